This design comes from an exercise in tuning for small area on the open sky130 flow, not from production work.
Where RTL was checked, it was by simulation tests only, not by an equivalence proof against the original.
Order is by start time. A run may have started before the one above it ended, and the first run may already hold edits.
Not every run is shown, and edits may drop behaviour that the tests do not exercise.
Function not checked in run 2: the RTL went through the layout flow alone.
No driver is modelled on the clock port, so clocking that relies on it looks cheaper here than on a real chip.
Power is estimated from default activity; no workload was simulated.

File: design.v
module clk_divider (
    input sys_clk_in,
    input reset,
    output new_clk_out
);
parameter clk_freq = 28'd100_000000;  
parameter Hz = 28'd100_000000;  
localparam timeCount = clk_freq / Hz;  
parameter dutyCycle = timeCount / 2;  
reg [28:0] count;  
reg freq;  
always @(posedge sys_clk_in or negedge reset) 
begin
        if(!reset)  
            count <= 28'd1;  
        else if(count == timeCount && timeCount != dutyCycle)
            count <= 28'd1;
        else if(timeCount != dutyCycle)
            count <= count + 28'd1;  
        else if(timeCount == dutyCycle)
            count <= 28'd1;
end    
always @(posedge sys_clk_in or negedge reset)
begin
        if(!reset)  
            freq <= 1'b0;  
        else if(count > dutyCycle && timeCount != dutyCycle)  
            freq <= 1'b0;  
        else if(timeCount != dutyCycle)  
            freq <= 1'b1;  
        else if(timeCount == dutyCycle)  
            freq <= ~freq;   
end
assign new_clk_out = freq;  
endmodule
module bcd_decoder(
    input [3:0] bcd_in,
    output reg [6:0] seg_out
);
always @(*) begin
    case (bcd_in)
        4'b0000: seg_out = 7'b0000001;  
        4'b0001: seg_out = 7'b1001111;  
        4'b0010: seg_out = 7'b0010010;  
        4'b0011: seg_out = 7'b0000110;  
        4'b0100: seg_out = 7'b1001100;  
        4'b0101: seg_out = 7'b0100100;  
        4'b0110: seg_out = 7'b0100000;  
        4'b0111: seg_out = 7'b0001111;  
        4'b1000: seg_out = 7'b0000000;  
        4'b1001: seg_out = 7'b0000100;  
        4'b1010: seg_out = 7'b1111110;  
        default: seg_out = 7'b1111111;  
    endcase
end
endmodule
module bcd_display(
    input sys_clk_in,
    input reset,
    input [7:0] display0,
    input [7:0] display1,
    input [7:0] display2,
    input [7:0] display3,
    input [7:0] display4,
    input [7:0] display5,
    input [7:0] display6,
    input [7:0] display7,
    output reg [7:0] display_out,
    output reg [7:0] seg_control
);
parameter clk_freq = 28'd100_000000;  
parameter refresh_rate_Hz = 28'd1000;  
parameter single_display_refresh_rate = refresh_rate_Hz * 8;  
parameter maximum_count = 4'd8;  
wire clk_out;
reg [3:0] count;
reg clk_out_q;  
wire refresh_tick;
clk_divider #(
    .clk_freq(clk_freq),
    .Hz(single_display_refresh_rate)
)clk(
    .sys_clk_in(sys_clk_in),
    .reset(reset),
    .new_clk_out(clk_out)
);
always @(posedge sys_clk_in or negedge reset)
begin
    if (!reset)
        clk_out_q <= 1'b0;
    else
        clk_out_q <= clk_out;
end
assign refresh_tick = clk_out & ~clk_out_q;
always @(posedge sys_clk_in or negedge reset) 
begin
    if (!reset)  
        count <= 4'd0;  
    else if(!refresh_tick)
        count <= count;
    else if(count == maximum_count)
        count <= 4'd1;  
    else
        count <= count + 1'd1;  
end
always @(*)
begin
    case (count)
        4'd1: 
        begin 
            display_out = display0;  
            seg_control = 8'b0111_1111;  
        end
        4'd2: 
        begin
            display_out = display1;  
            seg_control = 8'b1011_1111;  
        end
        4'd3: 
        begin
            display_out = display2;  
            seg_control = 8'b1101_1111;  
        end
        4'd4: 
        begin
            display_out = display3;  
            seg_control = 8'b1110_1111;  
        end
        4'd5: 
        begin 
            display_out = display4;  
            seg_control = 8'b1111_0111;  
        end
        4'd6: 
        begin
            display_out = display5;  
            seg_control = 8'b1111_1011;  
        end
        4'd7: 
        begin
            display_out = display6;  
            seg_control = 8'b1111_1101;  
        end
        4'd8: 
        begin
            display_out = display7;  
            seg_control = 8'b1111_1110;  
        end
        default: 
        begin
            display_out = 8'b11111111;  
            seg_control = 8'b1111_1111;  
        end
    endcase
end
endmodule
module bcd_display_module(
    input sys_clk_in,
    input reset,
    input [31:0] binary_in,
    input [7:0] dp,
    output [7:0] display_out,
    output [7:0] seg_control
);
wire [3:0] bcd_in [7:0];
wire [6:0] seg_out [7:0];
wire [7:0] display [7:0];
assign {bcd_in[0], bcd_in[1], bcd_in[2], bcd_in[3], bcd_in[4], bcd_in[5], bcd_in[6], bcd_in[7]} = binary_in;
genvar bcd_count;
generate
    for(bcd_count = 0; bcd_count < 8; bcd_count = bcd_count + 1) 
    begin : bcd_decoder
        bcd_decoder bcd_dec(
            .bcd_in(bcd_in[bcd_count]),
            .seg_out(seg_out[bcd_count])
        );
    end
endgenerate
genvar display_count;
generate
    for(display_count = 0; display_count < 8; display_count = display_count + 1) 
    begin : segments_info_compose
        assign display[display_count] = {seg_out[display_count], dp[7 - display_count]};
    end
endgenerate
bcd_display bcd_display1(
    .sys_clk_in(sys_clk_in),
    .reset(reset),
    .display0(display[0]),
    .display1(display[1]),
    .display2(display[2]),
    .display3(display[3]),
    .display4(display[4]),
    .display5(display[5]),
    .display6(display[6]),
    .display7(display[7]),
    .display_out(display_out),
    .seg_control(seg_control)
);
endmodule
module circulate_shift_ver2(
    input sys_clk_in,  
    input reset,  
    input pause,  
    input direction,  
    input [4:0] shifting_bits,  
    input [binary_in_length - 1:0] binary_in,  
    output reg [binary_in_length - 1:0] binary_out,  
    output clk_out  
);
parameter clk_freq = 28'd100_000000;  
parameter shift_freqHz = 28'd1;  
parameter binary_in_length = 32;  
reg [6:0] shift_count;
reg clk_out_q;  
wire shift_tick;
clk_divider #(
    .clk_freq(clk_freq),
    .Hz(shift_freqHz)
) clk_div (
    .sys_clk_in(sys_clk_in),
    .reset(reset),
    .new_clk_out(clk_out)
);
always @(posedge sys_clk_in or negedge reset)
begin
    if (!reset)
        clk_out_q <= 1'b0;
    else
        clk_out_q <= clk_out;
end
assign shift_tick = clk_out & ~clk_out_q;
always @(posedge sys_clk_in or negedge reset)
begin
    if (!reset)
    begin
        shift_count <= 1'd0;
    end
    else if(shift_tick && !pause)
    begin
        if (direction == 1'b0) 
        begin  
            if (shift_count >= binary_in_length - 4'd4)
                shift_count <= 4'd0;
            else 
                shift_count <= shift_count + shifting_bits;
        end
        else if (direction == 1'b1) 
        begin  
             if (shift_count <= 4'd0)
                shift_count <= binary_in_length - 4'd4;
             else 
                shift_count <= shift_count - shifting_bits;
        end
    end
end
always @(*)
begin
    binary_out = (binary_in << shift_count) | (binary_in >> (binary_in_length - shift_count));
end
endmodule
module digital_clock(
    input sys_clk_in,
    input reset,
    input switch,
    input freq_switch1,
    input freq_switch2,
    input pause_switch,
    input direction_switch,
    output [83:0] binary_out,
    output [7:0] display_out,
    output [7:0] seg_control
);
parameter clk_freq = 28'd172_800;  
parameter shift_freqHz = 2'd2;
parameter binary_in_length = 84;
parameter timer_freqHz = 28'd1;  
reg [3:0] year [3:0];
reg [3:0] month [1:0];
reg [3:0] day [1:0];
reg [3:0] hour [1:0];
reg [3:0] minute [1:0];
reg [3:0] second [1:0];
reg [83:0] binary_in;
reg clock_clk;
reg clock_clk_q;  
wire clock_tick;
wire slow_clk_out;
wire mid_clk_out;
wire fast_clk_out;
wire super_clk_out;
wire clk_out;
circulate_shift_ver2 #(
    .clk_freq(clk_freq), 
    .shift_freqHz(shift_freqHz),
    .binary_in_length(binary_in_length) 
) circulate_shift1(
    .sys_clk_in(sys_clk_in),
    .reset(reset),
    .pause(pause_switch),
    .direction(direction_switch), 
    .shifting_bits(5'b0_0100),
    .binary_in(binary_in),
    .binary_out(binary_out),
    .clk_out(clk_out)
);
bcd_display_module bcd_display1(
    .sys_clk_in(sys_clk_in),
    .reset(reset),
    .binary_in(binary_out),
    .dp(8'b1111_1111),
    .display_out(display_out),
    .seg_control(seg_control)
);
clk_divider #(
    .clk_freq(clk_freq),
    .Hz(timer_freqHz)
) clk_div_slow (
    .sys_clk_in(sys_clk_in),
    .reset(reset),
    .new_clk_out(slow_clk_out)
);
clk_divider #(
    .clk_freq(clk_freq),
    .Hz(timer_freqHz*60)
) clk_div_mid (
    .sys_clk_in(sys_clk_in),
    .reset(reset),
    .new_clk_out(mid_clk_out)
);
clk_divider #(
    .clk_freq(clk_freq),
    .Hz(timer_freqHz*60*60)
) clk_div_fast (
    .sys_clk_in(sys_clk_in),
    .reset(reset),
    .new_clk_out(fast_clk_out)
);
clk_divider #(
    .clk_freq(clk_freq),
    .Hz(timer_freqHz*60*60*24)
) clk_div_super (
    .sys_clk_in(sys_clk_in),
    .reset(reset),
    .new_clk_out(super_clk_out)
);
always@(*)
begin
    case({freq_switch2, freq_switch1})
        2'b00: clock_clk = slow_clk_out;
        2'b01: clock_clk = mid_clk_out;
        2'b10: clock_clk = fast_clk_out;
        default: clock_clk = super_clk_out;
    endcase
end
always@(posedge sys_clk_in or negedge reset)
begin
    if(!reset)
        clock_clk_q <= 1'b0;
    else
        clock_clk_q <= clock_clk;
end
assign clock_tick = clock_clk & ~clock_clk_q;
always@(posedge sys_clk_in or negedge reset)
begin
    if(!reset)
    begin    
        year[3] <= 4'd2;
        year[2] <= 4'd0;
        year[1] <= 4'd2;
        year[0] <= 4'd5;
        month[1] <= 4'd0;
        month[0] <= 4'd5;
        day[1] <= 4'd0;
        day[0] <= 4'd1;
        hour[1] <= 4'd0;
        hour[0] <= 4'd0;
        minute[1] <= 4'd0;
        minute[0] <= 4'd0;
        second[1] <= 4'd0;
        second[0] <= 4'd0;
        binary_in <= 4'd0;
    end
    else if(clock_tick)
    begin
        if(second[0] < 4'd9)
            second[0] <= second[0] + 4'd1;
        else 
        begin
            second[0] <= 4'd0;
            if(second[1] < 4'd5)
                second[1] <= second[1] + 4'd1;
            else
            begin
                second[1] <= 4'd0;
                if(minute[0] < 4'd9)
                    minute[0] <= minute[0] + 4'd1;
                else
                begin
                    minute[0] <= 4'd0;
                    if(minute[1] < 4'd5)
                        minute[1] <= minute[1] + 4'd1;
                    else
                    begin
                        minute[1] <= 4'd0;
                        if(!((hour[1] == 4'd2 && hour[0] == 4'd3) || hour[0] >= 4'd9))
                            hour[0] <= hour[0] + 4'd1;
                        else
                        begin
                            hour[0] <= 4'd0;
                            if(!(hour[1] >= 4'd2))
                                hour[1] <= hour[1] + 4'd1;
                            else
                            begin 
                                hour[1] <= 4'd0;
                                if(!((day[1] == 4'd3 && day[0] == 4'd1) || day[0] >= 4'd9))
                                    day[0] <= day[0] + 4'd1;
                                else
                                begin
                                    day[0] <= 4'd1;
                                    if(!(day[1] >= 4'd3))
                                        day[1] <= day[1] + 4'd1;
                                    else
                                        day[1] <= 4'd0;
                                end
                            end
                        end
                    end
                end
            end
        end
        binary_in <= {year[3],year[2],year[1],year[0],4'd10,
                      month[1],month[0],4'd10,
                      day[1],day[0],4'd10,
                      hour[1],hour[0],4'd10,
                      minute[1],minute[0],4'd10,
                      second[1],second[0],4'd10,
                      4'd15};
    end
end
endmodule
File: run.sh
#!/bin/bash
# synth_recipe.tcl (not shown) runs the flow's synth.tcl, then flattens the netlist and writes it again
# the make line also repeats each setting of config.mk as NAME=value (left out here)
make -C /OpenROAD-flow-scripts/flow DESIGN_CONFIG=/design/flow/config.mk WORK_HOME=/design/flow/orfs CLKGATE_MAP_FILE= SYNTH_SCRIPT=/design/flow/synth_recipe.tcl finish
File: config.mk
export PLATFORM = sky130hd
export DESIGN_NAME = digital_clock
export DESIGN_NICKNAME = digital_clock
export VERILOG_FILES = /design/flow/design.v
export SDC_FILE = /design/flow/constraint.sdc
export NUM_CORES = 4
export LEC_CHECK = 0
export CAP_MARGIN = 20
export CORE_MARGIN = 2
export CORE_UTILIZATION = 40
export SLEW_MARGIN = 20
File: constraint.sdc
create_clock -name core_clock -period 10.0 [get_ports {sys_clk_in}]
set_input_delay 2.0000 -clock core_clock [delete_from_list [all_inputs] [get_ports {sys_clk_in}]]
set_output_delay 2.0000 -clock core_clock [all_outputs]
set_load 0.01 [all_outputs]
==> impl_results.md, run 1 <==
- Outcome: no timing/DRC/antenna violations
- Fin cells: 3013
- Top cells by area, synth: dfrtp_1, nand2_1, xnor2_1
- Req. time, crit path: 8000 ps
- GRT Overall Usage: 28.2%
- Worst Tran Pin Value: 1110 ps
- Half-perimeter wire length after placement: 53900 um
- Final setup violation count: 0
- Post-route cell area: 21900 sq um
- Inst Count DP: 2962
- Crit path largest cell delay: 900 ps
- Core Area: 47700 sq um
- Avg WL per Cell: 23.6 um
- Hold Violations, Final: 0
- Max-slew headroom: 25.4%
- Gr ovfl total: 0
- Layout area overhead: 13.1%
- Clock root buffer: clkbuf_16
- Hold slack: 374 ps
- Pin count of the biggest net entering global routing: 113
- Final TNS setup: 0 ps
- Cts bufs inserted: 27
- GP Congestion: 1.06
- Most common cell in the netlist: nand2_1
- DR DRC count: 0
- CTS Sinks: 257
- #FFs+latches synth: 257
- Post-Synthesis Cells: 2321
- CP bufs+invs: 3
- Postcts setup bufs: 0
- Met1 Usage GRT: 37.9%
- Vias in the first global route: 17768
- Die H: 224 um
- CTS Hold Bufs: 0
- Crit-path max FO: 24
- Clk_skew: 13.0 ps
- Synth cell count leaders: nand2_1, dfrtp_1, nor2_1, o21ai_0, a21oi_1
- Asr flop ratio synth: 100%
- Unrepaired setup endpoints after global routing: false
- Worst slack at placement: 2340 ps
- Max Cap Violations: 0
- Crit path max-delay cell type: a211oi_2
- Antenna violations before repair: 2
- VDD IR max: 0.145 mV
- Placed Instance Area: 20900 sq um
- Global route hottest layer: met2
- HP Class: register to register
- Nets@finish: 2470
- Mapped cell area: 19400 sq um
- Cells on Worst Hold Path: 0
- Clk latency of the worst-skew pair: 530 ps
- Distinct cell type count of the synthesized netlist: 99
- Detailed Routing Iterations Pass 1: 6
- Grt met3 use: 3.93%
- Critical Path AT: 6460 ps
- Tot Pwr: 2.94 mW
- Starting Density: 40.6%
- Period minus WS final: 8460 ps
- First-pass GRT wire length: 109000 um
- Stages on worst setup path: 14
- R2R Path Start: clk_div_fast.freq
- R2r setup slk: 6830 ps
- Avg Inst Size Synth: 8.34 sq um
- DRT antenna net count: 0
- GRT met2 Usage: 44.1%
- PortBufs: 104
- Top_reg_cell synth: dfrtp_1
- Sequential share of the synthesized area: 33.2%
- CTS tree: yes
- Total number of vias: 18381
- Cell Chain, Critical Path: inv_2, ha_1, nor3_2, a211oi_2, a21oi_1, o21ai_0, nor2_1, o21ai_0, inv_1, ha_1, a211oi_1, o221ai_1, or4_1, clkdlybuf4s50_1
- Worst setup path start: circulate_shift1.shift_count[3]
- Die width: 224 um
- DR iter-0 viols: 2080
- Total Wirelength: 71300 um
- Fmax: 118 MHz
- Crit end category: output port
- Fin. max-slew vios: 0
- PwrDens: 134 nW/um^2
- H-Tree Depth: 1
- Leak pwr: 9.61 nW
- Length in cells of the worst reg-to-reg path: 9
- Clk slew on worst S/H paths: 60 ps
- Layout Utilization: 45.9%
- # rows: 80
- Synth warn: 18
- Post-synth EDFFs: 0
- Final Cycle Share: 84.6%
- Setup CP Type: register to output port
- # IOs: 107
- Layout cell share with drive strength beyond 1: 7.93%
- Critical Path Start Type: register
- Die footprint: 50200 sq um
- CP top delay family: compound AO/OA/AOI/OAI gates
- Clock tree buffer depth: 3
- Final WS setup: 1540 ps
- Via density: 6.10
- Synth area leader: dfrtp_1
- Hold Crit Start: bcd_display1.bcd_display1.clk.freq
- Synth top area share: 32.3%
- Net Count, Synth: 2414
- Post-CTS Resized: 0
[cell type report]
cell class | instances | area, sq um
multi-input combinational | 1844 | 12000
sequential | 257 | 6450
antenna | 2 | 5.00
fill | 4743 | 25800
timing repair buffer | 150 | 1400
clock inverter | 6 | 115
inverter | 97 | 364
clock buffer | 42 | 832
tap | 615 | 769
[final timing paths]
check	to
min	bcd_display1.bcd_display1.clk_out_q
max	display_out[7]
min reg2reg	bcd_display1.bcd_display1.clk_out_q
max in group asynchronous	clk_div_mid.count[22]
min in group asynchronous	circulate_shift1.shift_count[6]
max reg2reg	day[1][2]
[cells by family (layout without fill, tap and decap cells)]
logic type,count (synthesis),in the layout,share of synthesized area (%)
AOI/OAI and AO/OA,571,571,19.4
xor gates and xnor gates,177,177,8.00
adders and majority gates,86,86,5.56
buffers and inverters,220,295,5.08
DFF,257,257,33.2
muxes,97,97,5.90
other,1,3,0.0194
and+or+nand+nor,912,912,22.8
[flip-flops by register name, indices dropped and copies added (netlist names)]
signal	cells
circulate_shift1.clk_div.count	29
day	8
clk_div_mid.count	29
bcd_display1.bcd_display1.clk_out_q	1
circulate_shift1.clk_out_q	1
minute	8
clk_div_slow.count	29
bcd_display1.bcd_display1.clk.freq	1
bcd_display1.bcd_display1.count	4
hour	8
clk_div_fast.freq	1
clk_div_super.freq	1
circulate_shift1.shift_count	5
second	8
clk_div_mid.freq	1
clk_div_fast.count	29
binary_in	33
circulate_shift1.clk_div.freq	1
clock_clk_q	1
clk_div_slow.freq	1
bcd_display1.bcd_display1.clk.count	29
clk_div_super.count	29
[placed cells by master (no fill, tap or decap), types with 24 or more instances in the layout]
cell / count
xor2_1: 52
and3_1: 37
nor3_1: 46
nor4_1: 35
and2_1: 24
clkbuf_16: 27
dfrtp_1: 246
a211oi_1: 28
nand2b_1: 25
buf_4: 44
nand2_1: 302
clkdlybuf4s50_1: 103
o22ai_1: 29
mux2i_1: 59
xnor2_1: 124
o21ai_0: 156
ha_1: 86
nand4_1: 41
nand3_1: 115
inv_1: 94
nor2_1: 184
mux2_2: 24
a21oi_1: 129
[per-layer routing]
metal / wire length, um / vias up / part of all wire [%]
met5: 0 / - / 0
met4: 4230 / 0 / 5.9
met3: 5480 / 208 / 7.7
met2: 31300 / 814 / 44
met1: 30200 / 8922 / 42
li1: - / 8437 / -
[where the power goes]
| group | internal, mW | total, mW | switching, mW |
|---|---|---|---|
| registers | 1.07 | 1.12 | 0.0501 |
| logic | 0.278 | 0.772 | 0.493 |
| clock network | 0.647 | 1.05 | 0.404 |
==> run 2, diff against run 1 <==
==> design.v (replaced) <==
module digital_clock(
    input sys_clk_in,
    input reset,
    input switch,
    input freq_switch1,
    input freq_switch2,
    input pause_switch,
    input direction_switch,
    output [83:0] binary_out,
    output [7:0] display_out,
    output [7:0] seg_control
);
reg [4:0] c24;
reg [5:0] c60;
reg [4:0] c30;
reg [1:0] c4;
wire t24 = (c24 == 5'd23);
wire t60 = t24 & (c60 == 6'd59);
wire t30 = t60 & (c30 == 5'd29);
always @(posedge sys_clk_in or negedge reset)
    if (!reset) begin
        c24 <= 5'd23;
        c60 <= 6'd59;
        c30 <= 5'd29;
        c4  <= 2'd3;
    end else begin
        c24 <= t24 ? 5'd0 : c24 + 5'd1;
        if (t24) c60 <= (c60 == 6'd59) ? 6'd0 : c60 + 6'd1;
        if (t60) c30 <= (c30 == 5'd29) ? 5'd0 : c30 + 5'd1;
        if (t30) c4 <= c4 + 2'd1;
    end
wire super_f = ~c24[0];
wire fast_f  = ~c60[0];
wire mid_f   = ~c30[0];
wire rot_f_n = c4[0];
wire slow_f  = ~c4[1];
reg sel;
always @(*)
    case ({freq_switch2, freq_switch1})
        2'b00: sel = slow_f;
        2'b01: sel = mid_f;
        2'b10: sel = fast_f;
        default: sel = super_f;
    endcase
reg sel_q;
reg rot_tick;
always @(posedge sys_clk_in or negedge reset)
    if (!reset) begin
        sel_q <= 1'b0;
        rot_tick <= 1'b0;
    end else begin
        sel_q <= sel;
        rot_tick <= t30 & rot_f_n;
    end
wire tick = sel & ~sel_q;
reg [1:0] d1;
reg [3:0] d0;
reg [1:0] h1;
reg [3:0] h0;
reg [2:0] m1;
reg [3:0] m0;
reg [2:0] s1;
reg [3:0] s0;
wire loaded = |d0;
wire s0w = (s0 == 4'd9);
wire s1w = s0w & (s1 == 3'd5);
wire m0w = s1w & (m0 == 4'd9);
wire m1w = m0w & (m1 == 3'd5);
wire h0w = m1w & ((h1 == 2'd2 && h0 == 4'd3) || h0 == 4'd9);
wire h1w = h0w & (h1 == 2'd2);
wire d0w = h1w & ((d1 == 2'd3 && d0 == 4'd1) || d0 == 4'd9);
wire [3:0] s0n = s0w ? 4'd0 : s0 + 4'd1;
wire [3:0] d0n = d0w ? 4'd1 : d0 + 4'd1;
always @(posedge sys_clk_in or negedge reset)
    if (!reset) begin
        d1 <= 2'd0; d0 <= 4'd0; h1 <= 2'd0; h0 <= 4'd0;
        m1 <= 3'd0; m0 <= 4'd0; s1 <= 3'd0; s0 <= 4'd0;
    end else if (tick) begin
        s0 <= {s0n[3:1], s0n[0] & loaded};
        if (s0w) s1 <= (s1 == 3'd5) ? 3'd0 : s1 + 3'd1;
        if (s1w) m0 <= (m0 == 4'd9) ? 4'd0 : m0 + 4'd1;
        if (m0w) m1 <= (m1 == 3'd5) ? 3'd0 : m1 + 3'd1;
        if (m1w) h0 <= h0w ? 4'd0 : h0 + 4'd1;
        if (h0w) h1 <= (h1 == 2'd2) ? 2'd0 : h1 + 2'd1;
        if (h1w) d0 <= d0n;
        else if (!loaded) d0 <= 4'd1;
        if (d0w) d1 <= (d1 == 2'd3) ? 2'd0 : d1 + 2'd1;
    end
wire [3:0] A = {4{loaded}} & 4'hA;
wire [83:0] word = {{16{loaded}} & 16'h2025, A, {8{loaded}} & 8'h05, A,
                    2'b00, d1, d0, A, 2'b00, h1, h0, A,
                    1'b0, m1, m0, A, 1'b0, s1, s0, A, {4{loaded}} & 4'hF};
reg [2:0] q;
reg [1:0] r;
always @(posedge sys_clk_in or negedge reset)
    if (!reset) begin
        q <= 3'd0;
        r <= 2'd0;
    end else if (rot_tick && !pause_switch) begin
        if (!direction_switch) begin
            r <= (r == 2'd2) ? 2'd0 : r + 2'd1;
            if (r == 2'd2) q <= (q == 3'd6) ? 3'd0 : q + 3'd1;
        end else begin
            r <= (r == 2'd0) ? 2'd2 : r - 2'd1;
            if (r == 2'd0) q <= (q == 3'd0) ? 3'd6 : q - 3'd1;
        end
    end
reg [83:0] sa;
reg [83:0] rot;
integer i, j, s;
always @(*) begin
    sa = 84'd0;
    for (i = 0; i < 21; i = i + 1)
        for (s = 0; s < 7; s = s + 1)
            if (q == s) sa[4*i +: 4] = sa[4*i +: 4] | word[4*((i + 21 - 3*s) % 21) +: 4];
    rot = 84'd0;
    for (j = 0; j < 21; j = j + 1)
        for (s = 0; s < 3; s = s + 1)
            if (r == s) rot[4*j +: 4] = rot[4*j +: 4] | sa[4*((j + 21 - s) % 21) +: 4];
end
assign binary_out = rot;
reg [13:0] w;
reg [2:0] k;
reg started;
wire stick = (w == 14'd0);
always @(posedge sys_clk_in or negedge reset)
    if (!reset) begin
        w <= 14'd1;
        k <= 3'd7;
        started <= 1'b0;
    end else begin
        w <= stick ? 14'd12499 : w - 14'd1;
        if (stick) begin
            k <= k + 3'd1;
            started <= 1'b1;
        end
    end
wire [3:0] nib = binary_out[31 - 4*k -: 4];
reg [6:0] seg;
always @(*)
    case (nib)
        4'd0: seg = 7'b0000001;
        4'd1: seg = 7'b1001111;
        4'd2: seg = 7'b0010010;
        4'd3: seg = 7'b0000110;
        4'd4: seg = 7'b1001100;
        4'd5: seg = 7'b0100100;
        4'd6: seg = 7'b0100000;
        4'd7: seg = 7'b0001111;
        4'd8: seg = 7'b0000000;
        4'd9: seg = 7'b0000100;
        4'd10: seg = 7'b1111110;
        default: seg = 7'b1111111;
    endcase
assign display_out = started ? {seg, 1'b1} : 8'hFF;
assign seg_control = started ? ~(8'b1000_0000 >> k) : 8'hFF;
endmodule
==> impl_results.md, run 2 <==
- Outcome: no timing/DRC/antenna violations
- Avg WL per Cell: 21.0 um (-11%)
- Switching Share: 29.9% (-2.3 points)
- Worst setup path start: q[2]
- Top_reg_cell synth: dfrtp_1
- Worst Tran Pin Value: 984 ps (-131 ps)
- Die width: 140 um (-38%)
- Via density: 6.46 (+5.8%)
- Avg Inst Size Synth: 8.18 sq um (-1.9%)
- PwrDens: 87.9 nW/um^2 (-35%)
- GP Congestion: 0.944 (-11%)
- Top reg by flops: w
- Final setup violation count: 0 (unchanged)
- Starting Density: 40.8% (+0.26 points)
- Most frequent cells in the layout: clkdlybuf4s50_1, nand2_1, dfrtp_1
- Crit end category: output port
- Clk latency of the worst-skew pair: 350 ps (-180 ps)
- Post-synth EDFFs: 0 (unchanged)
- Post-Synthesis Cells: 899 (-61%)
- Clk network pwr share: 41.1% (+5.4 points)
- Half-perimeter wire length after placement: 17400 um (-68%)
- Hold Violations, Final: 0 (unchanged)
- Leak pwr: 3.54 nW (-63%)
- Largest register FFs: 14 (-58%)
- Req. time, crit path: 8000 ps (about the same)
- Total number of vias: 7497 (-59%)
- Nets@finish: 969 (-61%)
- Vias in the first global route: 6764 (-62%)
- Fill cells: 1857 (-61%)
- Unrepaired setup endpoints after global routing: false
- Layout area overhead: 15.0%
- Detailed Routing Iterations Pass 1: 6 (unchanged)
- Antenna violations before repair: 0 (-2)
- Most common cell after layout, fill and taps aside: clkdlybuf4s50_1
- Met1 Usage GRT: 36.0% (-1.9 points)
- First-pass GRT wire length: 38800 um (-65%)
- Critical Path Start Type: register
- Pin count of the biggest net entering global routing: 70 (-38%)
- Max-slew headroom: 34.1% (+8.7 points)
- Critical Path AT: 5650 ps (-810 ps)
- VDD IR max: 0.0915 mV (-37%)
- Global route hottest layer: met2
- Setup CP Type: register to output port
- Total Wirelength: 24400 um (-66%)
- Postcts setup bufs: 0 (unchanged)
- Core Area: 18000 sq um (-62%)
- Net switching power: 0.222 mW (-77%)
- Fin. max-slew vios: 0 (unchanged)
- Inserted Diodes: 0 (-2)
- Sequential share of the synthesized area: 23.8% (-9.5 points)
- Clk slew on worst S/H paths: 60 ps (about the same)
- Top flop regs: w (14), c60 (6)
- Synth warn: 1 (-17)
- CTS Sinks: 69 (-73%)
- H-Tree Depth: 3 (+2)
- Sequential Power Share: 44.1% (+6.1 points)
- Cts bufs inserted: 9 (-67%)
- Internal cell power: 0.521 mW (-74%)
- Post-CTS Resized: 0 (unchanged)
- Final WS setup: 2350 ps (+810 ps)
- Period minus WS final: 7650 ps (-810 ps)
- DRT antenna net count: 0 (unchanged)
- Clock root buffer: clkbuf_16
- Clk_skew: 9.32 ps (-3.73 ps)
- Die H: 140 um (-38%)
- Top cells by area, synth: dfrtp_1, dfstp_2, ha_1
- Hold Crit Start: w[12]
- Net Count, Synth: 941 (-61%)
- Gr ovfl total: 0 (unchanged)
- Final Cycle Share: 76.5% (-8.1 points)
- HP Class: register to register
- Clock tree buffer depth: 2 (-1)
- Grt met3 use: 4.89% (+0.95 points)
- Asr flop ratio synth: 100% (unchanged)
- # IOs: 107 (unchanged)
- Die footprint: 19500 sq um (-61%)
- Power share of the combinational group: 14.9% (-11 points)
- # rows: 49 (-39%)
- Distinct cell type count of the synthesized netlist: 88 (-11%)
- DR DRC count: 0 (unchanged)
- Synth area leader: dfrtp_1
- Synth cell count leaders: nand2_1, clkbuf_1, dfrtp_1, a22oi_1, o21ai_0
- Synth top area share: 17.0% (-15 points)
- #FFs+latches synth: 69 (-73%)
- Cells on Worst Hold Path: 1 (+1)
- CTS tree: yes
- DR iter-0 viols: 1046 (-50%)
- Fmax: 131 MHz (+11%)
- PortBufs: 104 (unchanged)
- Max Cap Violations: 0 (unchanged)
- Crit-path max FO: 58 (+140%)
- Worst slack at placement: 2840 ps (+502 ps)
- Mapped cell area: 7360 sq um (-62%)
- Most common cell in the netlist: nand2_1
- Length in cells of the worst reg-to-reg path: 6 (-3)
- Layout cell share with drive strength beyond 1: 9.66% (+1.7 points)
- Final TNS setup: 0 ps (unchanged)
- GRT met2 Usage: 36.9% (-7.2 points)
- CTS Hold Bufs: 0 (unchanged)
- R2R Path Start: s0[2]
- GRT Overall Usage: 24.6% (-3.6 points)
-- run 2: changes by cell type after synthesis, sizes merged, moves of 37 or more --
cell and change:
a21oi -113, a22o +37, buf -43, dfrtp -200, ha -51, inv -57
mux2i -52, nand2 -213, nand3 -84, nor2 -141, o21ai -113, xnor2 -110
xor2 -45
-- run 2: final timing paths --
check | slack, ps | endpoint
min | 470 | w[12]
min in group asynchronous | 1840 | c24[3]
max in group asynchronous | 7570 | m1[0]
max reg2reg | 7040 | d1[1]
max | 2350 | display_out[4]
min reg2reg | 470 | w[12]
-- run 2: critical path, stage by stage (launching register included) --
cell and delay, ps:
dfrtp_1 320, buf_4 470, inv_1 550, ha_1 370
buf_4 250, a21o_1 210, a222oi_1 540, o221ai_1 320
or2b_1 280, o2111a_1 130, or4_4 590, inv_1 130
ha_1 250, o211a_1 110, o31ai_1 220, clkdlybuf4s50_1 570
-- run 2: through the flow --
| step | area (sq um) | cells | util, % | total power [mW] | hold WS [ps] |
|---|---|---|---|---|---|
| after CTS | 8460 | 1161 | 46.9 | 0.748 | 477 |
| final | 8460 | 1161 | 46.9 | 0.743 | 468 |
| after global routing | 8460 | 1161 | 46.9 | 0.775 | 492 |
| after floorplan | 7360 | 899 | - | 0.387 | 443 |
| after global placement | 8180 | 1145 | 45.4 | 0.438 | 461 |
| after detailed placement | 8180 | 1145 | 45.4 | 0.438 | 462 |
-- run 2: kinds of logic (layout without fill, tap and decap cells) --
family          after synthesis  in the layout  synth area share, %
fa+ha+maj                    35             35                 5.95
flops                        69             69                 23.8
buf+inv                     143            176                 10.6
other cells                   1              1               0.0510
compound gates              324            324                 34.3
xor+xnor                     22             22                 2.62
mux                          19             19                 3.09
simple gates                286            286                 19.5
-- run 2: cell type report --
class	instances	area, sq um	share of cell area (%)
Timing Repair Buffer	119	1150	13.6
Inverter	41	154	1.82
Tap cell	229	287	3.39
Clock buffer	10	239	2.83
Sequential cell	69	1750	20.7
Multi-Input combinational cell	687	4840	57.2
Clock inverter	6	42.5	0.503
-- run 2: routing by layer --
layer,wire (um),vias up
met5,0,-
met3,2180,32
li1,-,3475
met1,11000,3587
met2,10800,403
met4,382,0
-- run 2: power groups by stage --
stage / Clock [mW] / Sequential [mW] / Combinational, mW
2_1_floorplan: 0 / 0.299 / 0.0885
3_3_place_gp: 0 / 0.330 / 0.108
3_5_place_dp: 0 / 0.330 / 0.108
4_1_cts: 0.314 / 0.325 / 0.109
5_1_grt: 0.326 / 0.329 / 0.120
6_report: 0.305 / 0.328 / 0.111
==> run 3, diff against run 2 <==
==> design.v (replaced) <==
module digital_clock(
    input sys_clk_in,
    input reset,
    input switch,
    input freq_switch1,
    input freq_switch2,
    input pause_switch,
    input direction_switch,
    output [83:0] binary_out,
    output [7:0] display_out,
    output [7:0] seg_control
);
reg [17:0] tb;
wire [4:0] c24 = tb[4:0];     
wire [5:0] c60 = tb[10:5];    
wire [4:0] c30 = tb[15:11];   
wire [1:0] c4  = tb[17:16];
wire t24 = &c24;
wire t60 = t24 & (&c60);
wire t30 = t60 & (&c30);
wire [17:0] tb_inc = tb + 18'd1;
always @(posedge sys_clk_in or negedge reset)
    if (!reset)
        tb <= 18'h3FFFF;
    else
        tb <= tb_inc | {2'b00, 3'b000, t30, 1'b0, 3'b000, t60, 2'b00, 1'b0, t24, 3'b000};
wire super_f = ~c24[0];
wire fast_f  = ~c60[0];
wire mid_f   = ~c30[0];
wire slow_f  = ~c4[1];
reg sel;
always @(*)
    case ({freq_switch2, freq_switch1})
        2'b00: sel = slow_f;
        2'b01: sel = mid_f;
        2'b10: sel = fast_f;
        default: sel = super_f;
    endcase
reg sel_q;
reg rot_tick;
always @(posedge sys_clk_in or negedge reset)
    if (!reset) begin
        sel_q <= 1'b0;
        rot_tick <= 1'b0;
    end else begin
        sel_q <= sel;
        rot_tick <= t30 & c4[0];
    end
wire tick = sel & ~sel_q;
reg [1:0] d1;
reg [3:0] d0;
reg [1:0] h1;
reg [3:0] h0;
reg [2:0] m1;
reg [3:0] m0;
reg [2:0] s1;
reg [3:0] s0;
wire loaded = |d0;
wire e0 = tick & loaded;
wire e1 = e0 & s0[3] & s0[0];
wire e2 = e1 & s1[2] & s1[0];
wire e3 = e2 & m0[3] & m0[0];
wire e4 = e3 & m1[2] & m1[0];
wire e5 = e4 & h0[0] & (h0[3] | (h1[1] & h0[1]));
wire e6 = e5 & h1[1];
wire d1_3 = d1[1] & d1[0];
wire e6d = e6 & ~d1_3;
wire e7 = e6 & (d1_3 | (d0[3] & d0[0]));
always @(posedge sys_clk_in or negedge reset)
    if (!reset) begin
        d1 <= 2'd0; d0 <= 4'd0; h1 <= 2'd0; h0 <= 4'd0;
        m1 <= 3'd0; m0 <= 4'd0; s1 <= 3'd0; s0 <= 4'd0;
    end else begin
        s0[0] <= s0[0] ^ e0;
        s0[1] <= s0[1] ^ (e0 & s0[0] & ~s0[3]);
        s0[2] <= s0[2] ^ (e0 & s0[0] & s0[1]);
        s0[3] <= s0[3] ^ (e0 & s0[0] & (s0[3] | (s0[1] & s0[2])));
        s1[0] <= s1[0] ^ e1;
        s1[1] <= s1[1] ^ (e1 & s1[0] & ~s1[2]);
        s1[2] <= s1[2] ^ (e1 & s1[0] & (s1[1] | s1[2]));
        m0[0] <= m0[0] ^ e2;
        m0[1] <= m0[1] ^ (e2 & m0[0] & ~m0[3]);
        m0[2] <= m0[2] ^ (e2 & m0[0] & m0[1]);
        m0[3] <= m0[3] ^ (e2 & m0[0] & (m0[3] | (m0[1] & m0[2])));
        m1[0] <= m1[0] ^ e3;
        m1[1] <= m1[1] ^ (e3 & m1[0] & ~m1[2]);
        m1[2] <= m1[2] ^ (e3 & m1[0] & (m1[1] | m1[2]));
        h0[0] <= h0[0] ^ e4;
        h0[1] <= h0[1] ^ (e4 & h0[0] & ~h0[3]);
        h0[2] <= h0[2] ^ (e4 & h0[0] & h0[1] & ~h1[1]);
        h0[3] <= h0[3] ^ (e4 & h0[0] & (h0[3] | (h0[1] & h0[2])));
        h1[0] <= h1[0] ^ (e5 & ~h1[1]);
        h1[1] <= h1[1] ^ (e5 & (h1[0] | h1[1]));
        d0[0] <= (d0[0] ^ (e6d & ~(d0[3] & d0[0]))) | (tick & ~loaded);
        d0[1] <= d0[1] ^ (e6d & d0[0] & ~d0[3]);
        d0[2] <= d0[2] ^ (e6d & d0[0] & d0[1]);
        d0[3] <= d0[3] ^ (e6d & d0[0] & (d0[3] | (d0[1] & d0[2])));
        d1[0] <= d1[0] ^ e7;
        d1[1] <= d1[1] ^ (e7 & d1[0]);
    end
wire [3:0] A = {4{loaded}} & 4'hA;
wire [83:0] word = {{16{loaded}} & 16'h2025, A, {8{loaded}} & 8'h05, A,
                    2'b00, d1, d0, A, 2'b00, h1, h0, A,
                    1'b0, m1, m0, A, 1'b0, s1, s0, A, {4{loaded}} & 4'hF};
reg [1:0] pa;    
reg [2:0] pb;    
wire pstep = rot_tick & ~pause_switch;
always @(posedge sys_clk_in or negedge reset)
    if (!reset) begin
        pa <= 2'b01;
        pb <= 3'b001;
    end else if (pstep) begin
        if (!direction_switch) begin
            pa <= {pa[0], pa[1] ^ pa[0]};
            pb <= {pb[1], pb[0], pb[2] ^ pb[1]};
        end else begin
            pa <= {pa[1] ^ pa[0], pa[1]};
            pb <= {pb[0] ^ pb[2], pb[2], pb[1]};
        end
    end
reg [2:0] ah;    
reg [6:0] bh;    
always @(*) begin
    ah = 3'd0;
    case (pa)
        2'b01: ah[0] = 1'b1;
        2'b11: ah[1] = 1'b1;
        default: ah[2] = 1'b1;
    endcase
    bh = 7'd0;
    case (pb)
        3'd1: bh[0] = 1'b1;
        3'd2: bh[1] = 1'b1;
        3'd5: bh[2] = 1'b1;
        3'd3: bh[3] = 1'b1;
        3'd7: bh[4] = 1'b1;
        3'd6: bh[5] = 1'b1;
        default: bh[6] = 1'b1;
    endcase
end
reg [83:0] sa;
reg [83:0] rot;
integer i, j, s;
always @(*) begin
    sa = 84'd0;
    for (i = 0; i < 21; i = i + 1)
        for (s = 0; s < 7; s = s + 1)
            if (bh[s]) sa[4*i +: 4] = sa[4*i +: 4] | word[4*((i + 21 - 3*((5*s) % 7)) % 21) +: 4];
    rot = 84'd0;
    for (j = 0; j < 21; j = j + 1)
        for (s = 0; s < 3; s = s + 1)
            if (ah[s]) rot[4*j +: 4] = rot[4*j +: 4] | sa[4*((j + 21 - 7*s) % 21) +: 4];
end
assign binary_out = rot;
reg [11:0] x;
wire x_end = (x[11:8] == 4'b0011) & (x[6:3] == 4'b0101) & (x[1:0] == 2'b10);
wire stick = x_end & (c24[1:0] == 2'b00);
reg [2:0] k;
reg started;
always @(posedge sys_clk_in or negedge reset)
    if (!reset) begin
        x <= 12'd2455;
        k <= 3'd7;
        started <= 1'b0;
    end else begin
        x <= {x[10:1], x[0] | x_end, x[0] ^ x[11]};
        if (stick) begin
            k <= k + 3'd1;
            started <= 1'b1;
        end
    end
reg [3:0] nib;
always @(*)
    case (k)
        3'd0: nib = binary_out[31:28];
        3'd1: nib = binary_out[27:24];
        3'd2: nib = binary_out[23:20];
        3'd3: nib = binary_out[19:16];
        3'd4: nib = binary_out[15:12];
        3'd5: nib = binary_out[11:8];
        3'd6: nib = binary_out[7:4];
        default: nib = binary_out[3:0];
    endcase
reg [6:0] seg;
always @(*)
    case (nib)
        4'd0: seg = 7'b0000001;
        4'd1: seg = 7'b1001111;
        4'd2: seg = 7'b0010010;
        4'd3: seg = 7'b0000110;
        4'd4: seg = 7'b1001100;
        4'd5: seg = 7'b0100100;
        4'd6: seg = 7'b0100000;
        4'd7: seg = 7'b0001111;
        4'd8: seg = 7'b0000000;
        4'd9: seg = 7'b0000100;
        4'd10: seg = 7'b1111110;
        default: seg = 7'b1111111;
    endcase
assign display_out = started ? {seg, 1'b1} : 8'hFF;
reg [7:0] sc;
always @(*)
    case (k)
        3'd0: sc = 8'b0111_1111;
        3'd1: sc = 8'b1011_1111;
        3'd2: sc = 8'b1101_1111;
        3'd3: sc = 8'b1110_1111;
        3'd4: sc = 8'b1111_0111;
        3'd5: sc = 8'b1111_1011;
        3'd6: sc = 8'b1111_1101;
        default: sc = 8'b1111_1110;
    endcase
assign seg_control = started ? sc : 8'hFF;
endmodule
--- a/config.mk
+++ b/config.mk
@@ -5,6 +5,7 @@
 export SDC_FILE = /design/flow/constraint.sdc
 export NUM_CORES = 4
 export LEC_CHECK = 0
+export ABC_AREA = 1
 export CAP_MARGIN = 20
 export CORE_MARGIN = 2
 export CORE_UTILIZATION = 40
==> impl_results.md, run 3 <==
- Met3 Wirelength: 1740 um (-20%)
- DR DRC count: 0 (unchanged)
- Gr ovfl total: 0 (unchanged)
- Register Area: 1710 sq um (-2.1%)
- Die footprint: 16500 sq um (-15%)
- Die width: 129 um (-7.9%)
- Postcts setup bufs: 0 (unchanged)
- PwrDens: 134 nW/um^2 (+52%)
- Clk slew on worst S/H paths: 60 ps (about the same)
- Final WS setup: 3060 ps (+717 ps)
- Clk latency of the worst-skew pair: 340 ps (about the same)
- Synth top area share: 21.1% (+4.1 points)
- CTS tree: yes
- Req. time, crit path: 8000 ps (about the same)
- Top flop regs: tb (18), x (12)
- Avg WL per Cell: 17.9 um (-15%)
- CTS Sinks: 67 (-2.9%)
- Synth cell count leaders: nand2_1, inv_1, nor2_1, o21ai_0, nand3_1
- Largest register FFs: 18 (+4)
- Post-synth EDFFs: 0 (unchanged)
- Total number of vias: 7043 (-6.1%)
- Layout area overhead: 22.9%
- R2r setup slk: 6090 ps (-950 ps)
- Inserted Diodes: 0 (unchanged)
- DRT met1 WL: 10700 um (-2.6%)
- Half-perimeter wire length after placement: 17200 um (-1.4%)
- Starting Density: 40.8% (about the same)
- First-pass GRT wire length: 36000 um (-7.1%)
- Synth Area in Compound Gates: 16.3% (-18 points)
- Largest family of logic cells by synthesized area: simple AND/OR/NAND/NOR gates
- Pin count of the biggest net entering global routing: 68 (-2.9%)
- Net Count, Synth: 1047 (+11%)
- Metal2 WL: 9780 um (-9.8%)
- Top reg by flops: tb
- HP Class: register to register
- Die H: 129 um (-7.9%)
- Fin. max-slew vios: 0 (unchanged)
- Cts bufs inserted: 9 (unchanged)
- Area of the multi-input gates: 3830 sq um (-21%)
- Final TNS setup: 0 ps (unchanged)
- PortBufs: 104 (unchanged)
- Total Wirelength: 22900 um (-6.0%)
- Max Cap Violations: 0 (unchanged)
- Fmax: 144 MHz (+10%)
- Post-Synthesis Cells: 1018 (+13%)
- Outcome: no timing/DRC/antenna violations
- Clk_skew: 8.39 ps (-0.923 ps)
- Layout cell share with drive strength beyond 1: 6.85% (-2.8 points)
- Final setup violation count: 0 (unchanged)
- Post-synthesis simple-gate area fraction: 37.9% (+18 points)
- Asr flop ratio synth: 100% (unchanged)
- Period minus WS final: 6940 ps (-717 ps)
- Synth area leader: nand2_1
- Vias in the first global route: 6531 (-3.4%)
- Clock root buffer: clkbuf_16
- H-Tree Depth: 3 (unchanged)
- # rows: 45 (-8.2%)
- Via density: 5.49 (-15%)
- Mux contribution to synthesized area: 0.181% (-2.9 points)
- Avg Inst Size Synth: 6.10 sq um (-26%)
- GP Congestion: 0.957 (+1.4%)
- Critical Path Start Type: register
- Placed Instance Area: 7320 sq um (-10%)
- Max-slew headroom: 36.1% (+2.0 points)
- Layout Utilization: 50.2% (+3.2 points)
- Sequential share of the synthesized area: 27.6% (+3.8 points)
- Most frequent cells in the layout: nand2_1, inv_1, clkdlybuf4s50_1
- VDD IR max: 0.107 mV (+17%)
- CTS Hold Bufs: 0 (unchanged)
- #FFs+latches synth: 67 (-2.9%)
- Most common cell after layout, fill and taps aside: nand2_1
- Worst Tran Pin Value: 957 ps (-27.0 ps)
- Synth warn: 1 (unchanged)
- Crit-path max FO: 22 (-62%)
- Top cells by area, synth: nand2_1, dfrtp_1, dfstp_2
- # IOs: 107 (unchanged)
- Mapped cell area: 6210 sq um (-16%)
- Post-route cell area: 7630 sq um (-9.9%)
- Final Cycle Share: 69.4% (-7.2 points)
- DR iter-0 viols: 818 (-22%)
- Uppermost routed layer: met4
- Post-Synth Adder-Cell Area: 4.44% (-1.5 points)
- Antenna violations before repair: 0 (unchanged)
- Distinct cell type count of the synthesized netlist: 41 (-53%)
- Crit end category: output port
- Setup CP Type: register to output port
- Post-CTS Resized: 0 (unchanged)
- Leak pwr: 3.62 nW (+2.2%)
- Most common cell in the netlist: nand2_1
- Clock tree buffer depth: 2 (unchanged)
- DRT antenna net count: 0 (unchanged)
- Critical Path AT: 4940 ps (-710 ps)
- GRT Overall Usage: 28.0% (+3.4 points)
- Hold Violations, Final: 0 (unchanged)
- Top_reg_cell synth: dfrtp_1
- Nets@finish: 1119 (+15%)
- Unrepaired setup endpoints after global routing: false
- Detailed Routing Iterations Pass 1: 5 (-1)
- Core Area: 15200 sq um (-16%)
- Fill cells: 1594 (-14%)
- Worst slack at placement: 3560 ps (+718 ps)
- XOR/XNOR Fraction of Synth Area: 2.82% (+0.20 points)
[run 3: changes by cell type in the layout (fill, tap and decap cells not counted), moves of 15 or more]
| cell | previous run | this run |
|---|---|---|
| nor2_1 | 46 | 101 |
| nand4_1 | 7 | 22 |
| a221o_1 | 27 | 1 |
| nand3_1 | 31 | 71 |
| inv_1 | 40 | 111 |
| a22o_1 | 44 | 1 |
| o21ai_0 | 48 | 78 |
| nand2_1 | 92 | 349 |
| a22oi_1 | 48 | 9 |
| nor3_1 | 30 | 6 |
[run 3: per-stage QoR]
step,instances,hold slack [ps],power (mW)
4_1_cts,1283,359,1.02
2_1_floorplan,1018,345,0.523
6_report,1283,360,1.02
3_5_place_dp,1267,349,0.688
3_3_place_gp,1267,346,0.687
5_1_grt,1283,359,1.07
[run 3: layout make-up]
type,count,area share (%)
inverter,118,5.81
timing repair buffer,113,14.5
tap,188,3.08
sequential,67,22.5
multi-input combinational,781,50.2
clock buffer,10,3.13
clock inverter,6,0.837
[run 3: path summary, 6_finish.rpt]
path                        from              to  depth (start not counted)
max                        pb[0]  display_out[2]                         20
min                         x[7]            x[8]                          0
max reg2reg                d0[0]           d0[0]                         19
min reg2reg                 x[7]            x[8]                          0
max in group asynchronous  reset           s0[2]                          2
min in group asynchronous  reset           d0[1]                          2
[run 3: where the power goes]
group	internal (mW)	switching, mW
combinational	0.135	0.199
clock	0.200	0.128
sequential	0.295	0.0625
[run 3: metal layers]
layer | vias up | track usage (%)
met5 | - | 0
met4 | 0 | 10.7
met3 | 50 | 4.16
met2 | 322 | 41.4
met1 | 3227 | 41.4
li1 | 3444 | -
[run 3: kinds of logic (layout without fill, tap and decap cells)]
kind of cell	count (synthesis)	in the layout
flip-flops	67	67
other	1	1
AO/OA/AOI/OAI	167	167
adder cells (fa/ha/maj)	22	22
buffers and inverters	170	247
XOR/XNOR	20	20
AND/OR/NAND/NOR	570	570
multiplexers	1	1
[run 3: worst max-delay path: stages (launching register included)]
cell and delay (ps):
dfstp_2 780, inv_1 330, nor2_2 720, nand2_1 450, nand2_1 220, nor2_1 70
o21ai_0 230, nand2_1 100, nand2_1 140, nand2_1 60, nand2_1 60, nor2_1 40
nand3_1 150, inv_1 120, ha_1 240, inv_1 60, nand4_1 80, nand2_1 90
nand2_1 50, nand3_1 70, clkdlybuf4s50_1 540
==> run 4, diff against run 3 <==
--- a/design.v
+++ b/design.v
@@ -10,7 +10,8 @@
     output [7:0] display_out,
     output [7:0] seg_control
 );
-reg [17:0] tb;
+reg [17:0] tbn;                 
+wire [17:0] tb = ~tbn;
 wire [4:0] c24 = tb[4:0];     
 wire [5:0] c60 = tb[10:5];    
 wire [4:0] c30 = tb[15:11];   
@@ -21,9 +22,9 @@
 wire [17:0] tb_inc = tb + 18'd1;
 always @(posedge sys_clk_in or negedge reset)
     if (!reset)
-        tb <= 18'h3FFFF;
+        tbn <= 18'h00000;
     else
-        tb <= tb_inc | {2'b00, 3'b000, t30, 1'b0, 3'b000, t60, 2'b00, 1'b0, t24, 3'b000};
+        tbn <= ~tb_inc & ~{2'b00, 3'b000, t30, 1'b0, 3'b000, t60, 2'b00, 1'b0, t24, 3'b000};
 wire super_f = ~c24[0];
 wire fast_f  = ~c60[0];
 wire mid_f   = ~c30[0];
@@ -107,15 +108,15 @@
 wire pstep = rot_tick & ~pause_switch;
 always @(posedge sys_clk_in or negedge reset)
     if (!reset) begin
-        pa <= 2'b01;
-        pb <= 3'b001;
+        pa <= 2'b00;
+        pb <= 3'b000;
     end else if (pstep) begin
         if (!direction_switch) begin
-            pa <= {pa[0], pa[1] ^ pa[0]};
-            pb <= {pb[1], pb[0], pb[2] ^ pb[1]};
+            pa <= {pa[0], ~(pa[1] ^ pa[0])};
+            pb <= {pb[1], pb[0], ~(pb[2] ^ pb[1])};
         end else begin
-            pa <= {pa[1] ^ pa[0], pa[1]};
-            pb <= {pb[0] ^ pb[2], pb[2], pb[1]};
+            pa <= {~(pa[0] ^ pa[1]), pa[1]};
+            pb <= {~(pb[0] ^ pb[2]), pb[2], pb[1]};
         end
     end
 reg [2:0] ah;    
@@ -123,18 +124,18 @@
 always @(*) begin
     ah = 3'd0;
     case (pa)
-        2'b01: ah[0] = 1'b1;
-        2'b11: ah[1] = 1'b1;
+        2'b00: ah[0] = 1'b1;
+        2'b01: ah[1] = 1'b1;
         default: ah[2] = 1'b1;
     endcase
     bh = 7'd0;
     case (pb)
-        3'd1: bh[0] = 1'b1;
-        3'd2: bh[1] = 1'b1;
-        3'd5: bh[2] = 1'b1;
-        3'd3: bh[3] = 1'b1;
-        3'd7: bh[4] = 1'b1;
-        3'd6: bh[5] = 1'b1;
+        3'd0: bh[0] = 1'b1;
+        3'd1: bh[1] = 1'b1;
+        3'd3: bh[2] = 1'b1;
+        3'd6: bh[3] = 1'b1;
+        3'd5: bh[4] = 1'b1;
+        3'd2: bh[5] = 1'b1;
         default: bh[6] = 1'b1;
     endcase
 end
@@ -155,35 +156,36 @@
 reg [11:0] x;
 wire x_end = (x[11:8] == 4'b0011) & (x[6:3] == 4'b0101) & (x[1:0] == 2'b10);
 wire stick = x_end & (c24[1:0] == 2'b00);
-reg [2:0] k;
+reg [2:0] kk;    
 reg started;
 always @(posedge sys_clk_in or negedge reset)
     if (!reset) begin
         x <= 12'd2455;
-        k <= 3'd7;
+        kk <= 3'd0;
         started <= 1'b0;
     end else begin
         x <= {x[10:1], x[0] | x_end, x[0] ^ x[11]};
         if (stick) begin
-            k <= k + 3'd1;
+            kk <= kk + 3'd1;
             started <= 1'b1;
         end
     end
 reg [3:0] nib;
 always @(*)
-    case (k)
-        3'd0: nib = binary_out[31:28];
-        3'd1: nib = binary_out[27:24];
-        3'd2: nib = binary_out[23:20];
-        3'd3: nib = binary_out[19:16];
-        3'd4: nib = binary_out[15:12];
-        3'd5: nib = binary_out[11:8];
-        3'd6: nib = binary_out[7:4];
+    case (kk)
+        3'd1: nib = binary_out[31:28];
+        3'd2: nib = binary_out[27:24];
+        3'd3: nib = binary_out[23:20];
+        3'd4: nib = binary_out[19:16];
+        3'd5: nib = binary_out[15:12];
+        3'd6: nib = binary_out[11:8];
+        3'd7: nib = binary_out[7:4];
         default: nib = binary_out[3:0];
     endcase
 reg [6:0] seg;
-always @(*)
-    case (nib)
+wire [3:0] nibg = nib | {4{~started}};
+always @(*)
+    case (nibg)
         4'd0: seg = 7'b0000001;
         4'd1: seg = 7'b1001111;
         4'd2: seg = 7'b0010010;
@@ -197,17 +199,17 @@
         4'd10: seg = 7'b1111110;
         default: seg = 7'b1111111;
     endcase
-assign display_out = started ? {seg, 1'b1} : 8'hFF;
+assign display_out = {seg, 1'b1};
 reg [7:0] sc;
 always @(*)
-    case (k)
-        3'd0: sc = 8'b0111_1111;
-        3'd1: sc = 8'b1011_1111;
-        3'd2: sc = 8'b1101_1111;
-        3'd3: sc = 8'b1110_1111;
-        3'd4: sc = 8'b1111_0111;
-        3'd5: sc = 8'b1111_1011;
-        3'd6: sc = 8'b1111_1101;
+    case (kk)
+        3'd1: sc = 8'b0111_1111;
+        3'd2: sc = 8'b1011_1111;
+        3'd3: sc = 8'b1101_1111;
+        3'd4: sc = 8'b1110_1111;
+        3'd5: sc = 8'b1111_0111;
+        3'd6: sc = 8'b1111_1011;
+        3'd7: sc = 8'b1111_1101;
         default: sc = 8'b1111_1110;
     endcase
 assign seg_control = started ? sc : 8'hFF;
==> flow/run.sh (new file) <==
#!/bin/bash
# Own flow: the standard layout (standard.sh), with the synthesis's
# technology mapping done by an area-oriented ABC script (flow/area.abc) in
# place of ORFS's. Everything else, including every register, is the
# standard synthesis's. Ports are buffered with buf_1, and the clock tree is
# built from clkbuf_4 without dummy loads. Each tool's full output is kept in the work folder:
# ORFS's per-step logs under orfs/logs/, and make's output in flow_make.log.
set -euo pipefail
W=$(pwd)
cat > "$W/area_synth.tcl" <<EOF
proc abc {args} {
  set i [lsearch -exact \$args -script]
  if {\$i >= 0} { lset args [expr {\$i + 1}] {$W/flow/area.abc} }
  yosys abc {*}\$args
}
source {$W/synth_recipe.tcl}
EOF
bash "$W/standard.sh" "SYNTH_SCRIPT=$W/area_synth.tcl" \
  "BUFFER_PORTS_ARGS=-buffer_cell sky130_fd_sc_hd__buf_1" \
  "CTS_ARGS=-sink_clustering_enable -repair_clock_nets -buf_list sky130_fd_sc_hd__clkbuf_4 -dont_use_dummy_load" \
  finish > "$W/flow_make.log" 2>&1
==> flow/area.abc (new file) <==
strash
dch -f
amap
topo
==> standard.sh (new file) <==
#!/bin/bash
# synth_recipe.tcl (not shown) runs the flow's synth.tcl, then flattens the netlist and writes it again
# the make line also repeats each setting of config.mk as NAME=value (left out here)
make -C /OpenROAD-flow-scripts/flow DESIGN_CONFIG=/design/flow/config.mk WORK_HOME=/design/flow/orfs CLKGATE_MAP_FILE= SYNTH_SCRIPT=/design/flow/synth_recipe.tcl "${@:-finish}"
--- a/config.mk
+++ b/config.mk
@@ -5,7 +5,6 @@
 export SDC_FILE = /design/flow/constraint.sdc
 export NUM_CORES = 4
 export LEC_CHECK = 0
-export ABC_AREA = 1
 export CAP_MARGIN = 20
 export CORE_MARGIN = 2
 export CORE_UTILIZATION = 40
removed: run.sh
==> impl_results.md, run 4 <==
- Total Wirelength: 19800 um (-14%)
- Starting Density: 40.7% (-0.14 points)
- Antenna violations before repair: 0 (unchanged)
- Asr flop ratio synth: 100% (unchanged)
- Gr ovfl total: 0 (unchanged)
- Vias in the first global route: 5374 (-18%)
- Die H: 117 um (-9.1%)
- Clk slew on worst S/H paths: 100 ps (+40 ps)
- Synth cell count leaders: o22ai_1, clkinv_1, nor2_1, dfrtp_1, o21ai_0
- PortBufs: 104 (unchanged)
- Postcts setup bufs: 0 (unchanged)
- Tot Pwr: 0.715 mW (-30%)
- DR DRC count: 0 (unchanged)
- Max-slew headroom: 31.5% (-4.7 points)
- Critical Path AT: 5810 ps (+870 ps)
- Final Cycle Share: 78.1% (+8.7 points)
- Net Count, Synth: 675 (-36%)
- HP Class: register to register
- Crit path largest cell delay: 810 ps (+30 ps)
- Max Cap Violations: 0 (unchanged)
- # IOs: 107 (unchanged)
- Via density: 6.56 (+19%)
- Outcome: no timing/DRC/antenna violations
- Period minus WS final: 7810 ps (+874 ps)
- Die footprint: 13600 sq um (-17%)
- Clk_skew: 40.3 ps (+31.9 ps)
- VDD IR max: 0.0861 mV (-20%)
- First-pass GRT wire length: 29900 um (-17%)
- Inst Count DP: 932 (-26%)
- Req. time, crit path: 8000 ps (about the same)
- Sequential share of the synthesized area: 33.1% (+5.5 points)
- Layout area overhead: 15.0%
- Most frequent cells in the layout: o22ai_1, buf_1, clkinv_1
- Mapped cell area: 5090 sq um (-18%)
- Clock tree buffer depth: 2 (unchanged)
- Final TNS setup: 0 ps (unchanged)
- Post-synth EDFFs: 0 (unchanged)
- CTS Sinks: 67 (unchanged)
- GRT Overall Usage: 28.6% (+0.52 points)
- Detailed Routing Iterations Pass 1: 6 (+1)
- Unrepaired setup endpoints after global routing: false
- GP Congestion: 0.969 (+1.3%)
- Top cells by area, synth: dfrtp_1, o22ai_1, o221ai_1
- Top flop regs: tbn (18), x (12)
- DRT antenna net count: 0 (unchanged)
- Clk latency of the worst-skew pair: 410 ps (+70 ps)
- Hold slack: 366 ps (+6.78 ps)
- Core Area: 12500 sq um (-18%)
- Die width: 117 um (-9.1%)
- Cell Chain, Critical Path: clkinv_1, nor2_1, clkinv_1, nor2_1, buf_4, clkinv_1, nor2_1, clkinv_1, nand3_1, nor4_1, or3_1, o221ai_1, nor2_1, a41oi_1, clkinv_1, ha_1, nor2b_1, o31ai_1, buf_1
- Cts bufs inserted: 9 (unchanged)
- CTS tree: yes
- Pin count of the biggest net entering global routing: 69 (+1.5%)
- Worst slack at placement: 2830 ps (-726 ps)
- Fin cells: 941 (-27%)
- Crit-path max FO: 20 (-9.1%)
- H-Tree Depth: 3 (unchanged)
- Post-Synthesis Cells: 645 (-37%)
- Layout cell share with drive strength beyond 1: 4.03% (-2.8 points)
- Fill cells: 1323 (-17%)
- Crit path max-delay cell type: nor2_1
- # rows: 41 (-8.9%)
- Setup CP Type: register to output port
- Avg WL per Cell: 21.0 um (+18%)
- Largest register FFs: 18 (unchanged)
- Half-perimeter wire length after placement: 14300 um (-17%)
- Nets@finish: 801 (-28%)
- Fin. max-slew vios: 0 (unchanged)
- DR iter-0 viols: 800 (-2.2%)
- Crit end category: output port
- Critical Path Start Type: register
- Post-CTS Resized: 0 (unchanged)
- Hold Violations, Final: 0 (unchanged)
- #FFs+latches synth: 67 (unchanged)
- Total number of vias: 6171 (-12%)
- Leak pwr: 2.04 nW (-44%)
- Synth top area share: 29.5% (+8.4 points)
- Top_reg_cell synth: dfrtp_1
- Clock root buffer: clkbuf_4
- Top reg by flops: tbn
- Avg Inst Size Synth: 7.90 sq um (+30%)
- Most common cell after layout, fill and taps aside: o22ai_1
- Most common cell in the netlist: o22ai_1
- Final WS setup: 2190 ps (-874 ps)
- Synth warn: 1 (unchanged)
- CP dominant cell by count: clkinv_1
- PwrDens: 122 nW/um^2 (-8.6%)
- Fmax: 128 MHz (-11%)
- CTS Hold Bufs: 0 (unchanged)
- Inserted Diodes: 0 (unchanged)
- Distinct cell type count of the synthesized netlist: 37 (-9.8%)
- Final setup violation count: 0 (unchanged)
- Synth area leader: dfrtp_1
- Worst Tran Pin Value: 1020 ps (+67.1 ps)
[run 4: cell count changes after synthesis, moves of 27 or more]
cell,change
o22ai_1,+96
o21ai_0,-31
inv_1,-111
clkbuf_1,-31
nand3_1,-60
o221ai_1,+27
clkinv_1,+78
nand2_1,-326
[run 4: power by group]
| part | total (mW) | switching [mW] | internal, mW |
|---|---|---|---|
| sequential | 0.324 | 0.0332 | 0.291 |
| combinational | 0.266 | 0.188 | 0.0778 |
| clock | 0.126 | 0.0840 | 0.0417 |
[run 4: layout make-up]
cell class | count | area (sq um) | area share (%)
Clock buffer | 9 | 67.6 | 1.15
Inverter | 83 | 312 | 5.32
Multi-Input combinational cell | 494 | 3100 | 52.9
Sequential cell | 67 | 1690 | 28.8
Tap cell | 172 | 215 | 3.67
Timing Repair Buffer | 116 | 482 | 8.22
[run 4: cell families (layout without fill, tap and decap cells)]
| group | Yosys count | after routing | synth area share [%] |
|---|---|---|---|
| compound gates | 278 | 278 | 36.7 |
| simple gates | 191 | 191 | 18.1 |
| buf+inv | 84 | 208 | 6.27 |
| flops | 67 | 67 | 33.1 |
| fa+ha+maj | 23 | 23 | 5.65 |
| other cells | 1 | 1 | 0.0736 |
| xor+xnor | 1 | 1 | 0.172 |
[run 4: critical path: cells and delay by family (launching register included)]
| kind | cells | cell delay, ps |
|---|---|---|
| buffers and inverters | 7 | 1880 |
| AOI/OAI and AO/OA | 3 | 830 |
| and+or+nand+nor | 8 | 1990 |
| adders and majority gates | 1 | 250 |
| DFF | 1 | 460 |
[run 4: per-layer routing]
metal	track usage, %	up-vias	part of all wire [%]
met5	0	-	0
met4	12.2	0	4.1
met3	5.51	65	9.1
met2	44.4	364	45
met1	39.0	2921	42
li1	-	2821	-
[run 4: path summary, 6_finish.rpt]
path                         from        endpoint  slack [ps]  cells past startpoint
max                         pb[1]  display_out[2]        2190                     19
min                          x[7]            x[8]         370                      0
max reg2reg                tbn[0]           d0[0]        6270                     17
min reg2reg                  x[7]            x[8]         370                      0
max in group asynchronous   reset          tbn[8]        7640                      2
min in group asynchronous   reset            x[5]        1770                      2
[run 4: stage by stage]
| step | utilization, % | area [sq um] |
|---|---|---|
| final | 46.8 | 5860 |
| after CTS | 46.8 | 5860 |
| after detailed placement | 46.3 | 5790 |
| after global placement | 46.2 | 5790 |
| after global routing | 46.8 | 5860 |
| after floorplan | - | 5090 |
==> run 5, diff against run 4 <==
--- a/flow/run.sh
+++ b/flow/run.sh
@@ -3,7 +3,9 @@
 # technology mapping done by an area-oriented ABC script (flow/area.abc) in
 # place of ORFS's. Everything else, including every register, is the
 # standard synthesis's. Ports are buffered with buf_1, and the clock tree is
-# built from clkbuf_4 without dummy loads. Each tool's full output is kept in the work folder:
+# built from clkbuf_4 without dummy loads. Adders are left to ABC (no
+# extract_fa), placement is not timing-driven, and repair aims at the
+# library's own slew and capacitance limits. Each tool's full output is kept in the work folder:
 # ORFS's per-step logs under orfs/logs/, and make's output in flow_make.log.
 set -euo pipefail
 W=$(pwd)
@@ -18,4 +20,5 @@
 bash "$W/standard.sh" "SYNTH_SCRIPT=$W/area_synth.tcl" \
   "BUFFER_PORTS_ARGS=-buffer_cell sky130_fd_sc_hd__buf_1" \
   "CTS_ARGS=-sink_clustering_enable -repair_clock_nets -buf_list sky130_fd_sc_hd__clkbuf_4 -dont_use_dummy_load" \
+  "ADDER_MAP_FILE=" GPL_TIMING_DRIVEN=0 CAP_MARGIN=0 SLEW_MARGIN=0 \
   finish > "$W/flow_make.log" 2>&1
==> flow/area.abc (replaced) <==
strash
dc2
dch -f
amap -m -F 4 -A 10
strash
dc2
dch -f
amap -m -F 4 -A 10
strash
dc2
dch -f
amap -m -F 4 -A 10
topo
==> impl_results.md, run 5 <==
- First-pass GRT wire length: 28800 um (-3.7%)
- Top cells by area, synth: dfrtp_1, o22ai_1, o221ai_1
- Period minus WS final: 7930 ps (+117 ps)
- Clk slew on worst S/H paths: 110 ps (about the same)
- Max-slew headroom: 14.6% (-17 points)
- Stages on worst setup path: 20 (+1)
- CP bufs+invs: 6 (-1)
- Crit-path max FO: 16 (-20%)
- Outcome: no timing/DRC/antenna violations
- Detailed Routing Iterations Pass 1: 7 (+1)
- PortBufs: 104 (unchanged)
- Total Wirelength: 18500 um (-6.5%)
- Clock root buffer: clkbuf_4
- Synth area leader: dfrtp_1
- Req. time, crit path: 8000 ps (about the same)
- Synth cell count leaders: o22ai_1, nor2_1, clkinv_1, dfrtp_1, o221ai_1
- Setup CP Type: register to output port
- GP Congestion: 0.990 (+2.1%)
- Fin. max-slew vios: 0 (unchanged)
- PwrDens: 156 nW/um^2 (+28%)
- Postcts setup bufs: 0 (unchanged)
- Top_reg_cell synth: dfrtp_1
- Pin count of the biggest net entering global routing: 61 (-12%)
- Worst setup path start: pb[1]
- Cts bufs inserted: 9 (unchanged)
- CP top delay family: simple AND/OR/NAND/NOR gates
- Asr flop ratio synth: 100% (unchanged)
- Die H: 112 um (-4.0%)
- Cell Chain, Critical Path: clkinv_1, nor2_1, clkinv_1, nor2_1, clkinv_1, nor2_1, nor2_1, o221ai_1, a221oi_1, o221ai_1, a222oi_1, nand3_1, o22ai_1, clkinv_1, nor2_1, nor2_1, clkinv_1, o22ai_1, nand2b_1, buf_1
- CTS Sinks: 67 (unchanged)
- Worst r2r dst: d0[3]
- Hold Violations, Final: 0 (unchanged)
- GRT Overall Usage: 28.9% (+0.33 points)
- Synth top area share: 32.1% (+2.6 points)
- Total number of vias: 5731 (-7.1%)
- Inserted Diodes: 0 (unchanged)
- Critical Path AT: 5930 ps (+120 ps)
- Distinct cell type count of the synthesized netlist: 32 (-14%)
- Worst Setup EP: display_out[4]
- H-Tree Depth: 3 (unchanged)
- Via density: 6.63 (+1.1%)
- Most frequent cells in the layout: buf_1, o22ai_1, nor2_1
- Clk latency of the worst-skew pair: 390 ps (-20 ps)
- Die width: 112 um (-4.0%)
- Final TNS setup: 0 ps (unchanged)
- Layout cell share with drive strength beyond 1: 4.16% (+0.13 points)
- #FFs+latches synth: 67 (unchanged)
- Starting Density: 40.9% (+0.27 points)
- Top flop regs: tbn (18), x (12)
- Layout area overhead: 16.2%
- Fin cells: 864 (-8.2%)
- Clk_skew: 50.6 ps (+10.3 ps)
- Post-Synthesis Cells: 601 (-6.8%)
- Final Cycle Share: 79.3% (+1.2 points)
- Leak pwr: 1.84 nW (-9.9%)
- VDD IR max: 0.108 mV (+26%)
- Nets@finish: 730 (-8.9%)
- Antenna violations before repair: 0 (unchanged)
- Core Area: 11400 sq um (-8.8%)
- CTS Hold Bufs: 0 (unchanged)
- Top reg by flops: tbn
- Cells on Worst Hold Path: 0 (unchanged)
- R2r setup slk: 4970 ps (-1300 ps)
- Worst Tran Pin Value: 1270 ps (+247 ps)
- CP dominant cell by count: nor2_1
- Net Count, Synth: 608 (-9.9%)
- DR iter-0 viols: 891 (+11%)
- Synth warn: 1 (unchanged)
- Largest register FFs: 18 (unchanged)
- Length in cells of the worst reg-to-reg path: 25 (+8)
- # IOs: 107 (unchanged)
- CTS tree: yes
- DR DRC count: 0 (unchanged)
- Max Cap Violations: 0 (unchanged)
- Final setup violation count: 0 (unchanged)
- # rows: 39 (-4.9%)
- Vias in the first global route: 5075 (-5.6%)
- Die footprint: 12600 sq um (-7.9%)
- Sequential share of the synthesized area: 36.0% (+2.9 points)
- Half-perimeter wire length after placement: 13900 um (-2.8%)
- Gr ovfl total: 0 (unchanged)
- Clock tree buffer depth: 2 (unchanged)
- Fmax: 126 MHz (-1.5%)
- Mapped cell area: 4680 sq um (-8.2%)
- Critical Path Start Type: register
- Unrepaired setup endpoints after global routing: false
- R2R Path Start: tbn[0]
- HP Class: register to register
- Crit path max-delay cell type: nor2_1
- Post-CTS Resized: 0 (unchanged)
- Crit path largest cell delay: 880 ps (+70 ps)
- Avg WL per Cell: 21.4 um (+1.8%)
- DRT antenna net count: 0 (unchanged)
- Avg Inst Size Synth: 7.78 sq um (-1.5%)
- Most common cell after layout, fill and taps aside: buf_1
- Most common cell in the netlist: o22ai_1
- Post-synth EDFFs: 0 (unchanged)
- Inst Count DP: 854 (-8.4%)
- Crit end category: output port
-- run 5: changes by cell type after synthesis, moves of 5 or more --
cell	delta
a221oi_1	+6
clkinv_1	-6
a222oi_1	+11
a2111oi_0	-6
o21ai_0	-15
nor4_1	-20
o221ai_1	+14
nand2_1	+30
a31oi_1	-5
nor3_1	+14
ha_1	-23
o22ai_1	-23
or2_0	-6
-- run 5: report_power, final --
group	switching [mW]	internal [mW]	total, mW
Sequential	0.0571	0.305	0.362
Clock	0.0850	0.0419	0.127
Combinational	0.249	0.111	0.359
Total	0.391	0.458	0.849
-- run 5: cells by family after synthesis --
| kind of cell | share of synthesized area [%] |
|---|---|
| other cells | 0.0802 |
| buf+inv | 6.34 |
| flops | 36.0 |
| compound gates | 38.7 |
| simple gates | 18.8 |
-- run 5: cell type report --
cell class	count	area (sq um)
clock buffer	9	67.6
inverter	77	289
fill	1207	5990
sequential	67	1690
multi-input combinational	456	2710
buffer	1	7.51
timing repair buffer	111	493
tap	143	179
-- run 5: how the worst min path moves through the flow --
stage / start / to
4_1_cts: x[7] / x[8]
6_report: x[7] / x[8]
2_1_floorplan: x[7] / x[8]
3_3_place_gp: x[7] / x[8]
3_5_place_dp: x[7] / x[8]
5_1_grt: x[7] / x[8]
-- run 5: worst reg2reg max path, cell delays in order, from the launching register on --
cell      delay (ps)
dfrtp_1          370
clkinv_1         140
o221ai_1         190
o31ai_1          130
or2_0            240
nor2_1           140
nand2_1          120
nor2_1           220
clkinv_1         200
nor2_1           230
nand2_1          100
nor2_1           250
clkinv_1         190
nor2_1           260
clkinv_1         180
nor2_1           210
nand2_1          110
nor2_1           290
o21ai_0          250
nor2_1           220
o21ai_0          150
nor2_1           160
clkinv_1         100
nor2_1           140
clkinv_1         120
o32ai_1          260
-- run 5: per-layer routing --
metal	vias to the layer above	global-route usage, %	part of all wire, %
li1	2631	-	-
met4	0	11.8	3.5
met2	326	44.7	45
met3	41	5.24	8.4
met5	-	0	0
met1	2733	40.2	43
-- run 5: metrics by stage --
stage | instance area, sq um | utilization, % | hold WS (ps) | worst slack, ps | power (mW)
after global routing | 5430 | 47.6 | 374 | 1610 | 0.898
after detailed placement | 5360 | 46.9 | 354 | 2440 | 0.714
final | 5430 | 47.6 | 368 | 2070 | 0.849
after global placement | 5250 | 45.9 | 346 | 804 | 0.705
after CTS | 5420 | 47.5 | 370 | 2020 | 0.842
after floorplan | 4680 | - | 345 | 3200 | 0.576
==> run 6, diff against run 5 <==
==> flow/run.sh (replaced) <==
#!/bin/bash
# Own flow: the standard layout (standard.sh), with the synthesis's
# technology mapping done by an area-oriented ABC script (flow/area.abc) in
# place of ORFS's. Everything else, including every register, is the
# standard synthesis's. Ports are buffered with buf_1, and the clock tree is
# built from clkbuf_4 without dummy loads; after CTS, flow/clock_fix.tcl swaps
# the clock buffers whose loads would see too slow a slew for clkbuf_8. Adders are left to ABC (no
# extract_fa), placement is not timing-driven, and repair aims at the
# library's own slew and capacitance limits. Each tool's full output is kept in the work folder:
# ORFS's per-step logs under orfs/logs/, and make's output in flow_make.log.
set -euo pipefail
W=$(pwd)
cat > "$W/area_synth.tcl" <<EOF
proc abc {args} {
  set i [lsearch -exact \$args -script]
  if {\$i >= 0} { lset args [expr {\$i + 1}] {$W/flow/area.abc} }
  yosys abc {*}\$args
}
source {$W/synth_recipe.tcl}
EOF
ARGS=("SYNTH_SCRIPT=$W/area_synth.tcl"
  "BUFFER_PORTS_ARGS=-buffer_cell sky130_fd_sc_hd__buf_1"
  "CTS_ARGS=-sink_clustering_enable -repair_clock_nets -buf_list sky130_fd_sc_hd__clkbuf_4 -dont_use_dummy_load"
  "ADDER_MAP_FILE=" GPL_TIMING_DRIVEN=0 CAP_MARGIN=0 SLEW_MARGIN=0)
bash "$W/standard.sh" "${ARGS[@]}" cts > "$W/flow_make_cts.log" 2>&1
RES="$W/orfs/results/$FLOW_PLATFORM/digital_clock/base" \
LIB="$FLOW_HOME/platforms/$FLOW_PLATFORM/lib/sky130_fd_sc_hd__tt_025C_1v80.lib" \
PLATFORM_DIR="$FLOW_HOME/platforms/$FLOW_PLATFORM" \
  openroad -no_init -exit "$W/flow/clock_fix.tcl" > "$W/clock_fix.log" 2>&1
bash "$W/standard.sh" "${ARGS[@]}" finish > "$W/flow_make.log" 2>&1
==> flow/clock_fix.tcl (new file) <==
# After CTS: every clock buffer whose load pins see a slew over 95 ps (with
# placement parasitics) is swapped for the stronger clkbuf_8 of the same
# kind, then the placement is legalised again. Only drive strength changes;
# the tree, its nets and every register stay as CTS made them.
set res $::env(RES)
read_db $res/4_cts.odb
read_liberty $::env(LIB)
read_sdc $res/4_cts.sdc
source $::env(PLATFORM_DIR)/setRC.tcl
set_propagated_clock [all_clocks]
estimate_parasitics -placement
set swapped 0
foreach inst [get_cells -filter "ref_name == sky130_fd_sc_hd__clkbuf_4"] {
  set out [get_pins -of_objects $inst -filter "direction == output"]
  set net [get_nets -of_objects $out]
  set worst 0
  foreach p [get_pins -of_objects $net -filter "direction == input"] {
    foreach e {rise fall} {
      foreach a {min max} {
        set worst [expr {max($worst, [get_property $p slew_${a}_$e])}]
      }
    }
  }
  set name [get_full_name $inst]
  if {$worst > 0.095} {
    replace_cell $inst sky130_fd_sc_hd__clkbuf_8
    incr swapped
    puts "clock_fix: $name slew $worst -> clkbuf_8"
  } else {
    puts "clock_fix: $name slew $worst kept"
  }
}
puts "clock_fix: swapped $swapped"
detailed_placement
check_placement -verbose
estimate_parasitics -placement
foreach inst [get_cells -filter "ref_name =~ sky130_fd_sc_hd__clkbuf_*"] {
  set out [get_pins -of_objects $inst -filter "direction == output"]
  set net [get_nets -of_objects $out]
  set worst 0
  foreach p [get_pins -of_objects $net -filter "direction == input"] {
    foreach e {rise fall} { foreach a {min max} { set worst [expr {max($worst, [get_property $p slew_${a}_$e])}] } }
  }
  puts "clock_fix: after [get_full_name $inst] [get_property $inst ref_name] slew $worst"
}
write_db $res/4_cts.odb
--- a/config.mk
+++ b/config.mk
@@ -7,5 +7,5 @@
 export LEC_CHECK = 0
 export CAP_MARGIN = 20
 export CORE_MARGIN = 2
-export CORE_UTILIZATION = 40
+export CORE_UTILIZATION = 65
 export SLEW_MARGIN = 20
==> impl_results.md, run 6 <==
- Outcome: no timing/DRC/antenna violations
- PwrDens: 164 nW/um^2 (+5.2%)
- # IOs: 107 (unchanged)
- # rows: 30 (-23%)
- HP Class: register to register
- Net Count, Synth: 608 (unchanged)
- Inst Count DP: 805 (-5.7%)
- H-Tree Depth: 3 (unchanged)
- Crit end category: output port
- Clk latency of the worst-skew pair: 360 ps (-30 ps)
- Final setup violation count: 0 (unchanged)
- Cells on Worst Hold Path: 0 (unchanged)
- Synth Area in Compound Gates: 38.7% (unchanged)
- Nets@finish: 727 (-0.41%)
- Worst r2r dst: d0[3]
- Top flop regs: tbn (18), x (12)
- Post-Synthesis Cells: 601 (unchanged)
- Die H: 88.8 um (-21%)
- Post-route cell area: 5340 sq um (-1.6%)
- Layout cell share with drive strength beyond 1: 3.90% (-0.26 points)
- Most common cell after layout, fill and taps aside: buf_1
- Area of the multi-input gates: 2720 sq um (+0.18%)
- Die width: 88.8 um (-21%)
- GRT Overall Usage: 44.3% (+15 points)
- Clk slew on worst S/H paths: 90 ps (-20 ps)
- Largest register FFs: 18 (unchanged)
- Fmax: 126 MHz (-0.33%)
- Layout area overhead: 14.3%
- Max Cap Violations: 0 (unchanged)
- Inserted Diodes: 0 (unchanged)
- Fin. max-slew vios: 0 (unchanged)
- Setup CP Type: register to output port
- Antenna violations before repair: 0 (unchanged)
- CTS Hold Bufs: 0 (unchanged)
- Avg WL per Cell: 21.6 um (+0.75%)
- Most common cell in the netlist: o22ai_1
- Critical Path AT: 5950 ps (+20 ps)
- Leak pwr: 1.82 nW (-0.88%)
- Clock root buffer: clkbuf_4
- Top reg by flops: tbn
- Critical Path Start Type: register
- Via density: 7.48 (+13%)
- DRT antenna net count: 0 (unchanged)
- Cts bufs inserted: 9 (unchanged)
- Largest family of logic cells by synthesized area: compound AO/OA/AOI/OAI gates
- Fill cells: 519 (-57%)
- Asr flop ratio synth: 100% (unchanged)
- DR DRC count: 0 (unchanged)
- Distinct cell type count of the synthesized netlist: 32 (unchanged)
- Starting Density: 68.1% (+27 points)
- Req. time, crit path: 8000 ps (about the same)
- Gr ovfl total: 0 (unchanged)
- Mapped cell area: 4680 sq um (unchanged)
- Clk_skew: 35.3 ps (-15.4 ps)
- Vias in the first global route: 5299 (+4.4%)
- XOR/XNOR Fraction of Synth Area: 0% (unchanged)
- Unrepaired setup endpoints after global routing: false
- Mux contribution to synthesized area: 0% (unchanged)
- Total Wirelength: 17600 um (-5.1%)
- Crit-path max FO: 16 (unchanged)
- Worst Tran Pin Value: 1350 ps (+82.2 ps)
- CTS Sinks: 67 (unchanged)
- Fin cells: 814 (-5.8%)
- Final Cycle Share: 79.5% (+0.26 points)
- Core Area: 6870 sq um (-40%)
- Avg Inst Size Synth: 7.78 sq um (unchanged)
- Top_reg_cell synth: dfrtp_1
- CTS tree: yes
- VDD IR max: 0.136 mV (+25%)
- Die footprint: 7890 sq um (-37%)
- Detailed Routing Iterations Pass 1: 12 (+5)
- Synth cell count leaders: o22ai_1, nor2_1, clkinv_1, dfrtp_1, o221ai_1
- Sequential share of the synthesized area: 36.0% (unchanged)
- GP Congestion: 1.07 (+8.1%)
- R2r setup slk: 4430 ps (-540 ps)
- Post-synthesis simple-gate area fraction: 18.8% (unchanged)
- DR iter-0 viols: 1352 (+52%)
- Clock tree buffer depth: 2 (unchanged)
- Layout Utilization: 77.8% (+30 points)
- Max-slew headroom: 9.44% (-5.2 points)
- Pin count of the biggest net entering global routing: 63 (+3.3%)
- Hold Violations, Final: 0 (unchanged)
- Half-perimeter wire length after placement: 12600 um (-9.5%)
- Post-synth EDFFs: 0 (unchanged)
- Synth top area share: 32.1% (unchanged)
- Hold Crit Start: x[7]
- Synth warn: 1 (unchanged)
- First-pass GRT wire length: 26700 um (-7.1%)
- Post-CTS Resized: 0 (unchanged)
- Top cells by area, synth: dfrtp_1, o22ai_1, o221ai_1
- Worst Hold End: x[8]
- Period minus WS final: 7950 ps (+26.5 ps)
- R2R Path Start: tbn[0]
- Tot Pwr: 0.878 mW (+3.5%)
- #FFs+latches synth: 67 (unchanged)
- Final TNS setup: 0 ps (unchanged)
- Total number of vias: 6091 (+6.3%)
- Synth area leader: dfrtp_1
- Length in cells of the worst reg-to-reg path: 25 (unchanged)
- Placed Instance Area: 5250 sq um (-2.1%)
- Post-Synth Adder-Cell Area: 0% (unchanged)
- PortBufs: 104 (unchanged)
- Register Area: 1690 sq um (unchanged)
- Most frequent cells in the layout: buf_1, o22ai_1, nor2_1
- Postcts setup bufs: 0 (unchanged)
-- run 6: cell counts after synthesis --
No cell type changed its count.
-- run 6: layout make-up --
type,instances,area share (%)
multi-input cells,456,50.8
flip-flops and latches,67,31.5
repair buffers,108,8.12
inverters,77,5.41
well taps,96,2.25
clock buffers,9,1.73
plain buffers,1,0.140
-- run 6: cells by family (layout without fill, tap and decap cells) --
group,Yosys count,count (layout)
compound gates,254,254
simple gates,201,201
buf+inv,78,195
flops,67,67
other cells,1,1
-- run 6: per-layer routing --
layer / track usage, % / vias up / part of all wire [%]
met4: 22.9 / 0 / 6.4
met3: 14.2 / 149 / 15
met2: 65.9 / 613 / 44
met1: 57.9 / 2701 / 35
met5: 0 / - / 0
li1: - / 2628 / -
-- run 6: worst max path at each step --
stage / start / end / slack [ps] / cells past startpoint
detailed placement: pa[1] / display_out[4] / 2680 / 13
global placement: d0[3] / display_out[4] / 1510 / 14
floorplan: d0[3] / display_out[4] / 3200 / 14
finish: pb[1] / display_out[4] / 2050 / 20
CTS: pa[1] / display_out[4] / 2220 / 13
global route: pb[1] / display_out[4] / 1790 / 20
-- run 6: critical path, cell delays in order, from the launching register on --
cell	delay, ps
dfrtp_1	420
clkinv_1	150
nor2_1	180
clkinv_1	100
nor2_1	1010
clkinv_1	850
nor2_1	690
nor2_1	230
o221ai_1	130
a221oi_1	160
o221ai_1	440
a222oi_1	170
nand3_1	140
o22ai_1	120
clkinv_1	90
nor2_1	60
nor2_1	130
clkinv_1	100
o22ai_1	130
nand2b_1	120
buf_1	150
-- run 6: where the power goes --
part           internal (mW)  switching [mW]
clock network         0.0594          0.0932
registers              0.305          0.0629
logic                  0.108           0.250
total                  0.472           0.406
-- run 6: metrics by stage --
stage	setup slack [ps]	hold WS, ps
final	2050	359
after global routing	1790	357
after CTS	2220	360
after detailed placement	2680	347
after global placement	1510	348
after floorplan	3200	345

-- what the ideal ports hide --
In the flow no input, the clock included, has a driving cell. The finished layouts below were timed again as built, in two steps. Step 1 assumes that a clkbuf_16 drives the clock port and a buf_2 every other input. Step 2 also shifts input and output timing later by t, the mid clock arrival at the registers, as if the neighbouring blocks saw the same clock. a / b / c = ideal / step 1 / step 2; a / b = the first two.
| run | t (ns) | setup slack, ns | worst register clock-pin slew, ns | worst data-port slew with drivers (ns) | cell pins on the clock port's net |
|---|---|---|---|---|---|
| run 1 | 0.579 | 1.537 / 1.487 / 2.066 | 0.07 / 0.07 | 0.09 | 1 |
| run 2 | 0.384 | 2.347 / 2.305 / 2.688 | 0.06 / 0.06 | 0.05 | 1 |
| run 3 | 0.381 | 3.064 / 3.018 / 3.399 | 0.06 / 0.06 | 0.05 | 1 |
| run 4 | 0.425 | 2.190 / 2.159 / 2.584 | 0.11 / 0.11 | 0.03 | 1 |
| run 5 | 0.401 | 2.072 / 2.040 / 2.441 | 0.12 / 0.12 | 0.03 | 1 |
| run 6 | 0.379 | 2.046 / 2.013 / 2.391 | 0.11 / 0.11 | 0.05 | 1 |
After both steps setup and hold are still met in every run listed.
